Background: an optimization exercise with open tools, aiming at small area. Do not read the settings as production practice.
The RTL was checked by simulation tests, not by an equivalence proof against the original design.
The runs stand in the order in which they began. Some may have run side by side, so a run need not build on the results above it, and the first need not be the original design.
The series may have gaps, and a smaller design here may also do less where the tests do not look.
The flow treats the clock pin as an ideal source. Dropping or thinning the clock tree relies on that and would not hold on a real chip.
No activity file was given, so power comes from the tool's default toggle rates.

==> design/flow/design.v <==
`timescale 1ns / 1ps
module led_segment(
    input clk,    
	input rst,
	output reg digit_select,   
	output reg  [6:0] seg_led
    );
	wire [7:0] value;
	wire [3:0] display;
	reg clk_divider;   
	integer cnt_select;  
	integer counter;  
    integer counter_display;   
    localparam select_timer_value = 99;   
	localparam div_value = 6249;    
assign value[7:4] = counter_display/10;     
assign value[3:0] = counter_display % 10;   
assign display = digit_select ? value[7:4] : value[3:0];
always @(posedge clk or posedge rst) begin
    if (rst)
      cnt_select <= 0;
    else if(cnt_select == select_timer_value)
      cnt_select <= 0;
	else 
	  cnt_select <= cnt_select + 1;
	end
always @(posedge clk or posedge rst) begin
    if (rst)
       digit_select <= 1'b0;
    else if(cnt_select == select_timer_value)
       digit_select <= ~digit_select;
	end	
always @(posedge clk or posedge rst) begin
    if (rst)
      counter <= 0;
    else if(counter == div_value)
      counter <= 0;
	else 
	  counter <= counter + 1;
	end
always @(posedge clk or posedge rst) begin
    if (rst)
      clk_divider <= 1'b0;
    else if(counter == div_value)
      clk_divider <= ~clk_divider;
	else 
	  clk_divider <= clk_divider;
	end
always @(posedge clk or posedge rst) begin
    if (rst)
      counter_display <= 0;
    else if (counter == div_value && !clk_divider) begin
      if (counter_display == 99)
	    counter_display <= 0;
	  else
        counter_display <= counter_display + 1;
    end
	end
always @(display or seg_led) begin
	case (display)
            4'h0:		seg_led <= 7'b0111111;
			4'h1:		seg_led <= 7'b0000110;
			4'h2:		seg_led <= 7'b1011011;
			4'h3:		seg_led <= 7'b1001111;
			4'h4:		seg_led <= 7'b1100110;
			4'h5:		seg_led <= 7'b1101101;
			4'h6:		seg_led <= 7'b1111101;
			4'h7:		seg_led <= 7'b0000111;
			4'h8:		seg_led <= 7'b1111111;
			4'h9:		seg_led <= 7'b1101111;
	default: seg_led <= 7'b1111110;
	endcase
 end
  endmodule
`timescale 1ns / 1ps
module seg_led_top(
    input  clk,
	input  rst,
	output digit_select,
	output [6:0]seg_led	
    );
led_segment seg(
   .clk          (clk),
   .rst          (rst),
   .digit_select (digit_select),
   .seg_led      (seg_led)
);	
  endmodule
==> design/flow/run.sh <==
#!/bin/bash
# synth_recipe.tcl (not shown) runs the flow's synth.tcl, then flattens the netlist and writes it again
# the make line also repeats each setting of config.mk as NAME=value (left out here)
make -C /OpenROAD-flow-scripts/flow DESIGN_CONFIG=/design/flow/config.mk WORK_HOME=/design/flow/orfs CLKGATE_MAP_FILE= SYNTH_SCRIPT=/design/flow/synth_recipe.tcl finish
==> design/flow/config.mk <==
export PLATFORM = sky130hd
export DESIGN_NAME = seg_led_top
export DESIGN_NICKNAME = seg_led_top
export VERILOG_FILES = /design/flow/design.v
export SDC_FILE = /design/flow/constraint.sdc
export NUM_CORES = 4
export LEC_CHECK = 0
export CAP_MARGIN = 20
export CORE_MARGIN = 2
export CORE_UTILIZATION = 40
export SLEW_MARGIN = 20
==> design/flow/constraint.sdc <==
create_clock -name core_clock -period 40.0 [get_ports {clk}]
set_input_delay 8.0000 -clock core_clock [delete_from_list [all_inputs] [get_ports {clk}]]
set_output_delay 8.0000 -clock core_clock [all_outputs]
set_load 0.01 [all_outputs]
==> results of run 1 <==
-- sequential cells by signal, summed over array words and instances, names as in the netlist --
signal               cells
seg.counter_display     32
seg.clk_divider          1
seg.digit_select         1
seg.counter             32
seg.cnt_select          32
-- logic make-up after synthesis --
logic type | after synthesis | synth area share (%)
fa+ha+maj | 13 | 1.54
simple gates | 573 | 28.7
buf+inv | 100 | 4.15
mux | 21 | 2.33
xor+xnor | 163 | 14.3
flops | 98 | 23.6
compound gates | 339 | 25.4
-- placed cells by master, fill, tap and decap left out, types with 7 or more instances in the layout --
cell type        synthesis  routed
nand2_1                136     136
nor2_1                 125     125
xnor2_1                110     109
dfrtp_1                 98      98
nand3_1                 69      69
o21ai_0                 48      48
xor2_1                  47      47
nor3_1                  42      42
a21oi_1                 42      42
nand4_1                 40      40
nor4_1                  31      31
inv_1                   28      27
and3_1                  20      20
a211oi_1                20      20
a31oi_1                 19      19
o31ai_1                 18      18
o211ai_1                16      16
o221ai_1                13      13
mux2i_1                 13      13
o22ai_1                 12      12
ha_1                    12      12
and4_1                  11      11
or4_1                   11      11
or3_1                   11      11
or2_2                   10      10
buf_4                    4      10
nand2b_1                 9       9
clkbuf_16                0       9
clkdlybuf4s50_1          0       9
nor4b_1                  8       8
o41ai_1                  8       8
o21a_1                   8       8
o21ai_1                  7       7
a32oi_1                  7       7
-- layout make-up --
class	instances	area, um^2	area share (%)
Clock inverter	7	97.6	0.888
Clock buffer	9	225	2.05
Multi-Input combinational cell	1109	7520	68.4
Sequential cell	98	2450	22.3
Inverter	30	115	1.05
Timing Repair Buffer	19	165	1.50
Tap cell	335	419	3.81
-- worst max-delay path, delay by kind of cell, from the launching register on --
kind	cells	cell delay, ns
AO/OA/AOI/OAI	20	6.96
buffers and inverters	3	0.74
multiplexers	6	1.58
AND/OR/NAND/NOR	16	4.85
flip-flops	1	0.54
adder cells (fa/ha/maj)	2	0.43
XOR/XNOR	2	0.49
-- worst max path at each step --
stage,startpoint,end,depth (start not counted)
floorplan,seg.counter_display[23],seg_led[0],51
global placement,seg.counter_display[0],seg_led[0],49
detailed placement,seg.counter_display[0],seg_led[0],49
CTS,seg.counter_display[0],seg_led[0],49
global route,seg.counter_display[0],seg_led[0],49
finish,seg.counter_display[0],seg_led[0],49
-- metal layers --
metal | wire length [um] | track usage (%)
met1 | 12400 | 26.8
met2 | 12100 | 30.7
met3 | 907 | 1.77
met4 | 183 | 3.44
met5 | 0 | 0
-- per-stage QoR --
step / std cells / setup slack, ns / cell area, um^2
floorplan: 1307 / 19.12 / 10400
global placement: 1591 / 16.85 / 10700
detailed placement: 1591 / 16.57 / 10700
CTS: 1607 / 16.11 / 11000
global route: 1607 / 14.51 / 11000
finish: 1607 / 16.02 / 11000
==> results.ini, run 1 <==
[run_status]
status=complete, no violations

[logic_synthesis]
synth_cell_types=117
syn_avg_cell_area_um2=7.95
synth_nets=1321
synth_edf_count=0
yosys_warnings=1
synth-seq-cells=98
synthTopCellsByCount=136 x nand2_1, 125 x nor2_1, 110 x xnor2_1
async_reset_ff_share_pct=100
synth-main-ff-cell=dfrtp_1
yosysMostFrequentCell=nand2_1
synth_top_area_share_pct=23.6
seq_area_frac_synth_pct=23.6
syn_area_um2=10400
ys_top_cells_by_area=dfrtp_1 24%, xnor2_1 9.3%, nand2_1 4.9%, nor2_1 4.5%, xor2_1 4.0%
synth_area_leader_cell=dfrtp_1
synthCells=1307

[timing]
finalSetupTns_ns=0
fmax_ghz=0.0417
whs_ns=0.486
skew_ns=0.00832
slew_headroom_pct=30.3
worstMarginPinSlew_ns=1.04
final_max_slew_viol_count=0
grt_setup_unrepaired=false
period_share_pct=59.9
finalSetupViolations=0
hold_viol=0
period_needed_ns=23.98

[worst_hold_path]
hold_end=seg.cnt_select[0]
holdCritPathClass=reg -> reg
hold-path-cell-count=1
min-delay-start=seg.cnt_select[0]

[cells_and_area]
drive_gt1_share_pct=8.81
fill_cells=2562
nNetsFinal=1281
syn_to_final_growth_pct=5.75
final_util_pct=42.7
diodes=0

[route]
viasPerCell=6.12
drt_iter0_markers=754
drc=0
wl_per_cell_um=16.0
finalWirelength_um=25600
antenna_left=0
firstDrtPassIters=6
vias=9836

[floorplan]
rows=59
core_area_um2=25800
die_area_um2=27300
fp.dieH_um=165
die_w_um=165
initial_core_util_pct=40.3
ioPinCount=10

[grt]
grt-ovfl-total=0
grt_max_degree=54
grt_pass1_wl_um=43500
antenna_found_initial=0
grt_use_total_pct=18.7
grt_pass1_vias=9001

[setup_path]
rrSetupSlack_ns=36.71
cp_data_required_time_ns=32.00
start_kind=flop
cp-end-kind=output pin
worstPathArrival_ns=15.98
reg2regPathDepth=10
critPathKind=reg -> out
critPathSlowestCell=a2111oi_2
r2r_end=seg.counter_display[29]
path_max_fanout=15
reg2reg_from=seg.counter[14]
critical-path-max-stage-delay_ns=0.75

[clocking]
postCtsHoldBufs=0
clkSinkCount=98
clk_path_buf_depth=2
clk_pin_slew_worst_paths_ns=0.07
cts_setup_buffers=0
cts_tree=built
h-tree-depth=3
cts-buffers-inserted=9
ctsResizeCount=0
clkLatencyLatePin_ns=0.36
cts_root_buffer=clkbuf_16

[placed_design]
dp_hpwl_um=18800
portBuffers=9
gp_congestion=0.875

[run]
maxCapViolations=0

Power of run 1 is not shown: the default activity estimate is doubtful for this run.
==> inputs of run 2 (changes only) <==
==> design/flow/design.v (replaced) <==
module led_segment(
    input clk,
    input rst,
    output digit_select,
    output reg [6:0] seg_led
    );
    reg [5:0] c;
    reg [7:0] q;
    reg [3:0] units, tens;
    wire c_wrap = (c == 6'd49);
    wire q_wrap = (q == 8'd249);
    wire step   = c_wrap & q_wrap;
    always @(posedge clk or posedge rst) begin
        if (rst) c <= 6'd0;
        else if (c_wrap) c <= 6'd0;
        else c <= c + 6'd1;
    end
    always @(posedge clk or posedge rst) begin
        if (rst) q <= 8'd125;
        else if (c_wrap) begin
            if (q_wrap) q <= 8'd0;
            else q <= q + 8'd1;
        end
    end
    always @(posedge clk or posedge rst) begin
        if (rst) begin
            units <= 4'd0;
            tens  <= 4'd0;
        end else if (step) begin
            if (units == 4'd9) begin
                units <= 4'd0;
                tens  <= (tens == 4'd9) ? 4'd0 : tens + 4'd1;
            end else
                units <= units + 4'd1;
        end
    end
    wire [7:0] q1 = q + 8'd1;
    assign digit_select = units[0] ^ ~q1[1];
    wire [3:0] display = digit_select ? tens : units;
    always @(*) begin
        case (display)
            4'h0: seg_led = 7'b0111111;
            4'h1: seg_led = 7'b0000110;
            4'h2: seg_led = 7'b1011011;
            4'h3: seg_led = 7'b1001111;
            4'h4: seg_led = 7'b1100110;
            4'h5: seg_led = 7'b1101101;
            4'h6: seg_led = 7'b1111101;
            4'h7: seg_led = 7'b0000111;
            4'h8: seg_led = 7'b1111111;
            4'h9: seg_led = 7'b1101111;
            default: seg_led = 7'b1111110;
        endcase
    end
endmodule
module seg_led_top(
    input  clk,
    input  rst,
    output digit_select,
    output [6:0] seg_led
    );
led_segment seg(
   .clk          (clk),
   .rst          (rst),
   .digit_select (digit_select),
   .seg_led      (seg_led)
);
endmodule
==> results.ini, run 2 <==
[run_status]
status=complete, no violations

[setup_path]
crit_buf_inv=2
cp_common_cell=ha_1
cp_data_required_time_ns=32.00
worstPathArrival_ns=3.15
path_max_fanout=6
reg2regPathDepth=5
cp_top_family=multiplexers
path_cells=ha_1, xor2_4, mux2i_1, inv_1, ha_1, mux2_1, nand2_1, clkdlybuf4s50_1
critPathKind=reg -> out
r2r_end=seg.units[3]
critical-path-max-stage-delay_ns=0.59
reg2reg_from=seg.q[0]
start_kind=flop
cp-end-kind=output pin
rrSetupSlack_ns=38.12
critPathSlowestCell=dfstp_2

[grt]
grt_use_total_pct=13.4
grt_pass1_wl_um=4310
antenna_found_initial=0
grt-ovfl-total=0
grt_max_degree=23
grt_pass1_vias=973

[logic_synthesis]
seq_area_frac_synth_pct=39.8
synth-seq-cells=22
synth_cell_types=41
async_reset_ff_share_pct=100
synth_nets=156
synthCells=144
synth_area_leader_cell=dfrtp_1
synth-main-ff-cell=dfrtp_1
synth_edf_count=0
synth_top_area_share_pct=28.5
synthTopCellsByCount=16 x dfrtp_1, 14 x nand2_1, 14 x nor2_1
yosys_warnings=1
syn_avg_cell_area_um2=9.75
ys_top_cells_by_area=dfrtp_1 29%, dfstp_2 11%, ha_1 8.9%, xnor2_1 5.6%, nand2_1 3.7%
syn_area_um2=1400
yosysMostFrequentCell=dfrtp_1

[worst_hold_path]
min-delay-start=seg.c[0]
holdCritPathClass=reg -> reg
hold-path-cell-count=1
hold_end=seg.c[0]

[timing]
final_max_slew_viol_count=0
hold_viol=0
fmax_ghz=0.0896
finalSetupTns_ns=0
worstMarginPinSlew_ns=0.844
period_needed_ns=11.15
period_share_pct=27.9
fin_ws_ns=28.85
slew_headroom_pct=43.6
finalSetupViolations=0
skew_ns=0.0145
grt_setup_unrepaired=false

[route]
firstDrtPassIters=4
finalWirelength_um=2360
vias=1004
antenna_left=0
drc=0
wl_per_cell_um=11.9
drt_iter0_markers=26
viasPerCell=5.07

[floorplan]
rows=21
fp.dieH_um=63.2
die_w_um=63.2
ioPinCount=10
initial_core_util_pct=41.7
core_area_um2=3360
die_area_um2=4000

[clocking]
clk_pin_slew_worst_paths_ns=0.12
cts_setup_buffers=0
cts_tree=built
ctsResizeCount=0
h-tree-depth=1
cts-buffers-inserted=3
cts_root_buffer=clkbuf_4
clkLatencyLatePin_ns=0.31
postCtsHoldBufs=0
clk_path_buf_depth=2
clkSinkCount=22

[placed_design]
portBuffers=9
gp_congestion=0.751
dp_slack_ns=29.16
dp_hpwl_um=1780
dpl_cell_area_um2=1530

[cells_and_area]
top_register=seg.q
final_common_cell=dfrtp_1
drive_gt1_share_pct=9.87
largestRegisters=seg.q x8, seg.c x6
syn_to_final_growth_pct=10.9
final_cell_area_um2=1560
largest_register_ffs=8
diodes=0
nNetsFinal=165
layout_common_cells=16 x dfrtp_1, 14 x nand2_1, 14 x nor2_1

[run]
maxCapViolations=0

run 2: cell type report:
type                       instances  area (um^2)
clock buffer                       4         26.3
fill                             337         1810
inverter                          10         37.5
multi-input combinational        107          787
sequential                        22          558
tap                               46         57.6
timing repair buffer               9         90.1
run 2: cell families (layout without fill, tap and decap cells):
group,Yosys count,after routing,share of synthesized area (%)
muxes,10,10,7.93
xor gates and xnor gates,13,13,9.45
adders and majority gates,10,10,8.91
AOI/OAI and AO/OA,14,14,7.22
buffers and inverters,15,23,4.19
and+or+nand+nor,60,60,22.6
DFF,22,22,39.8
run 2: metal layers:
| layer | share of wire (%) | global-route usage (%) |
|---|---|---|
| met1 | 46 | 16.5 |
| met2 | 50 | 23.5 |
| met3 | 2.0 | 1.79 |
| met4 | 0.93 | 5.71 |
| met5 | 0 | 0 |
run 2: per-stage QoR:
step | std cells | utilization (%) | hold slack, ns
global placement | 194 | 45.5 | 0.479
finish | 198 | 46.3 | 0.506
CTS | 198 | 46.3 | 0.514
detailed placement | 194 | 45.5 | 0.496
global route | 198 | 46.3 | 0.554
floorplan | 144 | - | 0.461
run 2: worst max path at each step:
stage | startpoint | end | slack (ns) | depth (start not counted)
global placement | seg.q[0] | seg_led[6] | 29.27 | 8
CTS | seg.q[0] | seg_led[6] | 28.80 | 8
finish | seg.q[0] | seg_led[6] | 28.85 | 8
global route | seg.q[0] | seg_led[6] | 28.64 | 8
detailed placement | seg.q[0] | seg_led[6] | 29.16 | 8
floorplan | seg.q[0] | seg_led[6] | 29.80 | 7
Power of run 2 is not shown: the default activity estimate is doubtful for this run.
==> inputs of run 3 (changes only) <==
==> design/flow/flow/run.sh (new file) <==
#!/bin/bash
# Own layout flow: the standard ORFS flow (standard.sh), with two changes:
#  - synthesis runs the standard flow's own synthesis script, but maps the combinational
#    logic with an area-oriented ABC script (flow/area.abc); registers are
#    mapped exactly as in the standard synthesis, before ABC runs;
#  - the port buffers are the smallest buffer cell.
set -euo pipefail
W=$(pwd)
F=$W/flow
# synthesis script: the standard flow's, with the ABC script swapped in
cat > $W/my_synth.tcl <<EOT
set ::my_abc_script $F/area.abc
proc my_fix_abc {n1 n2 op} {
  set i [lsearch -exact \$::abc_args -script]
  if { \$i >= 0 } { set ::abc_args [lreplace \$::abc_args [expr {\$i+1}] [expr {\$i+1}] \$::my_abc_script] }
}
trace add variable ::abc_args write my_fix_abc
source $W/synth_recipe.tcl
EOT
bash standard.sh SYNTH_SCRIPT=$W/my_synth.tcl ADDER_MAP_FILE= synth > $W/synth.log 2>&1
bash standard.sh SYNTH_SCRIPT=$W/my_synth.tcl ADDER_MAP_FILE= \
  "BUFFER_PORTS_ARGS=-buffer_cell sky130_fd_sc_hd__buf_1" finish > $W/layout.log 2>&1
==> design/flow/flow/area.abc (new file) <==
strash
dc2
dch -f
amap
topo
==> design/flow/standard.sh (new file) <==
#!/bin/bash
# synth_recipe.tcl (not shown) runs the flow's synth.tcl, then flattens the netlist and writes it again
# the make line also repeats each setting of config.mk as NAME=value (left out here)
make -C /OpenROAD-flow-scripts/flow DESIGN_CONFIG=/design/flow/config.mk WORK_HOME=/design/flow/orfs CLKGATE_MAP_FILE= SYNTH_SCRIPT=/design/flow/synth_recipe.tcl "${@:-finish}"
removed: design/flow/run.sh
==> results.ini, run 3 <==
[run_status]
status=complete, no violations

[setup_path]
cp_data_required_time_ns=32.00
reg2reg_from=seg.c[3]
cp-end-kind=output pin
critical-path-max-stage-delay_ns=0.57
start_kind=flop
path_cells=clkinv_1, o22ai_1, nor2_1, a21oi_1, clkinv_1, o22ai_1, clkinv_1, a21oi_1, nor2_1, a21oi_1, buf_1
critPathKind=reg -> out
critPathSlowestCell=dfstp_2
path_max_fanout=5
cp_top_family=compound AO/OA/AOI/OAI gates
crit_start=seg.q[0]
crit_buf_inv=4
worstPathArrival_ns=2.94

[grt]
antenna_found_initial=0
grt_max_degree=23
grt_pass1_wl_um=3390
grt_use_total_pct=13.5
grt-ovfl-total=0
grt_pass1_vias=842

[route]
viasPerCell=5.00
finalWirelength_um=1880
wl_per_cell_um=11.0
drc=0
drt_iter0_markers=7
firstDrtPassIters=4
antenna_left=0
vias=850

[clocking]
cts_setup_buffers=0
postCtsHoldBufs=0
clkLatencyLatePin_ns=0.30
cts-buffers-inserted=3
cts_tree=built
clk_pin_slew_worst_paths_ns=0.12
clkSinkCount=22
ctsResizeCount=0
h-tree-depth=1
clk_path_buf_depth=2
cts_root_buffer=clkbuf_4

[cells_and_area]
top_register=seg.q
syn_to_final_growth_pct=10.6
diodes=0
drive_gt1_share_pct=7.86
largest_register_ffs=8
stdcell_count=170
nNetsFinal=143
final_common_cell=nor2_1
layout_common_cells=25 x nor2_1, 24 x clkinv_1, 16 x dfrtp_1
largestRegisters=seg.q x8, seg.c x6

[floorplan]
core_area_um2=2500
fp.dieH_um=55.5
initial_core_util_pct=42.5
die_w_um=55.5
ioPinCount=10
die_area_um2=3080
rows=18

[logic_synthesis]
ys_top_cells_by_area=dfrtp_1 38%, dfstp_2 15%, nor2_1 8.8%, clkinv_1 8.5%, a211oi_1 4.2%
syn_avg_cell_area_um2=8.50
synth_nets=127
synth_top_area_share_pct=37.7
async_reset_ff_share_pct=100
synthCells=125
synth_cell_types=23
synth-main-ff-cell=dfrtp_1
synth-seq-cells=22
yosys_warnings=1
syn_area_um2=1060
synthTopCellsByCount=25 x nor2_1, 24 x clkinv_1, 16 x dfrtp_1
seq_area_frac_synth_pct=52.5
yosysMostFrequentCell=nor2_1
synth_edf_count=0
synth_area_leader_cell=dfrtp_1

[timing]
period_share_pct=27.3
slew_headroom_pct=49.1
hold_viol=0
finalSetupViolations=0
period_needed_ns=10.94
skew_ns=0.00426
grt_setup_unrepaired=false
fmax_ghz=0.0914
worstMarginPinSlew_ns=0.759
finalSetupTns_ns=0
final_max_slew_viol_count=0
fin_ws_ns=29.06

[run]
maxCapViolations=0

[placed_design]
dp_cells=166
portBuffers=9
dp_hpwl_um=1460
gp_congestion=0.744
dp_slack_ns=29.44

[worst_hold_path]
min-delay-start=seg.q[7]
holdCritPathClass=reg -> reg

## run 3: cell count changes in the layout (fill, tap and decap cells not counted), sizes merged, moves of 5 or more
cell           change
clkinv            +24
buf               +11
nor2              +11
ha                -10
inv               -10
clkdlybuf4s50      -9
xnor2              -9
mux2i              -7
nand2              -7
a211oi             +6
a21oi              +6
nand3              -5
nand4              -5
## run 3: path summary, 6_finish.rpt
path,endpoint,slack (ns),depth (start not counted)
worst max-delay path,seg_led[0],29.06,11
worst min-delay path,seg.q[7],0.49,1
worst max register to register,seg.tens[3],36.95,11
worst min register to register,seg.q[7],0.49,1
max in group asynchronous,seg.q[2],31.94,2
min in group asynchronous,seg.c[0],7.70,2
## run 3: area by class of cell
class / count / area (um^2)
Multi-Input combinational cell: 79 / 414
Clock buffer: 4 / 26.3
Tap cell: 30 / 37.5
Fill cell: 235 / 1330
Sequential cell: 22 / 558
Timing Repair Buffer: 11 / 48.8
Inverter: 24 / 90.1
## run 3: logic make-up (layout without fill, tap and decap cells)
| kind of cell | Yosys count | in the layout | synth area share (%) |
|---|---|---|---|
| AND/OR/NAND/NOR | 49 | 49 | 20.4 |
| AO/OA/AOI/OAI | 29 | 29 | 17.8 |
| buffers and inverters | 24 | 39 | 8.48 |
| flip-flops | 22 | 22 | 52.5 |
| XOR/XNOR | 1 | 1 | 0.825 |
## run 3: stage by stage
| stage | util, % | hold slack (ns) | area (um^2) |
|---|---|---|---|
| CTS | 47.0 | 0.497 | 1170 |
| global route | 47.0 | 0.518 | 1170 |
| finish | 47.0 | 0.489 | 1170 |
| global placement | 45.9 | 0.469 | 1150 |
| detailed placement | 45.9 | 0.475 | 1150 |
| floorplan | - | 0.446 | 1060 |
## run 3: worst register-to-register path: cells and delay by family (launching register included)
kind | cells | cell delay [ns]
compound gates | 1 | 0.18
simple gates | 7 | 1.89
flops | 1 | 0.42
buf+inv | 3 | 0.49
## run 3: layer usage
layer	share of wire (%)	global-route usage (%)	wire length, um
met5	0	0	0
met4	0.80	4.18	15
met3	1.4	2.11	27
met2	48	23.3	894
met1	50	17.2	940
Power of run 3 is not shown: the default activity estimate is doubtful for this run.
==> inputs of run 4 (changes only) <==
==> design/flow/design.v (replaced) <==
module led_segment(
    input clk,
    input rst,
    output digit_select,
    output reg [6:0] seg_led
    );
    reg [5:0] c;
    reg [7:0] qs;
    reg [3:0] u, t;
    wire cw = c[0] & ~c[1] & ~c[2] & ~c[3] & c[4];
    wire cfb = ~(c[0] ^ c[5]) ^ cw;
    always @(posedge clk or posedge rst) begin
        if (rst) c <= 6'd35;
        else c <= {c[4:0], cfb};
    end
    wire [7:0] q = qs ^ 8'h83;
    wire [8:0] k;
    assign k[0] = cw;
    genvar i;
    generate for (i = 0; i < 8; i = i + 1) begin : qc
        assign k[i+1] = k[i] & q[i];
    end endgenerate
    wire step = k[8];
    wire [7:0] qn = (q ^ k[7:0]) | {5'b0, step, step, 1'b0};
    always @(posedge clk or posedge rst) begin
        if (rst) qs <= 8'd0;
        else qs <= qn ^ 8'h83;
    end
    wire e0 = step & u[0];
    wire cu = e0 & u[3];
    always @(posedge clk or posedge rst) begin
        if (rst) u <= 4'd0;
        else u <= u ^ {e0 & (u[3] | (u[1] & u[2])), e0 & u[1], e0 & ~u[3], step};
    end
    wire e1 = cu & t[0];
    always @(posedge clk or posedge rst) begin
        if (rst) t <= 4'd0;
        else t <= t ^ {e1 & (t[3] | (t[1] & t[2])), e1 & t[1], e1 & ~t[3], cu};
    end
    assign digit_select = u[0] ^ q[1] ^ q[0];
    wire [3:0] display = digit_select ? t : u;
    always @(*) begin
        case (display)
            4'h0: seg_led = 7'b0111111;
            4'h1: seg_led = 7'b0000110;
            4'h2: seg_led = 7'b1011011;
            4'h3: seg_led = 7'b1001111;
            4'h4: seg_led = 7'b1100110;
            4'h5: seg_led = 7'b1101101;
            4'h6: seg_led = 7'b1111101;
            4'h7: seg_led = 7'b0000111;
            4'h8: seg_led = 7'b1111111;
            4'h9: seg_led = 7'b1101111;
            default: seg_led = 7'bxxxxxxx;
        endcase
    end
endmodule
module seg_led_top(
    input  clk,
    input  rst,
    output digit_select,
    output [6:0] seg_led
    );
led_segment seg(
   .clk          (clk),
   .rst          (rst),
   .digit_select (digit_select),
   .seg_led      (seg_led)
);
endmodule
==> design/flow/flow/run.sh (replaced) <==
#!/bin/bash
# Own layout flow: the standard ORFS flow (standard.sh), with two changes:
#  - synthesis runs the standard flow's own synthesis script (synth_recipe.tcl), but maps the
#    combinational logic with area-oriented ABC scripts (flow/abc/*.abc) in
#    place of ORFS's speed script; each script is tried and the smallest
#    netlist is kept. Registers are mapped before ABC runs, exactly as in the
#    standard synthesis;
#  - the port buffers are the smallest buffer cell (buf_1);
#  - clock tree synthesis takes its arguments from flow/cts_args.txt, if present.
# Each tool's output goes to a log file of its own in this folder.
set -euo pipefail
W=$(pwd)
F=$W/flow
R=$W/orfs/results/sky130hd/seg_led_top/base
REP=$W/orfs/reports/sky130hd/seg_led_top/base
cat > $W/my_synth.tcl <<EOT
set ::my_abc_script \$::env(MY_ABC_SCRIPT)
proc my_fix_abc {n1 n2 op} {
  set i [lsearch -exact \$::abc_args -script]
  if { \$i >= 0 } { set ::abc_args [lreplace \$::abc_args [expr {\$i+1}] [expr {\$i+1}] \$::my_abc_script] }
}
trace add variable ::abc_args write my_fix_abc
source $W/synth_recipe.tcl
EOT
best=""; bestarea=""
for s in $F/abc/*.abc; do
  n=$(basename $s .abc)
  rm -rf $W/orfs
  MY_ABC_SCRIPT=$s bash standard.sh SYNTH_SCRIPT=$W/my_synth.tcl ADDER_MAP_FILE= synth > $W/synth_$n.log 2>&1 || continue
  a=$(awk '/Chip area for module/ {print $NF}' $REP/synth_stat.txt)
  echo "$n $a" >> $W/synth_areas.txt
  if [[ -z "$best" ]] || awk -v a=$a -v b=$bestarea 'BEGIN{exit !(a<b)}'; then best=$s; bestarea=$a; fi
done
echo "best $best $bestarea" >> $W/synth_areas.txt
rm -rf $W/orfs
MY_ABC_SCRIPT=$best bash standard.sh SYNTH_SCRIPT=$W/my_synth.tcl ADDER_MAP_FILE= synth > $W/synth.log 2>&1
EXTRA=()
if [[ -f $F/cts_args.txt ]]; then EXTRA+=("CTS_ARGS=$(cat $F/cts_args.txt)"); fi
MY_ABC_SCRIPT=$best bash standard.sh SYNTH_SCRIPT=$W/my_synth.tcl ADDER_MAP_FILE= \
  "BUFFER_PORTS_ARGS=-buffer_cell sky130_fd_sc_hd__buf_1" "${EXTRA[@]}" finish > $W/layout.log 2>&1
==> design/flow/flow/abc/dch_amap.abc (new file) <==
strash
dc2
dch -f
amap
topo
==> design/flow/flow/abc/dch_amap2.abc (new file) <==
strash
dc2
dch -f
amap
strash
dch -f
amap
topo
==> design/flow/flow/abc/deepsyn_nf.abc (new file) <==
strash
&get -n
&deepsyn -T 10
&put
dch -f
&get -n
&nf -a -R 1000 -E 10
&put
topo
==> design/flow/flow/abc/ds30_amap.abc (new file) <==
strash
&get -n
&deepsyn -T 30 -S 1
&put
dch -f
amap
topo
==> design/flow/flow/abc/ds30_map.abc (new file) <==
strash
&get -n
&deepsyn -T 30 -S 3
&put
map -a
amap
topo
==> design/flow/flow/cts_args.txt (new file) <==
-buf_list sky130_fd_sc_hd__clkbuf_8 -root_buf sky130_fd_sc_hd__clkbuf_8 -sink_clustering_enable -sink_clustering_size 30 -sink_clustering_max_diameter 300 -dont_use_dummy_load -repair_clock_nets
removed: design/flow/flow/area.abc
==> results.ini, run 4 <==
[run_status]
status=complete, no violations

[logic_synthesis]
syn_avg_cell_area_um2=9.00
synthTopCellsByCount=29 x nor2_1, 19 x dfrtp_1, 10 x clkinv_1
synth_top_area_share_pct=51.3
synth_edf_count=0
yosys_warnings=1
synth_cell_types=17
async_reset_ff_share_pct=100
ys_top_cells_by_area=dfrtp_1 51%, nor2_1 12%, dfstp_2 8.5%, clkinv_1 4.0%, a21oi_1 3.8%
synth_nets=105
synth_area_leader_cell=dfrtp_1
synth-main-ff-cell=dfrtp_1
syn_area_um2=927
synthCells=103
seq_area_frac_synth_pct=59.8
yosysMostFrequentCell=nor2_1
synth-seq-cells=22

[setup_path]
critPathKind=reg -> out
worstPathArrival_ns=2.61
reg2reg_from=seg.c[3]
reg2regPathDepth=12
start_kind=flop
cp-end-kind=output pin
path_max_fanout=6
r2r_end=seg.t[2]
rrSetupSlack_ns=37.07
cp_data_required_time_ns=32.00

[pwr]
p_switching_uw=6.73
peakVddDrop_mv=0.0178
clockPowerShare_pct=36.5
total_power_uw=35.7
p_comb_share_pct=1.2
p_seq_share_pct=62.3
power.leakage_uw=0.000471
powerDensity_nw_per_um2=34.4
internal_power_uw=29.0
netSwitchingFraction_pct=18.8

[cells_and_area]
fill_cells=229
top_register=seg.qs
drive_gt1_share_pct=5.22
nNetsFinal=119
largest_register_ffs=8
syn_to_final_growth_pct=11.9
largestRegisters=seg.qs x8, seg.c x6
final_common_cell=nor2_1
diodes=0
layout_common_cells=29 x nor2_1, 19 x dfrtp_1, 10 x clkinv_1
stdcell_count=143

[floorplan]
die_area_um2=2720
rows=17
core_area_um2=2210
die_w_um=52.1
fp.dieH_um=52.1
initial_core_util_pct=41.9
ioPinCount=10

[timing]
worstMarginPinSlew_ns=0.740
final_max_slew_viol_count=0
fin_ws_ns=29.39
skew_ns=0.0102
finalSetupTns_ns=0
slew_headroom_pct=50.3
period_share_pct=26.5
fmax_ghz=0.0943
hold_viol=0
grt_setup_unrepaired=false
finalSetupViolations=0
whs_ns=0.374
period_needed_ns=10.61

[placed_design]
dp_slack_ns=29.69
dp_cells=140
dp_hpwl_um=1170
portBuffers=9
gp_congestion=0.735

[route]
antenna_left=0
viasPerCell=4.91
drc=0
firstDrtPassIters=4
vias=702
finalWirelength_um=1540
wl_per_cell_um=10.7
drt_iter0_markers=20

[clocking]
cts_tree=built
ctsResizeCount=0
h-tree-depth=1
cts-buffers-inserted=3
clkSinkCount=22
postCtsHoldBufs=0
cts_root_buffer=clkbuf_8
cts_setup_buffers=0
clk_pin_slew_worst_paths_ns=0.07
clkLatencyLatePin_ns=0.26
clk_path_buf_depth=2

[run]
maxCapViolations=0

[grt]
grt_max_degree=23
grt-ovfl-total=0
grt_pass1_wl_um=2810
grt_use_total_pct=14.6
grt_pass1_vias=683
antenna_found_initial=0

[worst_hold_path]
holdCritPathClass=reg -> reg
hold-path-cell-count=0
min-delay-start=seg.c[0]
hold_end=seg.c[1]

[run 4: worst max-delay path by stage]
stage                          from          to
after floorplan           seg.qs[0]  seg_led[1]
after global placement    seg.qs[0]  seg_led[1]
after detailed placement  seg.qs[0]  seg_led[1]
after CTS                 seg.qs[0]  seg_led[1]
after global routing      seg.qs[0]  seg_led[1]
final                     seg.qs[0]  seg_led[1]
[run 4: layout make-up]
| cell class | instances | area, um^2 | share of cell area (%) |
|---|---|---|---|
| Tap cell | 28 | 35.0 | 3.38 |
| Sequential cell | 22 | 554 | 53.4 |
| Timing Repair Buffer | 9 | 33.8 | 3.26 |
| Clock buffer | 3 | 41.3 | 3.98 |
| Inverter | 10 | 37.5 | 3.62 |
| Multi-Input combinational cell | 71 | 335 | 32.3 |
[run 4: metal layers]
layer	up-vias	GRT usage, %	share of wire [%]
met2	12	22.6	45
met5	-	0	0
met4	0	10.3	3.0
met1	324	17.7	48
li1	361	-	-
met3	5	3.45	3.6
[run 4: power groups by stage]
| stage | Clock (uW) | Sequential, uW | Combinational, uW |
|---|---|---|---|
| after detailed placement | 0 | 22.7 | 0.501 |
| after CTS | 14.1 | 22.2 | 0.495 |
| after global placement | 0 | 22.7 | 0.482 |
| after global routing | 14.9 | 22.2 | 0.546 |
| final | 13.0 | 22.3 | 0.436 |
| after floorplan | 0 | 22.7 | 0.329 |
[run 4: metrics by stage]
stage,cell area (um^2),utilization (%)
final,1040,46.9
after global routing,1040,46.9
after CTS,1040,46.9
after detailed placement,996,45.0
after global placement,996,45.0
after floorplan,927,-
[run 4: kinds of logic (layout without fill, tap and decap cells)]
group / count (synthesis) / after routing / synth area share (%)
AND/OR/NAND/NOR: 53 / 53 / 25.1
AO/OA/AOI/OAI: 18 / 18 / 11.1
flip-flops: 22 / 22 / 59.8
buffers and inverters: 10 / 22 / 4.05
[run 4: critical path, cell delays in order (launching register included)]
cell and delay (ns):
dfrtp_1 0.41, nor2_1 0.07, a21oi_1 0.21, nor2b_1 0.20, nor2_1 0.10, clkinv_1 0.07
nor2_1 0.04, a22oi_1 0.32, o21ai_0 0.19, nor2_1 0.13, nor2_1 0.06, a21oi_1 0.26
or2_0 0.14, buf_1 0.15
==> inputs of run 5 (changes only) <==
==> design/flow/flow/run.sh (replaced) <==
#!/bin/bash
# Own layout flow: the standard ORFS flow (standard.sh), with these changes:
#  - synthesis runs the standard flow's own synthesis script (synth_recipe.tcl), but maps the
#    combinational logic with area-oriented ABC scripts (flow/abc/*.abc) in
#    place of ORFS's speed script; each script is tried and the smallest
#    netlist is kept. Registers are mapped before ABC runs, exactly as in the
#    standard synthesis;
#  - the port buffers are the smallest buffer cell (buf_1);
#  - clock tree synthesis takes its arguments from flow/cts_args.txt, if present.
# Each tool's output goes to a log file of its own in this folder.
set -euo pipefail
W=$(pwd)
F=$W/flow
cat > $W/my_synth.tcl <<EOT
set ::my_abc_script \$::env(MY_ABC_SCRIPT)
proc my_fix_abc {n1 n2 op} {
  set i [lsearch -exact \$::abc_args -script]
  if { \$i >= 0 } { set ::abc_args [lreplace \$::abc_args [expr {\$i+1}] [expr {\$i+1}] \$::my_abc_script] }
}
trace add variable ::abc_args write my_fix_abc
source $W/synth_recipe.tcl
EOT
best=""; bestarea=""
for s in $F/abc/*.abc; do
  n=$(basename $s .abc)
  rm -rf $W/orfs
  if MY_ABC_SCRIPT=$s bash standard.sh SYNTH_SCRIPT=$W/my_synth.tcl ADDER_MAP_FILE= synth > $W/synth_$n.log 2>&1; then
    a=$(awk '/Chip area for module/ {print $NF}' $W/orfs/reports/sky130hd/seg_led_top/base/synth_stat.txt)
    echo "$n $a" >> $W/synth_areas.txt
    if [[ -z "$best" ]] || awk -v a=$a -v b=$bestarea 'BEGIN{exit !(a<b)}'; then
      best=$n; bestarea=$a; rm -rf $W/orfs_best; mv $W/orfs $W/orfs_best
    fi
  fi
done
echo "best $best $bestarea" >> $W/synth_areas.txt
rm -rf $W/orfs
mv $W/orfs_best $W/orfs
EXTRA=()
if [[ -f $F/cts_args.txt ]]; then EXTRA+=("CTS_ARGS=$(cat $F/cts_args.txt)"); fi
MY_ABC_SCRIPT=$F/abc/$best.abc bash standard.sh SYNTH_SCRIPT=$W/my_synth.tcl ADDER_MAP_FILE= \
  "BUFFER_PORTS_ARGS=-buffer_cell sky130_fd_sc_hd__buf_1" "${EXTRA[@]}" finish > $W/layout.log 2>&1
==> design/flow/flow/cts_args.txt (replaced) <==
-buf_list sky130_fd_sc_hd__clkbuf_4 -root_buf sky130_fd_sc_hd__clkbuf_4 -sink_clustering_enable -sink_clustering_size 30 -sink_clustering_max_diameter 300 -dont_use_dummy_load -repair_clock_nets
--- a/design/flow/config.mk
+++ b/design/flow/config.mk
@@ -7,5 +7,5 @@
 export LEC_CHECK = 0
 export CAP_MARGIN = 20
-export CORE_MARGIN = 2
-export CORE_UTILIZATION = 40
+export CORE_AREA = 4 4 64 64
+export DIE_AREA = 0 0 68 68
 export SLEW_MARGIN = 20
==> results.ini, run 5 <==
[logic_synthesis]
yosys_warnings=1
synth-main-ff-cell=dfrtp_1
seq_area_frac_synth_pct=59.8
synthCells=103
synth_nets=105
synthTopCellsByCount=29 x nor2_1, 19 x dfrtp_1, 10 x clkinv_1
synth_edf_count=0
syn_area_um2=927
ys_top_cells_by_area=dfrtp_1 51%, nor2_1 12%, dfstp_2 8.5%, clkinv_1 4.0%, a21oi_1 3.8%
synth_area_leader_cell=dfrtp_1
synth-seq-cells=22
syn_avg_cell_area_um2=9.00
async_reset_ff_share_pct=100
synth_top_area_share_pct=51.3
yosysMostFrequentCell=nor2_1
synth_cell_types=17

[run_status]
status=complete, no violations

[route]
firstDrtPassIters=4
drc=0
wl_per_cell_um=10.3
viasPerCell=4.44
finalWirelength_um=1650
drt_iter0_markers=22
antenna_left=0
vias=715

[timing]
finalSetupViolations=0
grt_setup_unrepaired=false
slew_headroom_pct=48.8
hold_viol=0
finalSetupTns_ns=0
period_needed_ns=10.70
final_max_slew_viol_count=0
skew_ns=0.0155
worstMarginPinSlew_ns=0.763
period_share_pct=26.7
fmax_ghz=0.0935

[pwr]
powerDensity_nw_per_um2=31.2
internal_power_uw=25.8
p_seq_share_pct=68.4
clockPowerShare_pct=30.2
peakVddDrop_mv=0.00879
p_comb_share_pct=1.4
netSwitchingFraction_pct=20.7
power.leakage_uw=0.000463
p_switching_uw=6.72

[cells_and_area]
drive_gt1_share_pct=5.22
layout_common_cells=29 x nor2_1, 19 x dfrtp_1, 10 x clkinv_1
regArea_um2=554
largest_register_ffs=8
nNetsFinal=119
diodes=0
top_register=seg.qs
syn_to_final_growth_pct=12.3
fill_cells=366
multiInputGateArea_um2=335
largestRegisters=seg.qs x8, seg.c x6
stdcell_count=161
final_common_cell=nor2_1

[clocking]
h-tree-depth=1
cts-buffers-inserted=3
cts_tree=built
clkSinkCount=22
clk_pin_slew_worst_paths_ns=0.12
ctsResizeCount=0
clk_path_buf_depth=2
clkLatencyLatePin_ns=0.31
cts_setup_buffers=0
cts_root_buffer=clkbuf_4
postCtsHoldBufs=0

[placed_design]
dp_hpwl_um=1250
gp_congestion=0.679
dp_cells=158
portBuffers=9

[setup_path]
path_max_fanout=6
rrSetupSlack_ns=36.97
crit_buf_inv=2
critPathKind=reg -> out
worstPathArrival_ns=2.70
cp_data_required_time_ns=32.00
cp_top_family=compound AO/OA/AOI/OAI gates
critPathSlowestCell=dfrtp_1
critical-path-max-stage-delay_ns=0.43
cp-end-kind=output pin
start_kind=flop
cp_common_cell=nor2_1
path_cells=nor2_1, a21oi_1, nor2b_1, nor2_1, clkinv_1, nor2_1, a22oi_1, o21ai_0, nor2_1, nor2_1, a21oi_1, or2_0, buf_1

[grt]
grt_use_total_pct=8.68
antenna_found_initial=0
grt_pass1_wl_um=2870
grt_pass1_vias=701
grt_max_degree=23
grt-ovfl-total=0

[worst_hold_path]
holdCritPathClass=reg -> reg

[floorplan]
die_w_um=68
core_area_um2=3420
initial_core_util_pct=27.1
rows=21
die_area_um2=4620
ioPinCount=10
fp.dieH_um=68

[run]
maxCapViolations=0

## run 5: power by group through the flow
| stage | combinational (uW) | clock (uW) | sequential, uW |
|---|---|---|---|
| after floorplan | 0.329 | 0 | 22.7 |
| after global placement | 0.454 | 0 | 22.7 |
| after detailed placement | 0.484 | 0 | 22.7 |
| after CTS | 0.486 | 10.1 | 22.3 |
| after global routing | 0.550 | 10.9 | 22.3 |
| final | 0.448 | 9.83 | 22.3 |
## run 5: stage by stage
step | instance area, um^2 | power, uW | worst slack [ns] | hold WS (ns) | utilization (%)
6_report | 1040 | 32.5 | 29.30 | 0.387 | 30.5
5_1_grt | 1040 | 33.7 | 28.97 | 0.395 | 30.5
4_1_cts | 1040 | 32.8 | 29.31 | 0.387 | 30.5
3_5_place_dp | 1020 | 23.2 | 29.68 | 0.361 | 29.8
3_3_place_gp | 1020 | 23.1 | 29.82 | 0.354 | 29.8
2_1_floorplan | 927 | 23.0 | 29.88 | 0.347 | -
## run 5: area by class of cell
cell class / count / share of cell area (%)
sequential: 22 / 53.2
inverter: 10 / 3.61
timing repair buffer: 9 / 3.25
clock buffer: 3 / 2.16
tap: 46 / 5.53
multi-input combinational: 71 / 32.2
## run 5: kinds of logic after synthesis
family,after synthesis,share of synthesized area (%)
flip-flops,22,59.8
AO/OA/AOI/OAI,18,11.1
AND/OR/NAND/NOR,53,25.1
buffers and inverters,10,4.05
## run 5: worst paths after layout
path	end	depth (start not counted)	start
worst min register to register	seg.c[1]	0	seg.c[0]
worst min-delay path	seg.c[1]	0	seg.c[0]
worst max register to register	seg.t[2]	12	seg.c[3]
worst max-delay path	seg_led[1]	13	seg.qs[0]
min in group asynchronous	seg.c[3]	2	rst
max in group asynchronous	seg.u[2]	2	rst
## run 5: metal layers
metal / track usage (%) / wire, um
met1: 9.30 / 744
met2: 14.0 / 802
met3: 1.48 / 26
met4: 8.93 / 78
met5: 0 / 0
## run 5: worst register-to-register path, cell delays in order, from the launching register on
cell     delay [ns]
dfrtp_1        0.39
nor4b_1        0.40
nand2_1        0.18
nor3_1         0.33
and3_1         0.29
and3_1         0.21
nand2_1        0.09
nor2_1         0.29
and3_1         0.27
nand2_1        0.11
nor2b_1        0.21
nor2_1         0.07
a21oi_1        0.11
==> inputs of run 6 (changes only) <==
--- a/design/flow/flow/run.sh
+++ b/design/flow/flow/run.sh
@@ -7,6 +7,5 @@
 #    standard synthesis;
 #  - the port buffers are the smallest buffer cell (buf_1);
-#  - clock tree synthesis takes its arguments from flow/cts_args.txt, if present.
-# Each tool's output goes to a log file of its own in this folder.
+#  - clock tree synthesis takes its arguments from flow/cts_args.txt, if present;
 set -euo pipefail
 W=$(pwd)
@@ -38,4 +37,5 @@
 EXTRA=()
 if [[ -f $F/cts_args.txt ]]; then EXTRA+=("CTS_ARGS=$(cat $F/cts_args.txt)"); fi
+if [[ -f $F/drop_root.tcl ]]; then EXTRA+=("POST_CTS_TCL=$F/drop_root.tcl"); fi
 MY_ABC_SCRIPT=$F/abc/$best.abc bash standard.sh SYNTH_SCRIPT=$W/my_synth.tcl ADDER_MAP_FILE= \
   "BUFFER_PORTS_ARGS=-buffer_cell sky130_fd_sc_hd__buf_1" "${EXTRA[@]}" finish > $W/layout.log 2>&1
==> design/flow/flow/drop_root.tcl (new file) <==
set blk [ord::get_db_block]
set clk_net [[$blk findBTerm clk] getNet]
set root ""
foreach it [$clk_net getITerms] {
  if {[[$it getMTerm] getIoType] eq "INPUT"} { set root [$it getInst] }
}
set root_out ""
foreach it [$root getITerms] {
  if {[[$it getMTerm] getIoType] eq "OUTPUT"} { set root_out [$it getNet] }
}
set loads {}
foreach it [$root_out getITerms] {
  if {[$it getInst] ne $root} { lappend loads $it }
}
if {[llength $loads] <= 4} {
  foreach it $loads { $it disconnect; $it connect $clk_net }
  foreach it [$root getITerms] { if {[$it getNet] ne "NULL"} { $it disconnect } }
  odb::dbInst_destroy $root
  odb::dbNet_destroy $root_out
  puts "drop_root: the clock port now drives [llength $loads] buffers directly"
}
detailed_placement
check_placement -verbose
estimate_parasitics -placement
report_clock_skew
==> results.ini, run 6 <==
[cells_and_area]
largestRegisters=seg.qs x8, seg.c x6
final_util_pct=30.3
final_common_cell=nor2_1
final_cell_area_um2=1030
layout_common_cells=29 x nor2_1, 19 x dfrtp_1, 10 x clkinv_1
drive_gt1_share_pct=4.39
stdcell_count=160
diodes=0
syn_to_final_growth_pct=11.5
top_register=seg.qs
nNetsFinal=118
largest_register_ffs=8

[logic_synthesis]
synth_edf_count=0
synthCells=103
yosysMostFrequentCell=nor2_1
ys_top_cells_by_area=dfrtp_1 51%, nor2_1 12%, dfstp_2 8.5%, clkinv_1 4.0%, a21oi_1 3.8%
synth-compound-area-share_pct=11.1
synth_top_family_by_area=simple AND/OR/NAND/NOR gates
synthSimpleGateAreaFrac_pct=25.1
synth_area_leader_cell=dfrtp_1
synth_cell_types=17
syn_area_um2=927
yosys_warnings=1
async_reset_ff_share_pct=100
synth-seq-cells=22
seq_area_frac_synth_pct=59.8
synth-main-ff-cell=dfrtp_1
muxShareOfSynthArea_pct=0
synth_nets=105
syn_avg_cell_area_um2=9.00
synthTopCellsByCount=29 x nor2_1, 19 x dfrtp_1, 10 x clkinv_1
synth_fa_ha_area_share_pct=0
synth_xor_area_share_pct=0
synth_top_area_share_pct=51.3

[floorplan]
rows=21
initial_core_util_pct=27.1
ioPinCount=10
die_area_um2=4620
die_w_um=68
fp.dieH_um=68
core_area_um2=3420

[placed_design]
dp_cells=158
dp_hpwl_um=1250
portBuffers=9
gp_congestion=0.679
dpl_cell_area_um2=1020
dp_slack_ns=29.68

[timing]
fin_ws_ns=29.45
period_needed_ns=10.55
worstMarginPinSlew_ns=0.764
finalSetupTns_ns=0
final_max_slew_viol_count=0
hold_viol=0
finalSetupViolations=0
period_share_pct=26.4
grt_setup_unrepaired=false
fmax_ghz=0.0948
skew_ns=0.0142
slew_headroom_pct=48.7

[pwr]
powerDensity_nw_per_um2=29.4
clockPowerShare_pct=25.4
internal_power_uw=24.7
p_seq_share_pct=73.1
netSwitchingFraction_pct=18.9
power.leakage_uw=0.000459
peakVddDrop_mv=0.00873
p_switching_uw=5.74
p_comb_share_pct=1.5

[grt]
antenna_found_initial=0
gr-usage-met2_pct=14.0
gr-usage-met1_pct=9.30
grt-ovfl-total=0
met3_usage_pct=0.985
busiest_layer=met2
grt_use_total_pct=7.96
grt_max_degree=23
grt_pass1_wl_um=2810
grt_pass1_vias=694

[route]
antenna_left=0
viasPerCell=4.41
wl_per_cell_um=10.1
drt_iter0_markers=19
vias=706
drc=0
finalWirelength_um=1610
firstDrtPassIters=4

[setup_path]
cp-end-kind=output pin
rrSetupSlack_ns=36.97
path_max_fanout=6
start_kind=flop
worstPathArrival_ns=2.55
cp_data_required_time_ns=32.00
critPathKind=reg -> out

[run_status]
status=complete, no violations

[worst_hold_path]
holdCritPathClass=reg -> reg

[clocking]
clkLatencyLatePin_ns=0.17
clk_pin_slew_worst_paths_ns=0.12
clkSinkCount=22

[run]
maxCapViolations=0

[run 6: critical path, stage by stage, from the launching register on]
cell	delay, ns
dfrtp_1	0.43
nor2_1	0.07
a21oi_1	0.19
nor2b_1	0.21
nor2_1	0.11
clkinv_1	0.07
nor2_1	0.04
a22oi_1	0.30
o21ai_0	0.20
nor2_1	0.15
nor2_1	0.07
a21oi_1	0.25
or2_0	0.14
buf_1	0.15
[run 6: final cells by class]
class	instances	area, um^2
Clock buffer	2	15.0
Timing Repair Buffer	9	33.8
Inverter	10	37.5
Fill cell	366	2380
Multi-Input combinational cell	71	335
Sequential cell	22	554
Tap cell	46	57.6
[run 6: logic make-up (layout without fill, tap and decap cells)]
group	count (synthesis)	count (layout)
compound gates	18	18
buf+inv	10	21
flops	22	22
simple gates	53	53
[run 6: routing by layer]
metal,share of wire [%],wire length [um],vias up
li1,-,-,365
met1,46,747,333
met2,50,808,5
met3,0.93,15,3
met4,2.5,40,0
met5,0,0,-
[run 6: metrics by stage]
| step | total power (uW) | hold slack, ns |
|---|---|---|
| 2_1_floorplan | 23.0 | 0.347 |
| 3_3_place_gp | 23.1 | 0.354 |
| 3_5_place_dp | 23.2 | 0.361 |
| 5_1_grt | 31.5 | 0.395 |
| 6_report | 30.4 | 0.387 |
[run 6: path summary, 6_finish.rpt]
kind,start,endpoint,depth (start not counted)
worst max-delay path,seg.qs[0],seg_led[1],13
worst min-delay path,seg.c[0],seg.c[1],0
worst max register to register,seg.c[3],seg.t[2],12
worst min register to register,seg.c[0],seg.c[1],0
max in group asynchronous,rst,seg.u[2],2
min in group asynchronous,rst,seg.c[3],2
[run 6: power groups by stage]
stage / Sequential [uW] / Clock, uW / Combinational (uW)
floorplan: 22.7 / 0 / 0.329
global placement: 22.7 / 0 / 0.454
detailed placement: 22.7 / 0 / 0.484
global route: 22.3 / 8.69 / 0.550
finish: 22.2 / 7.72 / 0.449
==> inputs of run 7 (changes only) <==
==> design/flow/flow/run.sh (replaced) <==
#!/bin/bash
# Own layout flow: the standard ORFS flow (standard.sh), with these changes:
#  - synthesis runs the standard flow's own synthesis script (synth_recipe.tcl), but maps the
#    combinational logic with area-oriented ABC scripts (flow/abc/*.abc) in
#    place of ORFS's speed script; each script is tried (4 at a time, each in a
#    work folder of its own) and the smallest netlist is kept. Registers are
#    mapped before ABC runs, exactly as in the standard synthesis;
#  - the port buffers are the smallest buffer cell (buf_1);
#  - clock tree synthesis takes its arguments from flow/cts_args.txt, if present;
set -euo pipefail
W=$(pwd)
F=$W/flow
cat > $W/my_synth.tcl <<EOT
set ::my_abc_script \$::env(MY_ABC_SCRIPT)
proc my_fix_abc {n1 n2 op} {
  set i [lsearch -exact \$::abc_args -script]
  if { \$i >= 0 } { set ::abc_args [lreplace \$::abc_args [expr {\$i+1}] [expr {\$i+1}] \$::my_abc_script] }
}
trace add variable ::abc_args write my_fix_abc
source $W/synth_recipe.tcl
EOT
try_synth() {
  local s=$1 n=$(basename $1 .abc)
  MY_ABC_SCRIPT=$s bash standard.sh WORK_HOME=$W/try_$n SYNTH_SCRIPT=$W/my_synth.tcl ADDER_MAP_FILE= synth \
    > $W/synth_$n.log 2>&1 || true
}
running=0
for s in $F/abc/*.abc; do
  try_synth $s &
  running=$((running+1))
  if (( running >= 4 )); then wait -n || true; running=$((running-1)); fi
done
wait || true
best=""; bestarea=""
for s in $F/abc/*.abc; do
  n=$(basename $s .abc)
  st=$W/try_$n/reports/sky130hd/seg_led_top/base/synth_stat.txt
  [[ -f $W/try_$n/results/sky130hd/seg_led_top/base/1_synth.odb && -f $st ]] || continue
  a=$(awk '/Chip area for module/ {print $NF}' $st)
  echo "$n $a" >> $W/synth_areas.txt
  if [[ -z "$best" ]] || awk -v a=$a -v b=$bestarea 'BEGIN{exit !(a<b)}'; then best=$n; bestarea=$a; fi
done
echo "best $best $bestarea" >> $W/synth_areas.txt
rm -rf $W/orfs
mv $W/try_$best $W/orfs
for d in $W/try_*; do [[ -d $d ]] && rm -rf $d; done
EXTRA=()
if [[ -f $F/cts_args.txt ]]; then EXTRA+=("CTS_ARGS=$(cat $F/cts_args.txt)"); fi
if [[ -f $F/drop_root.tcl ]]; then EXTRA+=("POST_CTS_TCL=$F/drop_root.tcl"); fi
MY_ABC_SCRIPT=$F/abc/$best.abc bash standard.sh SYNTH_SCRIPT=$W/my_synth.tcl ADDER_MAP_FILE= \
  "BUFFER_PORTS_ARGS=-buffer_cell sky130_fd_sc_hd__buf_1" "${EXTRA[@]}" finish > $W/layout.log 2>&1
==> design/flow/flow/abc/deepsyn_amap_1.abc (new file) <==
strash
&get -n
&deepsyn -T 40 -S 1
&put
dch -f
amap
topo
==> design/flow/flow/abc/deepsyn_amap_2.abc (new file) <==
strash
&get -n
&deepsyn -T 40 -S 2
&put
dch -f
amap
topo
==> design/flow/flow/abc/deepsyn_amap_3.abc (new file) <==
strash
&get -n
&deepsyn -T 40 -S 3
&put
dch -f
amap
topo
==> design/flow/flow/abc/deepsyn_amap_4.abc (new file) <==
strash
&get -n
&deepsyn -T 40 -S 4
&put
dch -f
amap
topo
==> design/flow/flow/abc/deepsyn_amap_5.abc (new file) <==
strash
&get -n
&deepsyn -T 40 -S 5
&put
dch -f
amap
topo
==> design/flow/flow/abc/deepsyn_amap_6.abc (new file) <==
strash
&get -n
&deepsyn -T 40 -S 6
&put
dch -f
amap
topo
==> design/flow/flow/abc/deepsyn_amap_7.abc (new file) <==
strash
&get -n
&deepsyn -T 40 -S 7
&put
dch -f
amap
topo
==> design/flow/flow/abc/deepsyn_amap_8.abc (new file) <==
strash
&get -n
&deepsyn -T 40 -S 8
&put
dch -f
amap
topo
==> design/flow/flow/abc/deepsyn_map_1.abc (new file) <==
strash
&get -n
&deepsyn -T 40 -S 1
&put
dch -f
map -a
topo
==> design/flow/flow/abc/deepsyn_map_2.abc (new file) <==
strash
&get -n
&deepsyn -T 40 -S 2
&put
dch -f
map -a
topo
==> design/flow/flow/abc/deepsyn_nf_1.abc (new file) <==
strash
&get -n
&deepsyn -T 40 -S 1
&put
dch -f
&get -n
&nf -a -R 1000 -E 10
&put
topo
==> design/flow/flow/abc/deepsyn_nf_2.abc (new file) <==
strash
&get -n
&deepsyn -T 40 -S 2
&put
dch -f
&get -n
&nf -a -R 1000 -E 10
&put
topo
removed: design/flow/flow/abc/deepsyn_nf.abc
removed: design/flow/flow/abc/ds30_amap.abc
removed: design/flow/flow/abc/ds30_map.abc
==> results.ini, run 7 <==
[logic_synthesis]
async_reset_ff_share_pct=100
synth_edf_count=0
synthSimpleGateAreaFrac_pct=25.0
synth_nets=101
synth_top_family_by_area=simple AND/OR/NAND/NOR gates
synth_xor_area_share_pct=0
yosys_warnings=1
yosysMostFrequentCell=nor2_1
synthCells=99
synthTopCellsByCount=25 x nor2_1, 19 x dfrtp_1, 9 x nand2_1
synth_top_area_share_pct=51.6
syn_avg_cell_area_um2=9.31
synth-compound-area-share_pct=12.1
synth_cell_types=17
syn_area_um2=922
synth-seq-cells=22
synth_fa_ha_area_share_pct=0
synth-main-ff-cell=dfrtp_1
seq_area_frac_synth_pct=60.1
muxShareOfSynthArea_pct=0
ys_top_cells_by_area=dfrtp_1 52%, nor2_1 10%, dfstp_2 8.5%, nand2_1 3.7%, a21oi_1 3.3%
synth_area_leader_cell=dfrtp_1

[cells_and_area]
fill_cells=369
regArea_um2=554
layout_common_cells=25 x nor2_1, 19 x dfrtp_1, 9 x nand2_1, 9 x buf_1, 7 x clkinv_1
final_cell_area_um2=1030
largest_register_ffs=8
largestRegisters=seg.qs x8, seg.c x6
drive_gt1_share_pct=4.55
top_register=seg.qs
syn_to_final_growth_pct=11.5
diodes=0
final_common_cell=nor2_1
nNetsFinal=114
multiInputGateArea_um2=342

[worst_hold_path]
hold-path-cell-count=0
min-delay-start=seg.c[4]
hold_end=seg.c[5]
holdCritPathClass=reg -> reg

[timing]
grt_setup_unrepaired=false
slew_headroom_pct=47.1
worstMarginPinSlew_ns=0.789
fmax_ghz=0.0949
period_needed_ns=10.53
period_share_pct=26.3
final_max_slew_viol_count=0
finalSetupTns_ns=0
hold_viol=0
finalSetupViolations=0
skew_ns=0.00976

[pwr]
internal_power_uw=24.7
p_switching_uw=6.00
p_comb_share_pct=1.5
powerDensity_nw_per_um2=29.8
power.leakage_uw=0.000461
netSwitchingFraction_pct=19.6
peakVddDrop_mv=0.0191
clockPowerShare_pct=26.0
p_seq_share_pct=72.5

[setup_path]
reg2reg_from=seg.c[3]
start_kind=flop
cp_data_required_time_ns=32.00
worstPathArrival_ns=2.53
r2r_end=seg.t[2]
rrSetupSlack_ns=37.07
path_max_fanout=6
critPathKind=reg -> out
cp-end-kind=output pin
reg2regPathDepth=11

[route]
wl_per_cell_um=10.4
drt_iter0_markers=18
firstDrtPassIters=4
drc=0
viasPerCell=4.42
vias=689
finalWirelength_um=1630
antenna_left=0

[run]
maxCapViolations=0

[floorplan]
fp.dieH_um=68
rows=21
die_area_um2=4620
die_w_um=68
core_area_um2=3420
ioPinCount=10
initial_core_util_pct=27.0

[grt]
grt_pass1_vias=658
grt-ovfl-total=0
grt_use_total_pct=7.68
grt_max_degree=23
antenna_found_initial=0
grt_pass1_wl_um=2800

[clocking]
clk_pin_slew_worst_paths_ns=0.12
clkLatencyLatePin_ns=0.17
clkSinkCount=22

[placed_design]
gp_congestion=0.756
dp_hpwl_um=1210
portBuffers=9
dpl_cell_area_um2=1010

[run_status]
status=complete, no violations

run 7: cell type report:
| type | instances | area share [%] |
|---|---|---|
| Sequential cell | 22 | 53.9 |
| Multi-Input combinational cell | 70 | 33.2 |
| Tap cell | 46 | 5.60 |
| Timing Repair Buffer | 9 | 3.28 |
| Inverter | 7 | 2.55 |
| Clock buffer | 2 | 1.46 |
run 7: through the flow:
step / util, % / setup slack [ns] / hold WS (ns) / total power, uW / cells
after floorplan: - / 29.86 / 0.347 / 23.0 / 99
after global placement: 29.7 / 29.88 / 0.355 / 23.1 / 154
after detailed placement: 29.7 / 29.72 / 0.358 / 23.2 / 154
after global routing: 30.1 / 29.16 / 0.396 / 32.2 / 156
final: 30.1 / 29.47 / 0.384 / 30.7 / 156
run 7: power groups by stage:
| stage | logic (uW) | clock network, uW | registers [uW] |
|---|---|---|---|
| after detailed placement | 0.499 | 0 | 22.7 |
| after floorplan | 0.329 | 0 | 22.7 |
| after global routing | 0.568 | 9.33 | 22.3 |
| after global placement | 0.462 | 0 | 22.7 |
| final | 0.464 | 7.98 | 22.3 |
run 7: kinds of logic after synthesis:
group | count (synthesis)
simple gates | 51
buf+inv | 7
flops | 22
compound gates | 19
run 7: layer usage:
layer | wire length, um | track usage, % | vias up | share of wire (%)
met1 | 803 | 9.69 | 325 | 49
met2 | 750 | 13.4 | 11 | 46
met4 | 0 | 1.74 | 0 | 0
met5 | 0 | 0 | - | 0
met3 | 71 | 1.64 | 0 | 4.4
li1 | - | - | 353 | -
run 7: worst max-delay path, stage by stage, from the launching register on:
cell and delay, ns:
dfrtp_1 0.43, nor2_1 0.06, a21oi_1 0.22, nor2b_1 0.27, nor2_1 0.10, nor2_1 0.15
a22oi_1 0.12, o21ai_0 0.17, nor2_1 0.10, o21ai_0 0.27, nand2_1 0.11, or2_0 0.20
buf_1 0.13
run 7: worst max path at each step:
stage / startpoint / to / depth (start not counted)
global route: seg.qs[0] / seg_led[1] / 12
finish: seg.qs[0] / seg_led[1] / 12
floorplan: seg.qs[0] / seg_led[1] / 11
detailed placement: seg.qs[0] / seg_led[1] / 12
global placement: seg.qs[0] / seg_led[1] / 12
==> inputs of run 8 (changes only) <==
--- a/design/flow/design.v
+++ b/design/flow/design.v
@@ -6,6 +6,9 @@
     );
     reg [5:0] c;
-    reg [7:0] qs;
-    reg [3:0] u, t;
+    reg q0n, x, q7n;
+    reg [6:2] qm;
+    reg [3:1] u;
+    reg [3:0] t;
+    reg ds;
     wire cw = c[0] & ~c[1] & ~c[2] & ~c[3] & c[4];
     wire cfb = ~(c[0] ^ c[5]) ^ cw;
@@ -14,22 +17,37 @@
         else c <= {c[4:0], cfb};
     end
-    wire [7:0] q = qs ^ 8'h83;
-    wire [8:0] k;
-    assign k[0] = cw;
+    wire q0 = ~q0n;
+    wire [7:2] qh = {~q7n, qm};
+    wire [8:2] k;
+    wire k1 = cw & q0;
+    assign k[2] = k1 & ~x;           
     genvar i;
-    generate for (i = 0; i < 8; i = i + 1) begin : qc
-        assign k[i+1] = k[i] & q[i];
+    generate for (i = 2; i < 8; i = i + 1) begin : qc
+        assign k[i+1] = k[i] & qh[i];
     end endgenerate
     wire step = k[8];
-    wire [7:0] qn = (q ^ k[7:0]) | {5'b0, step, step, 1'b0};
+    wire tog = cw & q0n;             
+    wire [7:2] qhn = (qh ^ k[7:2]) | {5'b0, step};
     always @(posedge clk or posedge rst) begin
-        if (rst) qs <= 8'd0;
-        else qs <= qn ^ 8'h83;
+        if (rst) begin
+            q0n <= 1'b0;
+            x   <= 1'b0;
+            qm  <= 5'd0;
+            q7n <= 1'b0;
+            ds  <= 1'b0;
+        end else begin
+            q0n <= q0n ^ cw;
+            x   <= (x ^ tog) | step;
+            qm  <= qhn[6:2];
+            q7n <= ~qhn[7];
+            ds  <= ds ^ tog;
+        end
     end
-    wire e0 = step & u[0];
+    assign digit_select = ds;
+    wire e0 = step & ds;
     wire cu = e0 & u[3];
     always @(posedge clk or posedge rst) begin
-        if (rst) u <= 4'd0;
-        else u <= u ^ {e0 & (u[3] | (u[1] & u[2])), e0 & u[1], e0 & ~u[3], step};
+        if (rst) u <= 3'd0;
+        else u <= u ^ {e0 & (u[3] | (u[1] & u[2])), e0 & u[1], e0 & ~u[3]};
     end
     wire e1 = cu & t[0];
@@ -38,6 +56,5 @@
         else t <= t ^ {e1 & (t[3] | (t[1] & t[2])), e1 & t[1], e1 & ~t[3], cu};
     end
-    assign digit_select = u[0] ^ q[1] ^ q[0];
-    wire [3:0] display = digit_select ? t : u;
+    wire [3:0] display = ds ? t : {u, x};
     always @(*) begin
         case (display)
==> design/flow/flow/abc/deepsyn_amap_10.abc (new file) <==
strash
&get -n
&deepsyn -T 40 -S 10
&put
dch -f
amap
topo
==> design/flow/flow/abc/deepsyn_amap_11.abc (new file) <==
strash
&get -n
&deepsyn -T 40 -S 11
&put
dch -f
amap
topo
==> design/flow/flow/abc/deepsyn_amap_12.abc (new file) <==
strash
&get -n
&deepsyn -T 40 -S 12
&put
dch -f
amap
topo
==> design/flow/flow/abc/deepsyn_amap_9.abc (new file) <==
strash
&get -n
&deepsyn -T 40 -S 9
&put
dch -f
amap
topo
removed: design/flow/flow/abc/deepsyn_map_1.abc
removed: design/flow/flow/abc/deepsyn_map_2.abc
==> results.ini, run 8 <==
[logic_synthesis]
synthTopCellsByCount=21 x nor2_1, 19 x dfrtp_1, 13 x clkinv_1
synth_edf_count=0
synth-main-ff-cell=dfrtp_1
syn_avg_cell_area_um2=9.47
seq_area_frac_synth_pct=61.6
synth_top_area_share_pct=52.9
synth-seq-cells=22
synth_cell_types=18
synth_nets=97
yosys_warnings=1
syn_area_um2=900
synth_area_leader_cell=dfrtp_1
synthCells=95
async_reset_ff_share_pct=100
yosysMostFrequentCell=nor2_1
ys_top_cells_by_area=dfrtp_1 53%, dfstp_2 8.8%, nor2_1 8.8%, clkinv_1 5.4%, o22ai_1 4.9%

[floorplan]
fp.dieH_um=68
die_w_um=68
ioPinCount=10
initial_core_util_pct=26.3
rows=21
die_area_um2=4620
core_area_um2=3420

[grt]
grt_pass1_vias=640
grt_use_total_pct=7.55
grt_pass1_wl_um=2690
gr-usage-met1_pct=8.99
grt_max_degree=23
busiest_layer=met2
grt-ovfl-total=0
met3_usage_pct=2.63
antenna_found_initial=0
gr-usage-met2_pct=13.1

[setup_path]
worstPathArrival_ns=2.21
path_max_fanout=8
cp-end-kind=output pin
reg2regPathDepth=14
start_kind=flop
cp_data_required_time_ns=32.00
reg2reg_from=seg.c[1]
r2r_end=seg.t[3]
crit_start=seg.ds
rrSetupSlack_ns=36.89
worstSetupEndpoint=seg_led[2]
critPathKind=reg -> out

[cells_and_area]
top_register=seg.c
largest_register_ffs=6
final_cell_area_um2=1010
multiInputGateArea_um2=297
drive_gt1_share_pct=4.72
regArea_um2=554
layout_common_cells=21 x nor2_1, 19 x dfrtp_1, 13 x clkinv_1
final_util_pct=29.5
nNetsFinal=110
syn_to_final_growth_pct=11.8
fill_cells=377
largestRegisters=seg.c x6, seg.qm x5, seg.t x4
diodes=0
final_common_cell=nor2_1

[clocking]
clkLatencyLatePin_ns=0.17
clkSinkCount=22
clk_pin_slew_worst_paths_ns=0.11

[pwr]
netSwitchingFraction_pct=18.9
powerDensity_nw_per_um2=30.3
p_switching_uw=5.75
p_comb_share_pct=1.4
power.leakage_uw=0.000443
clockPowerShare_pct=25.5
p_seq_share_pct=73.1
peakVddDrop_mv=0.0129
internal_power_uw=24.7

[timing]
fmax_ghz=0.0979
period_share_pct=25.5
finalSetupTns_ns=0
worstMarginPinSlew_ns=0.739
hold_viol=0
skew_ns=0.00493
final_max_slew_viol_count=0
grt_setup_unrepaired=false
slew_headroom_pct=50.4
finalSetupViolations=0
period_needed_ns=10.21

[route]
drc=0
wl_per_cell_um=9.70
vias=652
antenna_left=0
viasPerCell=4.29
finalWirelength_um=1470
drt_iter0_markers=10
firstDrtPassIters=2

[run_status]
status=complete, no violations

[placed_design]
gp_congestion=0.739
dpl_cell_area_um2=991
dp_hpwl_um=1150
portBuffers=9

[worst_hold_path]
holdCritPathClass=reg -> reg

[run]
maxCapViolations=0

==> run 8: worst max-delay path: stages (launching register included) <==
cell and delay (ns):
dfrtp_1 0.49, clkinv_1 0.15, o22ai_1 0.37, nor2_1 0.12
o22ai_1 0.20, clkinv_1 0.12, nor2_1 0.15, nand2_1 0.09
nand2_1 0.09, or2_0 0.10, buf_1 0.15
==> run 8: final cells by class <==
class                      instances  share of cell area [%]
clock buffer                       2                    1.49
inverter                          13                    4.85
multi-input combinational         60                    29.5
sequential                        22                    55.1
tap                               46                    5.72
timing repair buffer               9                    3.36
==> run 8: logic make-up after synthesis <==
family | Yosys count | share of synthesized area [%]
AND/OR/NAND/NOR | 40 | 19.6
flip-flops | 22 | 61.6
AO/OA/AOI/OAI | 20 | 13.4
buffers and inverters | 13 | 5.42
==> run 8: power groups by stage <==
| stage | combinational (uW) | sequential (uW) | clock, uW |
|---|---|---|---|
| floorplan | 0.329 | 22.7 | 0 |
| global placement | 0.465 | 22.7 | 0 |
| detailed placement | 0.489 | 22.7 | 0 |
| global route | 0.563 | 22.3 | 9.14 |
| finish | 0.439 | 22.2 | 7.75 |
==> run 8: metal layers <==
layer | vias to the layer above | wire length (um)
li1 | 345 | -
met1 | 293 | 727
met3 | 2 | 85
met5 | - | 0
met4 | 0 | 10
met2 | 12 | 650
==> run 8: worst min path at each step <==
| stage | to | cells after the start | slack, ns | start |
|---|---|---|---|---|
| 2_1_floorplan | seg.c[4] | 0 | 0.35 | seg.c[3] |
| 3_3_place_gp | seg.c[4] | 0 | 0.35 | seg.c[3] |
| 3_5_place_dp | seg.c[4] | 0 | 0.36 | seg.c[3] |
| 5_1_grt | seg.c[1] | 0 | 0.39 | seg.c[0] |
| 6_report | seg.c[1] | 0 | 0.38 | seg.c[0] |
==> run 8: metrics by stage <==
| step | worst slack (ns) | power (uW) | hold WS (ns) | std cells |
|---|---|---|---|---|
| finish | 29.79 | 30.4 | 0.376 | 152 |
| floorplan | 29.89 | 23.0 | 0.347 | 95 |
| global placement | 30.18 | 23.1 | 0.351 | 150 |
| detailed placement | 30.02 | 23.2 | 0.356 | 150 |
| global route | 29.52 | 32.0 | 0.390 | 152 |
==> inputs of run 9 (changes only) <==
--- a/design/flow/design.v
+++ b/design/flow/design.v
@@ -8,6 +8,4 @@
     reg q0n, x, q7n;
     reg [6:2] qm;
-    reg [3:1] u;
-    reg [3:0] t;
     reg ds;
     wire cw = c[0] & ~c[1] & ~c[2] & ~c[3] & c[4];
@@ -45,28 +43,33 @@
     end
     assign digit_select = ds;
-    wire e0 = step & ds;
-    wire cu = e0 & u[3];
+    reg [2:0] uv, tv;
+    reg t0;
+    wire e0 = step & ds;              
+    wire cu = e0 & uv[2] & ~uv[1];    
+    wire e1 = cu & t0;                
     always @(posedge clk or posedge rst) begin
-        if (rst) u <= 3'd0;
-        else u <= u ^ {e0 & (u[3] | (u[1] & u[2])), e0 & u[1], e0 & ~u[3]};
+        if (rst) begin
+            uv <= 3'd0;
+            tv <= 3'd0;
+            t0 <= 1'b0;
+        end else begin
+            if (e0) uv <= {uv[1:0], ~(uv[2] | uv[1])};
+            if (e1) tv <= {tv[1:0], ~(tv[2] | tv[1])};
+            t0 <= t0 ^ cu;
+        end
     end
-    wire e1 = cu & t[0];
-    always @(posedge clk or posedge rst) begin
-        if (rst) t <= 4'd0;
-        else t <= t ^ {e1 & (t[3] | (t[1] & t[2])), e1 & t[1], e1 & ~t[3], cu};
-    end
-    wire [3:0] display = ds ? t : {u, x};
+    wire [3:0] display = ds ? {tv, t0} : {uv, x};
     always @(*) begin
         case (display)
-            4'h0: seg_led = 7'b0111111;
-            4'h1: seg_led = 7'b0000110;
-            4'h2: seg_led = 7'b1011011;
-            4'h3: seg_led = 7'b1001111;
-            4'h4: seg_led = 7'b1100110;
-            4'h5: seg_led = 7'b1101101;
-            4'h6: seg_led = 7'b1111101;
-            4'h7: seg_led = 7'b0000111;
-            4'h8: seg_led = 7'b1111111;
-            4'h9: seg_led = 7'b1101111;
+            4'b000_0: seg_led = 7'b0111111;
+            4'b000_1: seg_led = 7'b0000110;
+            4'b001_0: seg_led = 7'b1011011;
+            4'b001_1: seg_led = 7'b1001111;
+            4'b011_0: seg_led = 7'b1100110;
+            4'b011_1: seg_led = 7'b1101101;
+            4'b110_0: seg_led = 7'b1111101;
+            4'b110_1: seg_led = 7'b0000111;
+            4'b100_0: seg_led = 7'b1111111;
+            4'b100_1: seg_led = 7'b1101111;
             default: seg_led = 7'bxxxxxxx;
         endcase
==> results.ini, run 9 <==
[logic_synthesis]
synth_top_area_share_pct=53.7
ys_top_cells_by_area=dfrtp_1 54%, dfstp_2 8.9%, nor2_1 8.1%, o22ai_1 4.9%, clkinv_1 4.2%
synth_area_leader_cell=dfrtp_1
synth_edf_count=0
synth-main-ff-cell=dfrtp_1
synth-seq-cells=22
async_reset_ff_share_pct=100
synthTopCellsByCount=19 x dfrtp_1, 19 x nor2_1, 10 x clkinv_1
syn_avg_cell_area_um2=9.73
yosys_warnings=1
seq_area_frac_synth_pct=62.6
synth_cell_types=17
syn_area_um2=886
synth_nets=93
synthCells=91

[grt]
grt_pass1_wl_um=2610
grt_use_total_pct=7.41
grt_max_degree=23
grt-ovfl-total=0
grt_pass1_vias=618
antenna_found_initial=0

[cells_and_area]
syn_to_final_growth_pct=12.0
nNetsFinal=106
multiInputGateArea_um2=294
largestRegisters=seg.c x6, seg.qm x5
final_util_pct=29.0
drive_gt1_share_pct=4.90
layout_common_cells=19 x nor2_1, 19 x dfrtp_1, 10 x clkinv_1
diodes=0
largest_register_ffs=6
regArea_um2=554
top_register=seg.c
fill_cells=376

[floorplan]
initial_core_util_pct=25.9
core_area_um2=3420
die_w_um=68
fp.dieH_um=68
rows=21
ioPinCount=10
die_area_um2=4620

[setup_path]
cp_data_required_time_ns=32.00
reg2reg_from=seg.c[1]
worstPathArrival_ns=1.98
critical-path-max-stage-delay_ns=0.46
start_kind=flop
crit_buf_inv=3
rrSetupSlack_ns=36.78
critPathSlowestCell=dfrtp_1
path_cells=clkinv_1, o22ai_1, clkinv_1, o21ai_0, o21ai_0, nor2b_1, buf_1
critPathKind=reg -> out
r2r_end=seg.tv[1]
reg2regPathDepth=17
path_max_fanout=7
cp_top_family=compound AO/OA/AOI/OAI gates
cp-end-kind=output pin

[pwr]
p_comb_share_pct=1.5
p_seq_share_pct=73.7
powerDensity_nw_per_um2=30.4
internal_power_uw=24.7
peakVddDrop_mv=0.0166
power.leakage_uw=0.000434
netSwitchingFraction_pct=18.2
clockPowerShare_pct=24.8
p_switching_uw=5.50

[route]
firstDrtPassIters=3
wl_per_cell_um=9.93
finalWirelength_um=1470
vias=641
drc=0
antenna_left=0
viasPerCell=4.33
drt_iter0_markers=20

[clocking]
clk_pin_slew_worst_paths_ns=0.11
clkSinkCount=22
clkLatencyLatePin_ns=0.16

[timing]
whs_ns=0.388
period_needed_ns=9.98
worstMarginPinSlew_ns=0.762
period_share_pct=24.9
finalSetupViolations=0
finalSetupTns_ns=0
skew_ns=0.00365
fmax_ghz=0.100
grt_setup_unrepaired=false
hold_viol=0
slew_headroom_pct=48.9
final_max_slew_viol_count=0
fin_ws_ns=30.02

[worst_hold_path]
hold-path-cell-count=0
min-delay-start=seg.c[3]
hold_end=seg.c[4]
holdCritPathClass=reg -> reg

[placed_design]
dp_hpwl_um=1140
gp_congestion=0.862
portBuffers=9
dp_slack_ns=30.24

[run]
maxCapViolations=0

[run_status]
status=complete, no violations

run 9: cell type report:
class | instances | share of cell area, %
flip-flops and latches | 22 | 55.9
inverters | 10 | 3.78
repair buffers | 9 | 3.40
multi-input cells | 59 | 29.6
well taps | 46 | 5.80
clock buffers | 2 | 1.51
run 9: logic make-up after synthesis:
group	Yosys count	synth area share (%)
compound gates	21	13.8
buf+inv	10	4.24
flops	22	62.6
simple gates	38	19.4
run 9: metal layers:
metal	up-vias	track usage (%)	part of all wire [%]
met5	-	0	0
met4	0	3.72	2.0
met3	3	1.64	5.5
met2	10	13.2	47
met1	297	8.16	46
li1	331	-	-
run 9: power by group through the flow:
| stage | Combinational, uW | Sequential, uW | Clock [uW] |
|---|---|---|---|
| global placement | 0.476 | 22.7 | 0 |
| floorplan | 0.329 | 22.7 | 0 |
| global route | 0.564 | 22.3 | 9.07 |
| finish | 0.449 | 22.2 | 7.48 |
| detailed placement | 0.492 | 22.7 | 0 |
run 9: how the worst max path moves through the flow:
stage                 endpoint  cells past startpoint  startpoint  slack, ns
global placement    seg_led[3]                      7      seg.ds      30.37
global route        seg_led[3]                      7      seg.ds      29.77
floorplan           seg_led[3]                      6      seg.ds      30.34
finish              seg_led[3]                      7      seg.ds      30.02
detailed placement  seg_led[3]                      7      seg.ds      30.24
run 9: through the flow:
stage               area [um^2]  power [uW]  instances
global route                992        31.9        148
global placement            977        23.1        146
finish                      992        30.2        148
floorplan                   886        23.0         91
detailed placement          977        23.2        146
==> inputs of run 10 (changes only) <==
--- a/design/flow/design.v
+++ b/design/flow/design.v
@@ -45,7 +45,14 @@
     reg [2:0] uv, tv;
     reg t0;
-    wire e0 = step & ds;              
-    wire cu = e0 & uv[2] & ~uv[1];    
-    wire e1 = cu & t0;                
+    wire uvn0 = ((~uv[0] & ~uv[1]) | (uv[0] & uv[1]));
+    wire uvn1 = ((~uv[2]));
+    wire uvn2 = ((uv[0] & ~uv[2]));
+    wire tvn0 = ((~tv[0] & ~tv[1]) | (tv[0] & tv[1]));
+    wire tvn1 = ((~tv[2]));
+    wire tvn2 = ((tv[0] & ~tv[2]));
+    wire u9 = ((~uv[0] & uv[1]));
+    wire e0 = step & ds;
+    wire cu = e0 & u9;
+    wire e1 = cu & t0;
     always @(posedge clk or posedge rst) begin
         if (rst) begin
@@ -54,25 +61,11 @@
             t0 <= 1'b0;
         end else begin
-            if (e0) uv <= {uv[1:0], ~(uv[2] | uv[1])};
-            if (e1) tv <= {tv[1:0], ~(tv[2] | tv[1])};
+            if (e0) uv <= {uvn2, uvn1, uvn0};
+            if (e1) tv <= {tvn2, tvn1, tvn0};
             t0 <= t0 ^ cu;
         end
     end
-    wire [3:0] display = ds ? {tv, t0} : {uv, x};
-    always @(*) begin
-        case (display)
-            4'b000_0: seg_led = 7'b0111111;
-            4'b000_1: seg_led = 7'b0000110;
-            4'b001_0: seg_led = 7'b1011011;
-            4'b001_1: seg_led = 7'b1001111;
-            4'b011_0: seg_led = 7'b1100110;
-            4'b011_1: seg_led = 7'b1101101;
-            4'b110_0: seg_led = 7'b1111101;
-            4'b110_1: seg_led = 7'b0000111;
-            4'b100_0: seg_led = 7'b1111111;
-            4'b100_1: seg_led = 7'b1101111;
-            default: seg_led = 7'bxxxxxxx;
-        endcase
-    end
+    wire [3:0] d = ds ? {tv, t0} : {uv, x};
+    always @(*) seg_led = {((~d[0] & d[1]) | (d[2])), ((~d[0] & ~d[2]) | (d[3])), ~((d[0]) | (d[1] & d[3])), ~((~d[0] & d[1] & d[3]) | (d[0] & ~d[2])), ~((~d[0] & d[2] & ~d[3])), ((~d[0] & d[2]) | (d[0] & ~d[3]) | (~d[1])), ~((~d[0] & d[1] & d[3]) | (d[0] & ~d[1] & ~d[2]))};
 endmodule
 module seg_led_top(
==> results.ini, run 10 <==
[run_status]
status=complete, no violations

[logic_synthesis]
synth-seq-cells=22
synth_xor_area_share_pct=0
async_reset_ff_share_pct=100
synth_top_family_by_area=simple AND/OR/NAND/NOR gates
seq_area_frac_synth_pct=63.4
synthTopCellsByCount=19 x dfrtp_1, 19 x nor2_1, 11 x nand2_1
synth_edf_count=0
synthSimpleGateAreaFrac_pct=18.6
ys_top_cells_by_area=dfrtp_1 54%, dfstp_2 9.0%, nor2_1 8.2%, nand2_1 4.7%, o22ai_1 3.6%
synth_nets=90
synth_fa_ha_area_share_pct=0
muxShareOfSynthArea_pct=0
synthCells=88
syn_area_um2=875
yosys_warnings=1
synth_cell_types=17
synth_top_area_share_pct=54.4
synth-main-ff-cell=dfrtp_1
syn_avg_cell_area_um2=9.94
synth-compound-area-share_pct=15.0
synth_area_leader_cell=dfrtp_1

[placed_design]
portBuffers=9
gp_congestion=0.715
dp_hpwl_um=1110

[timing]
slew_headroom_pct=49.6
whs_ns=0.361
finalSetupViolations=0
period_needed_ns=9.80
finalSetupTns_ns=0
hold_viol=0
fmax_ghz=0.102
final_max_slew_viol_count=0
skew_ns=0.0186
grt_setup_unrepaired=false
worstMarginPinSlew_ns=0.751
period_share_pct=24.5

[setup_path]
cp_data_required_time_ns=32.00
reg2reg_from=seg.c[0]
r2r_end=seg.tv[0]
start_kind=flop
critPathKind=reg -> out
rrSetupSlack_ns=36.96
worstPathArrival_ns=1.80
reg2regPathDepth=18
cp-end-kind=output pin
path_max_fanout=8

[clocking]
clk_pin_slew_worst_paths_ns=0.12
clkLatencyLatePin_ns=0.18
clkSinkCount=22

[route]
wl_per_cell_um=9.88
viasPerCell=4.27
firstDrtPassIters=4
antenna_left=0
drc=0
vias=619
top_layer=met4
drt_iter0_markers=24
wl_met2_um=635
met1_length_um=701
finalWirelength_um=1430
met3_length_um=79

[pwr]
peakVddDrop_mv=0.0191
powerDensity_nw_per_um2=31.0
total_power_uw=30.4
power.leakage_uw=0.000471

[cells_and_area]
largestRegisters=seg.c x6, seg.qm x5
largest_register_ffs=6
diodes=0
syn_to_final_growth_pct=12.2
multiInputGateArea_um2=294
fill_cells=364
layout_common_cells=19 x nor2_1, 19 x dfrtp_1, 11 x nand2_1
nNetsFinal=103
final_util_pct=28.7
drive_gt1_share_pct=5.05
regArea_um2=554
top_register=seg.c

[worst_hold_path]
holdCritPathClass=reg -> reg
hold_end=seg.c[4]
min-delay-start=seg.c[3]
hold-path-cell-count=0

[floorplan]
fp.dieH_um=68
die_area_um2=4620
core_area_um2=3420
initial_core_util_pct=25.6
rows=21
die_w_um=68
ioPinCount=10

[run]
maxCapViolations=0

[grt]
grt_pass1_vias=593
grt_pass1_wl_um=2520
grt_use_total_pct=7.06
antenna_found_initial=0
grt-ovfl-total=0
grt_max_degree=23

-- run 10: changes by cell type in the layout (fill, tap and decap cells not counted), moves of 2 or more --
cell      previous run  this run
o22ai_1              7         5
a21oi_1              7         4
a22o_1               0         2
a21o_1               0         2
clkinv_1            10         7
nor2b_1              2         0
nand2_1              8        11
-- run 10: layer usage --
layer,up-vias,track usage (%)
met5,-,0
met4,0,1.49
met3,2,2.46
met2,11,11.7
met1,280,8.88
li1,326,-
-- run 10: cells by family (layout without fill, tap and decap cells) --
group	after synthesis	after routing
flip-flops	22	22
AO/OA/AOI/OAI	21	21
AND/OR/NAND/NOR	38	38
buffers and inverters	7	18
-- run 10: where the power goes --
group / total (uW) / internal [uW] / leakage [uW] / switching [uW]
sequential: 22.2 / 22.2 / 0.000286 / 0
combinational: 0.443 / 0.0301 / 0.000176 / 0.412
clock: 7.71 / 2.40 / 0.00000920 / 5.31
total: 30.4 / 24.7 / 0.000471 / 5.72
-- run 10: worst max-delay path by stage --
stage	from	to	slack (ns)	cells after the start
final	seg.ds	seg_led[0]	30.20	6
after global routing	seg.ds	seg_led[0]	29.95	6
after detailed placement	seg.ds	seg_led[0]	30.42	6
after global placement	seg.ds	seg_led[0]	30.54	6
after floorplan	seg.ds	seg_led[0]	30.52	5
-- run 10: critical path, stage by stage (launching register included) --
cell	delay, ns
dfrtp_1	0.49
clkinv_1	0.19
o22ai_1	0.32
o21ai_0	0.19
o21ai_0	0.13
o21bai_1	0.14
buf_1	0.16
-- run 10: cell type report --
cell class / count / share of cell area [%]
Sequential cell: 22 / 56.5
Multi-Input combinational cell: 59 / 30.0
Tap cell: 46 / 5.87
Clock buffer: 2 / 1.53
Timing Repair Buffer: 9 / 3.44
Inverter: 7 / 2.68
-- run 10: through the flow --
stage | cells | instance area (um^2) | worst slack (ns)
3_5_place_dp | 143 | 966 | 30.42
5_1_grt | 145 | 981 | 29.95
6_report | 145 | 981 | 30.20
2_1_floorplan | 88 | 875 | 30.52
3_3_place_gp | 143 | 966 | 30.54
==> inputs of run 11 (changes only) <==
--- a/design/flow/design.v
+++ b/design/flow/design.v
@@ -10,7 +10,7 @@
     reg ds;
     wire cw = c[0] & ~c[1] & ~c[2] & ~c[3] & c[4];
-    wire cfb = ~(c[0] ^ c[5]) ^ cw;
+    wire cfb = ~(c[4] ^ c[5]) ^ cw;
     always @(posedge clk or posedge rst) begin
-        if (rst) c <= 6'd35;
+        if (rst) c <= 6'd34;
         else c <= {c[4:0], cfb};
     end
==> results.ini, run 11 <==
[run_status]
status=complete, no violations

[worst_hold_path]
hold-path-cell-count=0
hold_end=seg.c[4]
min-delay-start=seg.c[3]
holdCritPathClass=reg -> reg

[cells_and_area]
regArea_um2=553
largest_register_ffs=6
layout_common_cells=20 x nor2_1, 20 x dfrtp_1, 11 x nand2_1
drive_gt1_share_pct=4.04
stdcell_count=145
diodes=0
largestRegisters=seg.c x6, seg.qm x5
multiInputGateArea_um2=293
syn_to_final_growth_pct=12.2
fill_cells=369
nNetsFinal=103
top_register=seg.c

[placed_design]
dp_hpwl_um=1120
gp_congestion=0.725
dp_cells=143
portBuffers=9

[pwr]
internal_power_uw=24.7
p_seq_share_pct=73.3
p_comb_share_pct=1.5
total_power_uw=30.3
power.leakage_uw=0.000468
clockPowerShare_pct=25.2
peakVddDrop_mv=0.0147
p_switching_uw=5.67
netSwitchingFraction_pct=18.7
powerDensity_nw_per_um2=31.0

[route]
antenna_left=0
viasPerCell=4.33
vias=628
drc=0
firstDrtPassIters=4
wl_per_cell_um=10.1
finalWirelength_um=1460
drt_iter0_markers=18

[logic_synthesis]
synth-seq-cells=22
synth_top_area_share_pct=57.4
synth-main-ff-cell=dfrtp_1
async_reset_ff_share_pct=100
synthTopCellsByCount=20 x dfrtp_1, 20 x nor2_1, 11 x nand2_1
ys_top_cells_by_area=dfrtp_1 57%, nor2_1 8.6%, dfstp_2 6.0%, nand2_1 4.7%, o22ai_1 3.6%
synth_cell_types=17
yosys_warnings=1
synth_nets=90
syn_avg_cell_area_um2=9.91
synth_edf_count=0
seq_area_frac_synth_pct=63.4
synthCells=88
syn_area_um2=872
synth_area_leader_cell=dfrtp_1

[clocking]
clk_pin_slew_worst_paths_ns=0.12
clkSinkCount=22
clkLatencyLatePin_ns=0.17

[setup_path]
reg2regPathDepth=17
critPathSlowestCell=dfrtp_1
cp_data_required_time_ns=32.00
critPathKind=reg -> out
reg2reg_from=seg.c[1]
crit_buf_inv=2
path_cells=clkinv_1, o22ai_1, o21ai_0, o21ai_0, o21bai_1, buf_1
worstPathArrival_ns=1.85
rrSetupSlack_ns=36.83
cp-end-kind=output pin
start_kind=flop
r2r_end=seg.tv[2]
critical-path-max-stage-delay_ns=0.49
path_max_fanout=8
cp_common_cell=o21ai_0
cp_top_family=compound AO/OA/AOI/OAI gates

[grt]
grt_pass1_vias=611
antenna_found_initial=0
grt_max_degree=23
grt-ovfl-total=0
grt_pass1_wl_um=2540
grt_use_total_pct=7.13

[timing]
final_max_slew_viol_count=0
period_needed_ns=9.85
grt_setup_unrepaired=false
slew_headroom_pct=48.3
skew_ns=0.0135
period_share_pct=24.6
finalSetupTns_ns=0
fmax_ghz=0.101
finalSetupViolations=0
hold_viol=0
worstMarginPinSlew_ns=0.771

[floorplan]
fp.dieH_um=68
die_area_um2=4620
initial_core_util_pct=25.5
rows=21
die_w_um=68
core_area_um2=3420
ioPinCount=10

[run]
maxCapViolations=0

==> run 11: power by group through the flow <==
stage / sequential [uW] / clock [uW] / combinational (uW)
5_1_grt: 22.3 / 9.09 / 0.561
3_3_place_gp: 22.7 / 0 / 0.460
2_1_floorplan: 22.7 / 0 / 0.330
3_5_place_dp: 22.7 / 0 / 0.504
6_report: 22.2 / 7.65 / 0.453
==> run 11: worst max-delay path by stage <==
stage | from | endpoint | slack (ns) | depth (start not counted)
floorplan | seg.ds | seg_led[0] | 30.52 | 5
global placement | seg.ds | seg_led[0] | 30.54 | 6
detailed placement | seg.ds | seg_led[0] | 30.37 | 6
global route | seg.ds | seg_led[0] | 29.93 | 6
finish | seg.ds | seg_led[0] | 30.15 | 6
==> run 11: cell families after synthesis <==
family | share of synthesized area [%]
compound gates | 15.1
buf+inv | 3.01
simple gates | 18.5
flops | 63.4
==> run 11: routing by layer <==
metal / part of all wire, % / vias to the layer above / global-route usage (%)
met4: 0 / 0 / 1.49
met5: 0 / - / 0
li1: - / 318 / -
met1: 51 / 296 / 8.58
met2: 45 / 14 / 12.6
met3: 4.5 / 0 / 1.97
==> run 11: worst register-to-register path, cell delays in order, from the launching register on <==
cell and delay [ns]:
dfstp_2 0.55, nor2_1 0.04, nand4b_1 0.11, clkinv_1 0.14, nand2_1 0.11, clkinv_1 0.12
nor2_1 0.19, and3_1 0.24, and2_0 0.21, and3_1 0.22, nand2_1 0.10, nor2_1 0.20
nand2_1 0.15, nor2_1 0.19, nor3_1 0.09, nand2_1 0.15, nor2_1 0.07, a22o_1 0.19
==> run 11: stage by stage <==
| step | setup WS [ns] | cell area [um^2] | utilization [%] | hold slack [ns] |
|---|---|---|---|---|
| 6_report | 30.15 | 978 | 28.6 | 0.377 |
| 5_1_grt | 29.93 | 978 | 28.6 | 0.394 |
| 3_5_place_dp | 30.37 | 963 | 28.2 | 0.352 |
| 3_3_place_gp | 30.54 | 963 | 28.2 | 0.348 |
| 2_1_floorplan | 30.52 | 872 | - | 0.345 |
==> run 11: layout make-up <==
class / instances / share of cell area (%)
Multi-Input combinational cell: 59 / 29.9
Clock buffer: 2 / 1.53
Sequential cell: 22 / 56.5
Tap cell: 46 / 5.88
Timing Repair Buffer: 9 / 3.45
Inverter: 7 / 2.69
==> inputs of run 12 (changes only) <==
--- a/design/flow/design.v
+++ b/design/flow/design.v
@@ -16,5 +16,5 @@
     end
     wire q0 = ~q0n;
-    wire [7:2] qh = {~q7n, qm};
+    wire [7:2] qh = {~q7n, qm ^ 5'b00101};
     wire [8:2] k;
     wire k1 = cw & q0;
@@ -31,5 +31,5 @@
             q0n <= 1'b0;
             x   <= 1'b0;
-            qm  <= 5'd0;
+            qm  <= 5'b00101;
             q7n <= 1'b0;
             ds  <= 1'b0;
@@ -37,5 +37,5 @@
             q0n <= q0n ^ cw;
             x   <= (x ^ tog) | step;
-            qm  <= qhn[6:2];
+            qm  <= qhn[6:2] ^ 5'b00101;
             q7n <= ~qhn[7];
             ds  <= ds ^ tog;
==> results.ini, run 12 <==
[run_status]
status=complete, no violations

[floorplan]
ioPinCount=10
initial_core_util_pct=25.3
fp.dieH_um=68
rows=21
die_w_um=68
core_area_um2=3420
die_area_um2=4620

[clocking]
clkLatencyLatePin_ns=0.17
clkSinkCount=22
clk_pin_slew_worst_paths_ns=0.12

[placed_design]
dp_hpwl_um=1100
portBuffers=9
gp_congestion=0.765
dp_slack_ns=30.36

[logic_synthesis]
synth-main-ff-cell=dfrtp_1
yosysMostFrequentCell=nor2_1
async_reset_ff_share_pct=100
syn_avg_cell_area_um2=10.2
syn_area_um2=866
synth_nets=87
ys_top_cells_by_area=dfrtp_1 52%, dfstp_2 12%, nor2_1 8.2%, nand2_1 4.8%, o22ai_1 3.6%
yosys_warnings=1
synth_area_leader_cell=dfrtp_1
synthCells=85
synth_edf_count=0
synth_top_area_share_pct=52.0
seq_area_frac_synth_pct=64.2
synthTopCellsByCount=19 x nor2_1, 18 x dfrtp_1, 11 x nand2_1
synth_cell_types=16
synth-seq-cells=22

[pwr]
powerDensity_nw_per_um2=31.2
clockPowerShare_pct=25.2
internal_power_uw=24.7
p_comb_share_pct=1.5
peakVddDrop_mv=0.00963
p_switching_uw=5.65
netSwitchingFraction_pct=18.6
power.leakage_uw=0.000459
p_seq_share_pct=73.3

[route]
finalWirelength_um=1440
drc=0
vias=595
antenna_left=0
viasPerCell=4.19
wl_per_cell_um=10.1
firstDrtPassIters=4
drt_iter0_markers=28

[timing]
fin_ws_ns=30.15
fmax_ghz=0.102
finalSetupTns_ns=0
period_needed_ns=9.85
worstMarginPinSlew_ns=0.773
period_share_pct=24.6
hold_viol=0
slew_headroom_pct=48.2
skew_ns=0.0138
grt_setup_unrepaired=false
finalSetupViolations=0
whs_ns=0.382
final_max_slew_viol_count=0

[grt]
grt_pass1_vias=603
grt-ovfl-total=0
grt_use_total_pct=7.13
antenna_found_initial=0
grt_pass1_wl_um=2520
grt_max_degree=23

[setup_path]
cp_common_cell=o21ai_0
cp_data_required_time_ns=32.00
path_cells=clkinv_1, o22ai_1, o21ai_0, o21ai_0, o21bai_1, buf_1
crit_buf_inv=2
rrSetupSlack_ns=36.83
reg2regPathDepth=19
critical_path_depth=6
critPathKind=reg -> out
critical-path-max-stage-delay_ns=0.49
start_kind=flop
critPathSlowestCell=dfrtp_1
worstPathArrival_ns=1.85
path_max_fanout=8
cp_top_family=compound AO/OA/AOI/OAI gates
cp-end-kind=output pin
reg2reg_from=seg.c[1]
r2r_end=seg.tv[2]

[cells_and_area]
drive_gt1_share_pct=6.25
largest_register_ffs=6
syn_to_final_growth_pct=12.3
nNetsFinal=100
top_register=seg.c
layout_common_cells=19 x nor2_1, 18 x dfrtp_1, 11 x nand2_1
final_common_cell=nor2_1
largestRegisters=seg.c x6, seg.qm x5
diodes=0

[worst_hold_path]
hold-path-cell-count=0
holdCritPathClass=reg -> reg
min-delay-start=seg.c[3]
hold_end=seg.c[4]

[run]
maxCapViolations=0

==> run 12: cell count changes in the layout (fill, tap and decap cells not counted) <==
cell,change
a21o_1,+2
and3_1,-2
dfrtp_1,-2
dfstp_2,+2
and2_0,-1
clkinv_1,-1
nor2_1,-1
o21a_1,+1
o21ai_0,-1
==> run 12: area by class of cell <==
type,instances,area (um^2)
Fill cell,365,2440
Sequential cell,22,556
Multi-Input combinational cell,57,288
Tap cell,46,57.6
Timing Repair Buffer,9,33.8
Inverter,6,22.5
Clock buffer,2,15.0
==> run 12: cell families (layout without fill, tap and decap cells) <==
| group | after synthesis | after routing | share of synthesized area, % |
|---|---|---|---|
| compound gates | 23 | 23 | 17.2 |
| flops | 22 | 22 | 64.2 |
| buf+inv | 6 | 17 | 2.60 |
| simple gates | 34 | 34 | 16.0 |
==> run 12: stage by stage <==
stage / area, um^2 / utilization, % / cells / power [uW]
3_3_place_gp: 957 / 28.0 / 140 / 23.1
3_5_place_dp: 957 / 28.0 / 140 / 23.2
5_1_grt: 972 / 28.5 / 142 / 31.9
2_1_floorplan: 866 / - / 85 / 23.0
6_report: 972 / 28.5 / 142 / 30.3
==> run 12: power by group through the flow <==
stage               clock, uW  sequential, uW  combinational [uW]
floorplan                   0            22.7               0.328
global placement            0            22.7               0.465
detailed placement          0            22.7               0.506
global route             9.09            22.3               0.578
finish                   7.63            22.3               0.454
==> run 12: worst register-to-register path: cells and delay by family, from the launching register on <==
kind | cells | cell delay [ns]
buf+inv | 2 | 0.22
simple gates | 16 | 2.10
compound gates | 1 | 0.20
flops | 1 | 0.55
==> run 12: worst max path at each step <==
stage | slack (ns) | start | endpoint
after global placement | 30.54 | seg.ds | seg_led[0]
after floorplan | 30.52 | seg.ds | seg_led[0]
after detailed placement | 30.36 | seg.ds | seg_led[0]
final | 30.15 | seg.ds | seg_led[0]
after global routing | 29.93 | seg.ds | seg_led[0]
==> run 12: metal layers <==
layer / track usage, % / wire length, um / vias up
li1: - / - / 310
met1: 8.26 / 678 / 272
met2: 12.6 / 664 / 10
met3: 1.48 / 71 / 3
met4: 2.98 / 25 / 0
met5: 0 / 0 / -
==> inputs of run 13 (changes only) <==
--- a/design/flow/design.v
+++ b/design/flow/design.v
@@ -6,5 +6,6 @@
     );
     reg [5:0] c;
-    reg q0n, x, q7n;
+    reg q0n, xs, q7n;
+    wire x = ~xs;
     reg [6:2] qm;
     reg ds;
@@ -30,5 +31,5 @@
         if (rst) begin
             q0n <= 1'b0;
-            x   <= 1'b0;
+            xs  <= 1'b1;
             qm  <= 5'b00101;
             q7n <= 1'b0;
@@ -36,5 +37,5 @@
         end else begin
             q0n <= q0n ^ cw;
-            x   <= (x ^ tog) | step;
+            xs  <= ~((x ^ tog) | step);
             qm  <= qhn[6:2] ^ 5'b00101;
             q7n <= ~qhn[7];
==> results.ini, run 13 <==
[floorplan]
die_area_um2=4620
ioPinCount=10
core_area_um2=3420
initial_core_util_pct=25.2
fp.dieH_um=68
rows=21
die_w_um=68

[logic_synthesis]
synth_edf_count=0
synth-main-ff-cell=dfrtp_1
synth_nets=84
seq_area_frac_synth_pct=64.7
synth_cell_types=18
synth_area_leader_cell=dfrtp_1
syn_avg_cell_area_um2=10.5
ys_top_cells_by_area=dfrtp_1 49%, dfstp_2 15%, nor2_1 7.4%, nand2_1 3.9%, a21o_1 3.5%
synth_top_area_share_pct=49.4
synthTopCellsByCount=17 x dfrtp_1, 17 x nor2_1, 9 x nand2_1
syn_area_um2=861
synth-seq-cells=22
async_reset_ff_share_pct=100
synthCells=82
yosys_warnings=1

[timing]
slew_headroom_pct=48.3
finalSetupTns_ns=0
fmax_ghz=0.102
worstMarginPinSlew_ns=0.771
period_needed_ns=9.80
skew_ns=0.0132
final_max_slew_viol_count=0
period_share_pct=24.5
hold_viol=0
grt_setup_unrepaired=false
finalSetupViolations=0

[route]
viasPerCell=4.25
firstDrtPassIters=3
vias=591
finalWirelength_um=1400
drc=0
antenna_left=0
drt_iter0_markers=22
wl_per_cell_um=10.1

[setup_path]
path_max_fanout=6
critPathKind=reg -> out
worstPathArrival_ns=1.80
start_kind=flop
cp-end-kind=output pin
cp_data_required_time_ns=32.00

[pwr]
powerDensity_nw_per_um2=31.3
internal_power_uw=24.7
power.leakage_uw=0.000469
clockPowerShare_pct=24.9
netSwitchingFraction_pct=18.4
total_power_uw=30.3
p_switching_uw=5.57
peakVddDrop_mv=0.0163
p_seq_share_pct=73.6
p_comb_share_pct=1.5

[clocking]
clkSinkCount=22
clkLatencyLatePin_ns=0.17
clk_pin_slew_worst_paths_ns=0.11

[cells_and_area]
diodes=0
largestRegisters=seg.c x6, seg.qm x5
top_register=seg.c
layout_common_cells=17 x nor2_1, 17 x dfrtp_1, 9 x nand2_1, 9 x buf_1
drive_gt1_share_pct=7.53
fill_cells=361
nNetsFinal=97
syn_to_final_growth_pct=12.4
largest_register_ffs=6

[run]
maxCapViolations=0

[grt]
antenna_found_initial=0
grt_use_total_pct=7.09
grt_pass1_vias=594
grt_max_degree=23
grt_pass1_wl_um=2510
grt-ovfl-total=0

[placed_design]
dp_hpwl_um=1080
gp_congestion=0.700
portBuffers=9

[worst_hold_path]
holdCritPathClass=reg -> reg

[run_status]
status=complete, no violations

run 13: cell count changes after synthesis, moves of 2 or more:
| cell | previous run | this run |
|---|---|---|
| clkinv_1 | 6 | 4 |
| nand3_1 | 0 | 2 |
| nor2_1 | 19 | 17 |
| nand2_1 | 11 | 9 |
run 13: routing by layer:
layer | wire length (um) | track usage, % | vias to the layer above
li1 | - | - | 307
met1 | 654 | 8.26 | 273
met2 | 658 | 12.4 | 11
met3 | 90 | 3.12 | 0
met4 | 0 | 0.744 | 0
met5 | 0 | 0 | -
run 13: power groups by stage:
stage          clock network, uW  registers (uW)  logic (uW)
2_1_floorplan                  0            22.7       0.327
3_3_place_gp                   0            22.7       0.467
3_5_place_dp                   0            22.7       0.489
5_1_grt                     8.96            22.3       0.564
6_report                    7.54            22.3       0.454
run 13: cell type report:
cell class / count / area, um^2 / share of cell area (%)
clock buffer: 2 / 15.0 / 1.55
inverter: 4 / 15.0 / 1.55
multi-input combinational: 56 / 289 / 29.9
sequential: 22 / 557 / 57.6
tap: 46 / 57.6 / 5.95
timing repair buffer: 9 / 33.8 / 3.49
run 13: worst paths after layout:
| path | from | endpoint | slack (ns) | depth (start not counted) |
|---|---|---|---|---|
| setup / recovery | seg.xs | seg_led[0] | 30.20 | 6 |
| hold / removal | seg.c[2] | seg.c[3] | 0.39 | 0 |
| setup reg to reg | seg.c[2] | seg.tv[2] | 36.87 | 14 |
| hold reg to reg | seg.c[2] | seg.c[3] | 0.39 | 0 |
| max in group asynchronous | rst | seg.xs | 31.78 | 2 |
| min in group asynchronous | rst | seg.c[3] | 7.83 | 2 |
run 13: metrics by stage:
stage	setup slack, ns	hold WS, ns	util (%)	instance area, um^2	instances
global placement	30.55	0.360	27.9	952	137
global route	29.99	0.415	28.3	967	139
finish	30.20	0.393	28.3	967	139
detailed placement	30.44	0.371	27.9	952	137
floorplan	30.57	0.354	-	861	82
run 13: cells by family (layout without fill, tap and decap cells):
| logic type | Yosys count | in the layout | share of synthesized area, % |
|---|---|---|---|
| compound gates | 24 | 24 | 18.3 |
| flops | 22 | 22 | 64.7 |
| simple gates | 32 | 32 | 15.3 |
| buf+inv | 4 | 15 | 1.74 |
run 13: worst max-delay path, cell delays in order (launching register included):
cell,delay (ns)
dfstp_2,0.56
nor2_1,0.04
a21oi_1,0.34
o21ai_0,0.21
o21ai_0,0.16
o21bai_1,0.16
buf_1,0.17

## port drivers added, routing unchanged
Ports are ideal in the flow. The routed layouts listed here were re-timed in OpenROAD. Step 1 sets driving cells, clkbuf_16 on the clock port and buf_2 on the other inputs (assumed; they add their load-dependent delay and slew). Step 2 times the ports against the registers' clock, not the clock port: input delays grow and output delays shrink by t, the midpoint of the rising clock arrivals with the driver on. Three values: no drivers, after step 1, after step 2; two values: the first two.
run	t, ns	slack for setup (ns)	latest minus earliest clock arrival (ns)
run 1	0.389	16.020 / 15.985 / 16.373	0.009 / 0.009
run 2	0.322	28.845 / 28.823 / 29.144	0.015 / 0.015
run 3	0.318	29.061 / 29.039 / 29.356	0.005 / 0.005
run 4	0.277	29.392 / 29.371 / 29.648	0.010 / 0.011
run 5	0.329	29.304 / 29.279 / 29.608	0.016 / 0.016
run 6	0.193	29.449 / 29.422 / 29.615	0.014 / 0.014
run 7	0.194	29.466 / 29.442 / 29.636	0.009 / 0.010
run 8	0.194	29.789 / 29.762 / 29.955	0.005 / 0.005
run 9	0.190	30.020 / 29.994 / 30.183	0.004 / 0.003
run 10	0.191	30.199 / 30.174 / 30.365	0.018 / 0.018
run 11	0.190	30.147 / 30.122 / 30.312	0.013 / 0.014
run 12	0.191	30.153 / 30.127 / 30.318	0.014 / 0.014
run 13	0.189	30.200 / 30.176 / 30.365	0.013 / 0.013
After both steps setup and hold are still met in every run listed.
